Background: an optimization exercise with open tools, aiming at small area and a short achievable clock period. Do not read the settings as production practice. RTL that was checked went through simulation tests only; none was proved equivalent to the original. Runs are listed by start time; runs that overlapped did not see each other's results, and the first one shown may already differ from the original design. Some runs may be left out. An edit can pass the tests and still lose a function that they never use. Function not checked in run 4: the RTL went through the layout flow alone. Power and IR drop assume default switching activity.

--- design/flow/design.v ---
module generic_dpram(
	rclk, rrst, rce, oe, raddr, dout,
	wclk, wrst, wce, we, waddr, di
);
	parameter aw = 5;   
	parameter dw = 16;  
	input           rclk;   
	input           rrst;   
	input           rce;    
	input           oe;	    
	input  [aw-1:0] raddr;  
	output [dw-1:0] dout;   
	input          wclk;   
	input          wrst;   
	input          wce;    
	input          we;     
	input [aw-1:0] waddr;  
	input [dw-1:0] di;     
	reg	[dw-1:0]	mem [(1<<aw)-1:0];  
	reg	[dw-1:0]	do_reg;             
	assign dout = do_reg;
	always @(posedge rclk)
		if (rce)
			do_reg <= mem[raddr];
	always @(posedge wclk)
		if (wce && we)
			mem[waddr] <= di;
endmodule
module generic_fifo_dc(clk, rst, clr, din, we, dout, re,
			full, empty, full_n, empty_n, level );
parameter dw=8;
parameter aw=8;
parameter n=9;
parameter max_size = 1<<aw;
input			clk, rst, clr;
input	[dw-1:0]	din;
input			we;
output	[dw-1:0]	dout;
input			re;
output			full; 
output			empty;
output			full_n;
output			empty_n;
output	[1:0]		level;
reg	[aw:0]		wp;
wire	[aw:0]		wp_pl1;
reg	[aw:0]		rp;
wire	[aw:0]		rp_pl1;
reg	[aw:0]		wp_s, rp_s;
wire	[aw:0]		diff;
reg	[aw:0]		diff_r1, diff_r2;
reg			re_r, we_r;
reg			full, empty, full_n, empty_n;
reg	[1:0]		level;
generic_dpram  #(aw,dw) u0(
	.rclk(		clk		),
	.rrst(		!rst		),
	.rce(		1'b1		),
	.oe(		1'b1		),
	.raddr(		rp[aw-1:0]	),
	.dout(		dout		),
	.wclk(		clk		),
	.wrst(		!rst		),
	.wce(		1'b1		),
	.we(		we		),
	.waddr(		wp[aw-1:0]	),
	.di(		din		)
	);
always @(posedge clk)
	if(!rst)	wp <= {aw+1{1'b0}};
	else
	if(clr)		wp <= {aw+1{1'b0}};
	else
	if(we)		wp <= wp_pl1;
assign wp_pl1 = wp + { {aw{1'b0}}, 1'b1};
always @(posedge clk)
	if(!rst)	rp <= {aw+1{1'b0}};
	else
	if(clr)		rp <= {aw+1{1'b0}};
	else
	if(re)		rp <= rp_pl1;
assign rp_pl1 = rp + { {aw{1'b0}}, 1'b1};
always @(posedge clk)	wp_s <= wp;
always @(posedge clk)	rp_s <= rp;
always @(posedge clk)
	empty <= (wp_s == rp) | (re & (wp_s == rp_pl1));
always @(posedge clk)
	full <= ((wp[aw-1:0] == rp_s[aw-1:0]) & (wp[aw] != rp_s[aw])) |
	(we & (wp_pl1[aw-1:0] == rp_s[aw-1:0]) & (wp_pl1[aw] != rp_s[aw]));
assign diff = wp-rp;
always @(posedge clk)
	re_r <= re;
always @(posedge clk)
	diff_r1 <= diff;
always @(posedge clk)
	empty_n <= (diff_r1 < n) | ((diff_r1==n) & (re | re_r));
always @(posedge clk)
	we_r <= we;
always @(posedge clk)
	diff_r2 <= diff;
always @(posedge clk)
	full_n <= (diff_r2 > max_size-n) | ((diff_r2==max_size-n) & (we | we_r));
always @(posedge clk)
	level <= {2{diff[aw]}} | diff[aw-1:aw-2];
endmodule
--- design/flow/run.sh ---
#!/bin/bash
# synth_recipe.tcl (not shown) runs the flow's synth.tcl, then flattens the netlist and writes it again
# the make line also repeats each setting of config.mk as NAME=value (left out here)
make -C /OpenROAD-flow-scripts/flow DESIGN_CONFIG=/design/flow/config.mk WORK_HOME=/design/flow/orfs CLKGATE_MAP_FILE= SYNTH_SCRIPT=/design/flow/synth_recipe.tcl finish
--- design/flow/config.mk ---
export PLATFORM = sky130hd
export DESIGN_NAME = generic_fifo_dc
export DESIGN_NICKNAME = generic_fifo_dc
export VERILOG_FILES = /design/flow/design.v
export SDC_FILE = /design/flow/constraint.sdc
export NUM_CORES = 4
export LEC_CHECK = 0
export CAP_MARGIN = 20
export CORE_MARGIN = 2
export CORE_UTILIZATION = 40
export SLEW_MARGIN = 20
--- design/flow/constraint.sdc ---
create_clock -name core_clock -period 5.0 [get_ports {clk}]
set_input_delay 1.0000 -clock core_clock [delete_from_list [all_inputs] [get_ports {clk}]]
set_output_delay 1.0000 -clock core_clock [all_outputs]
set_load 0.01 [all_outputs]
==> notes.md, run 1 <==
- Synth cell types: 74
- Pwr per Cell Area: 385 mW/mm²
- Leak: 0.0280 µW
- Total CTS buffers: 210
- Drt pass-1 iters: 6
- Fin nets: 4186
- Most common cell after layout, fill and taps aside: edfxtp_1
- Post-Route WL: 221000 µm
- Non-Filler Instances: 7023
- Slew Viols, Final: 0
- Crit end category: flip-flop
- DRC errors left: 0
- Hold Violations, Final: 0
- CTS tree: yes
- Reg clk slew, reported paths: 0.07 ns
- Setup ws final: 0.986 ns
- Initial antenna violation count: 11
- Ys Warns: 2
- Root Buffer: clkbuf_16
- Grt total ovfl: 0
- Tmin final: 4.01 ns
- PostCTS Resize Cnt: 0
- Slew HR: 20.0%
- Post-synth EDFFs: 2048
- Worst Max-Slew Pin Slew: 1.19 ns
- Cell count after placement: 6634
- Site Rows: 166
- Synthesized area: 0.0826 mm²
- CORE AREA: 0.205 mm²
- Largest register by flop count: u0.mem
- Register area share after synthesis: 76.0%
- Hpwl dp: 137000 µm
- Drt wl/cell: 31.5 µm
- Post-CTS Setup Bufs: 0
- Startpoint Class: flip-flop
- # Max-Cap Violations: 0
- Gr usage total: 21.0%
- Mapped Avg Cell Area: 20.6 µm²
- Commonest non-fill, non-tap cells in the layout: edfxtp_1, mux4_2, nor2_1
- Pre-CTS setup slack: 0.837 ns
- Port buffer count: 26
- Vias in the first global route: 41177
- Post-synthesis async set-or-reset flop share: 0%
- I/O pin total: 27
- Routability cong.: 0.859
- F_max: 0.249 GHz
- Yosys reg bits: 2109
- Final ANT Viol Nets: 0
- Clock Tree Buf Depth: 3
- RSZ-0062 raised after global routing: no
- VDD IR-drop max: 0.285 mV
- Vias: 41122
- Synth Flop Type: edfxtp_1
- Critical Path RT: 5.73 ns
- Area grow syn2layout: 12.3%
- Fraction of layout cells with a size suffix above 1: 22.9%
- Period utilisation layout: 80.3%
- H-tree depth: 4
- Mapped Cells: 4011
- Skew-Pair Late Insertion Delay: 0.85 ns
- Run status: complete, no violations
- Total Die Area: 0.210 mm²
- CP max FO: 76
- Number of flip-flops under the largest register name: 2048
- 1st-iter DRT viols: 5067
- Die Span Y: 458 µm
- Die width: 458 µm
- First-pass GRT wire length: 315000 µm
- Hold buffers post-CTS: 0
- Clock Skew: 0.0286 ns
- Min-Delay Path Class: reg -> reg
- Syn_nets: 4038
- Arrival time of the worst setup path: 4.74 ns
- Largest net degree at the start of global routing: 133
- Setup tns final: 0 ns
- Setup Viol. Count Final: 0
- Setup Crit Path Kind: reg -> reg
- Clock Sink Count: 2109
- Initial Util: 40.3%
- Via density: 5.86
[per-layer routing]
layer	track usage, %	routed length, µm	up-vias
met5	0	41	-
met4	7.32	7570	6
met3	3.84	18300	351
met2	32.9	105000	1999
met1	29.5	90200	21947
li1	-	-	16819
[cell families after synthesis]
kind of cell	count (synthesis)	synth area share (%)
DFF	2109	76.0
AOI/OAI and AO/OA	266	2.23
xor gates and xnor gates	43	0.456
adders and majority gates	14	0.221
and+or+nand+nor	690	3.55
muxes	641	15.7
buffers and inverters	248	1.91
[final cells by class]
class	instances	area (µm²)
Clock inverter	115	943
Fill cell	16981	112000
Clock buffer	270	5630
Antenna cell	3	7.51
Multi-Input combinational cell	1654	18300
Sequential cell	2109	62700
Inverter	15	62.6
Timing Repair Buffer	169	1640
Tap cell	2688	3360
[cell usage after synthesis (13+ instances only)]
master	n	area, µm²
edfxtp_1	2048	61500
mux4_2	513	11600
nor2_1	330	1240
nand2_1	200	751
mux2i_1	118	1180
clkbuf_1	93	349
dfxtp_1	61	1220
buf_2	53	265
nand3_1	53	265
a21oi_1	52	260
a22oi_1	44	330
buf_6	33	372
o21ai_0	33	165
o22ai_1	29	181
nand4_1	23	144
xor2_1	22	193
xnor2_1	21	184
a31oi_1	17	106
buf_4	17	128
buf_1	16	60.1
nor3_1	16	80.1
and2_1	14	87.6
buf_8	14	210
o221ai_1	14	123
a211oi_1	13	97.6
ha_1	13	163
nor2b_1	13	81.3
[per-stage QoR]
step           cell area (µm²)  total power (µW)  hold WS, ns  util, %
2_1_floorplan            82600             20400        0.326        -
3_3_place_gp             86100             20900        0.435     42.0
3_5_place_dp             86100             20900        0.437     42.0
4_1_cts                  92700             36000        0.457     45.2
5_1_grt                  92700             36700        0.447     45.2
6_report                 92700             35700        0.452     45.2
[worst max-delay path, cell delays in order (launching register included)]
cell	delay, ns
dfxtp_4	1.00
buf_12	0.42
buf_4	0.44
mux4_2	0.38
mux2i_1	0.32
o32ai_1	0.15
a211oi_1	0.74
a22oi_1	0.16
and3_1	0.21
[where the power goes]
part | total, µW | switching, µW | leakage [µW] | internal (µW)
sequential | 19400 | 37.5 | 0.0189 | 19400
combinational | 1090 | 688 | 0.00586 | 399
clock | 15200 | 6650 | 0.00321 | 8550
[path summary, 6_finish.rpt]
kind	from	end	slack [ns]	cells past startpoint
hold / removal	rp[8]	rp_s[8]	0.45	0
setup / recovery	rp[1]	u0.do_reg[6]	0.99	8
setup reg to reg	rp[1]	u0.do_reg[6]	0.99	8
hold reg to reg	rp[8]	rp_s[8]	0.45	0
==> inputs of run 2 (changes only) <==
==> design/flow/design.v (replaced) <==
module generic_dpram(clk, we, waddr, di, rsel_lo, rsel_hi, dout);
	parameter aw = 8;
	parameter dw = 8;
	parameter gb = 2;           
	localparam la = aw/2;
	localparam ha = aw-la;
	localparam ng = 1<<gb;
	localparam gs = (1<<aw)/ng;  
	input                 clk;
	input                 we;
	input  [aw-1:0]       waddr;
	input  [dw-1:0]       di;
	input  [(1<<la)-1:0]  rsel_lo;  
	input  [(1<<ha)-1:0]  rsel_hi;  
	output [dw-1:0]       dout;
	reg	[dw-1:0]	mem [(1<<aw)-1:0];
	reg	[dw-1:0]	part [ng-1:0];
	reg	[dw-1:0]	rd [ng-1:0];
	reg	[dw-1:0]	orp;
	integer g, i;
	always @* begin
		for (g = 0; g < ng; g = g + 1) begin
			rd[g] = {dw{1'b0}};
			for (i = g*gs; i < (g+1)*gs; i = i + 1)
				rd[g] = rd[g] | (mem[i] & {dw{rsel_lo[i % (1<<la)] & rsel_hi[i / (1<<la)]}});
		end
	end
	always @(posedge clk)
		for (g = 0; g < ng; g = g + 1)
			part[g] <= rd[g];
	always @* begin
		orp = {dw{1'b0}};
		for (g = 0; g < ng; g = g + 1)
			orp = orp | part[g];
	end
	assign dout = orp;
	always @(posedge clk)
		if (we)
			mem[waddr] <= di;
endmodule
module generic_fifo_dc(clk, rst, clr, din, we, dout, re,
			full, empty, full_n, empty_n, level );
parameter dw=8;
parameter aw=8;
parameter n=9;
parameter max_size = 1<<aw;
localparam la = aw/2;
localparam ha = aw-la;
input			clk, rst, clr;
input	[dw-1:0]	din;
input			we;
output	[dw-1:0]	dout;
input			re;
output			full;
output			empty;
output			full_n;
output			empty_n;
output	[1:0]		level;
reg	[aw:0]		wp;
wire	[aw:0]		wp_pl1;
reg	[aw:0]		rp;
wire	[aw:0]		rp_pl1;
reg	[aw:0]		wp_s, rp_s;
wire	[aw:0]		diff;
reg	[aw:0]		diff_r1, diff_r2;
reg			re_r, we_r;
reg			full, empty, full_n, empty_n;
reg	[1:0]		level;
reg	[aw:0]		fp;
reg	[(1<<la)-1:0]	fp_lo;		 
reg	[(1<<ha)-1:0]	fp_hi;		 
wire			fetch;
reg			fetch_r;
reg	[1:0]		fidx_r;
wire	[dw-1:0]	rdata;
reg	[dw-1:0]	buf0, buf1, buf2, buf3;
reg	[dw-1:0]	do_reg;
assign dout = do_reg;
generic_dpram  #(aw,dw) u0(
	.clk(		clk		),
	.we(		we		),
	.waddr(		wp[aw-1:0]	),
	.di(		din		),
	.rsel_lo(	fp_lo		),
	.rsel_hi(	fp_hi		),
	.dout(		rdata		)
	);
always @(posedge clk)
	if(!rst)	wp <= {aw+1{1'b0}};
	else
	if(clr)		wp <= {aw+1{1'b0}};
	else
	if(we)		wp <= wp_pl1;
assign wp_pl1 = wp + { {aw{1'b0}}, 1'b1};
always @(posedge clk)
	if(!rst)	rp <= {aw+1{1'b0}};
	else
	if(clr)		rp <= {aw+1{1'b0}};
	else
	if(re)		rp <= rp_pl1;
assign rp_pl1 = rp + { {aw{1'b0}}, 1'b1};
assign fetch = (fp != wp) & ~((fp[1:0] == rp[1:0]) & (fp[2] != rp[2]));
always @(posedge clk)
	if(!rst | clr) begin
		fp    <= {aw+1{1'b0}};
		fp_lo <= {{(1<<la)-1{1'b0}}, 1'b1};
		fp_hi <= {{(1<<ha)-1{1'b0}}, 1'b1};
	end else if(fetch) begin
		fp    <= fp + { {aw{1'b0}}, 1'b1};
		fp_lo <= {fp_lo[(1<<la)-2:0], fp_lo[(1<<la)-1]};
		if(fp_lo[(1<<la)-1])
			fp_hi <= {fp_hi[(1<<ha)-2:0], fp_hi[(1<<ha)-1]};
	end
always @(posedge clk) begin
	fetch_r <= fetch & rst & ~clr;
	fidx_r  <= fp[1:0];
end
always @(posedge clk)
	if(fetch_r)
		case(fidx_r)
		2'd0: buf0 <= rdata;
		2'd1: buf1 <= rdata;
		2'd2: buf2 <= rdata;
		default: buf3 <= rdata;
		endcase
always @(posedge clk)
	case(rp[1:0])
	2'd0: do_reg <= buf0;
	2'd1: do_reg <= buf1;
	2'd2: do_reg <= buf2;
	default: do_reg <= buf3;
	endcase
always @(posedge clk)	wp_s <= wp;
always @(posedge clk)	rp_s <= rp;
always @(posedge clk)
	empty <= (wp_s == rp) | (re & (wp_s == rp_pl1));
always @(posedge clk)
	full <= ((wp[aw-1:0] == rp_s[aw-1:0]) & (wp[aw] != rp_s[aw])) |
	(we & (wp_pl1[aw-1:0] == rp_s[aw-1:0]) & (wp_pl1[aw] != rp_s[aw]));
assign diff = wp-rp;
always @(posedge clk)	re_r <= re;
always @(posedge clk)	diff_r1 <= diff;
always @(posedge clk)
	empty_n <= (diff_r1 < n) | ((diff_r1==n) & (re | re_r));
always @(posedge clk)	we_r <= we;
always @(posedge clk)	diff_r2 <= diff;
always @(posedge clk)
	full_n <= (diff_r2 > max_size-n) | ((diff_r2==max_size-n) & (we | we_r));
always @(posedge clk)
	level <= {2{diff[aw]}} | diff[aw-1:aw-2];
endmodule
--- a/design/flow/config.mk
+++ b/design/flow/config.mk
@@ -8,4 +8,4 @@
 export CAP_MARGIN = 20
 export CORE_MARGIN = 2
-export CORE_UTILIZATION = 40
+export CORE_UTILIZATION = 60
 export SLEW_MARGIN = 20
==> notes.md, run 2 <==
- Slew Viols, Final: 0
- Switching share of power: 20.4%
- Startpoint Class: flip-flop
- Hpwl dp: 155000 µm
- Post-CTS Setup Bufs: 0
- Post-synth top cells: edfxtp_1, a22oi_1, nor2_1
- Ys Warns: 4
- Via density: 7.28
- # Max-Cap Violations: 0
- Drt pass-1 iters: 10
- Routability cong.: 0.917
- Psw: 7480 µW
- Register area share after synthesis: 80.4%
- Largest area contributor in the synthesized netlist: edfxtp_1
- Util after Layout: 67.8%
- Clock Skew: 0.0240 ns
- Largest register by flop count: u0.mem
- Register share of total power: 55.6%
- VDD IR-drop max: 0.371 mV
- F_max: 0.291 GHz
- Root Buffer: clkbuf_16
- Fin nets: 4840
- Int Power: 29100 µW
- Area grow syn2layout: 11.8%
- Drt wl/cell: 38.0 µm
- Setup Viol. Count Final: 0
- Grt total ovfl: 0
- Largest net degree at the start of global routing: 111
- Setup tns final: 0 ns
- Site Rows: 134
- Post-synthesis async set-or-reset flop share: 0%
- Min-Delay Path Class: reg -> reg
- Commonest non-fill, non-tap cells in the layout: edfxtp_1, a22oi_1, nor2_1
- Post-synth EDFFs: 2080
- Crit end category: flip-flop
- Reg clk slew, reported paths: 0.06 ns
- Syn_nets: 4744
- Initial Util: 60.6%
- Die Span Y: 372 µm
- Total Die Area: 0.138 mm²
- Worst Max-Slew Pin Slew: 1.26 ns
- Setup Crit Path Kind: reg -> reg
- Clock Sink Count: 2217
- I/O pin total: 27
- Final ANT Viol Nets: 0
- Mapped Avg Cell Area: 17.2 µm²
- RSZ-0062 raised after global routing: no
- Total CTS buffers: 210
- First-pass GRT wire length: 359000 µm
- Skew-Pair Late Insertion Delay: 0.84 ns
- 1st-iter DRT viols: 9155
- CTS tree: yes
- Top Registers: u0.mem (2048), u0.part (32)
- Fill count: 8900
- Pwr per Cell Area: 403 mW/mm²
- Gr usage total: 37.3%
- Vias in the first global route: 46413
- Port buffer count: 26
- Die width: 372 µm
- CORE AREA: 0.134 mm²
- Clock Tree Buf Depth: 3
- DRC errors left: 0
- Top cells by area, synth: edfxtp_1, a22oi_1, dfxtp_1
- Period utilisation layout: 68.6%
- Tmin final: 3.43 ns
- Run status: complete, no violations
- Synth Flop Type: edfxtp_1
- Mapped Cells: 4713
- Most frequent cell after synthesis: edfxtp_1
- Fraction of layout cells with a size suffix above 1: 10.5%
- Comb power frac: 2.1%
- Share of the synthesized area in the top cell type: 77.0%
- Initial antenna violation count: 11
- Hold Violations, Final: 0
- CP max FO: 16
- Most common cell after layout, fill and taps aside: edfxtp_1
- Yosys reg bits: 2217
- Slew HR: 15.7%
- Critical Path RT: 5.46 ns
- Number of flip-flops under the largest register name: 2048
- Leak: 0.0285 µW
- Post-Route WL: 257000 µm
- PostCTS Resize Cnt: 0
- Hold buffers post-CTS: 0
- Final hold slack: 0.428 ns
- H-tree depth: 4
- Clock network power share: 42.3%
- Vias: 49288
- Synthesized area: 0.0811 mm²
- Arrival time of the worst setup path: 3.89 ns
- Synth cell types: 52
## run 2: cell count changes in the layout (fill, tap and decap cells not counted), moves of 66 or more
cell	delta
mux2i_1	-91
nand3_1	+141
a22o_1	+233
mux4_2	-513
dfxtp_1	+66
a22oi_1	+444
a221oi_1	+187
a222oi_1	+116
nand4_1	+94
## run 2: cell families (layout without fill, tap and decap cells)
family | Yosys count | count (layout) | share of synthesized area (%)
multiplexers | 27 | 27 | 0.333
AND/OR/NAND/NOR | 847 | 847 | 4.82
adder cells (fa/ha/maj) | 18 | 18 | 0.287
buffers and inverters | 374 | 653 | 1.89
other | 0 | 6 | 0
XOR/XNOR | 71 | 71 | 0.767
AO/OA/AOI/OAI | 1159 | 1159 | 11.5
flip-flops | 2217 | 2217 | 80.4
## run 2: critical path: stages (launching register included)
cell and delay, ns:
dfxtp_1 0.88, nor2b_1 0.70, nand3_2 0.34, buf_4 0.30
buf_4 0.25, nor2_1 0.57
## run 2: routing by layer
layer,wire [µm],global-route usage (%),vias to the layer above,part of all wire (%)
met5,69,0,-,0.027
met4,10100,14.0,10,3.9
met3,32000,8.91,523,12
met2,117000,55.4,3887,45
met1,98100,54.2,25278,38
li1,-,-,19590,-
## run 2: path summary, 6_finish.rpt
path              slack (ns)              to  cells after the start  startpoint
setup / recovery        1.57  u0.mem[152][3]                      5       wp[3]
hold / removal          0.43         empty_n                      1  diff_r1[4]
setup reg to reg        1.57  u0.mem[152][3]                      5       wp[3]
hold reg to reg         0.43         empty_n                      1  diff_r1[4]
## run 2: final cells by class
| class | instances | area [µm²] | area share [%] |
|---|---|---|---|
| tap | 1768 | 2210 | 2.44 |
| timing repair buffer | 217 | 2000 | 2.20 |
| clock inverter | 126 | 1020 | 1.12 |
| multi-input combinational | 2122 | 14400 | 15.9 |
| sequential | 2217 | 65300 | 71.9 |
| clock buffer | 269 | 5610 | 6.19 |
| antenna | 6 | 15.0 | 0.0166 |
| inverter | 41 | 154 | 0.170 |
## run 2: power by group through the flow
stage	clock [µW]	combinational [µW]	sequential (µW)
5_1_grt	16200	776	20300
2_1_floorplan	0	200	20700
6_report	15500	750	20300
4_1_cts	15500	739	20300
3_3_place_gp	0	740	20700
3_5_place_dp	0	740	20700
## run 2: through the flow
stage	setup slack (ns)	total power [µW]	instances	area [µm²]
global route	1.54	37400	6760	90700
global placement	1.18	21500	6365	84100
CTS	1.70	36600	6760	90700
finish	1.57	36600	6766	90700
floorplan	2.51	20900	4713	81100
detailed placement	1.14	21500	6365	84100
==> inputs of run 3 (changes only) <==
--- a/design/flow/config.mk
+++ b/design/flow/config.mk
@@ -9,3 +9,4 @@
 export CORE_MARGIN = 2
 export CORE_UTILIZATION = 60
+export SETUP_SLACK_MARGIN = 2.6
 export SLEW_MARGIN = 20
==> notes.md, run 3 <==
- Fin nets: 5106
- Grt total ovfl: 0
- Die width: 372 µm
- Clock Skew: 0.0281 ns
- Syn_nets: 4744
- Top Registers: u0.mem (2048), u0.part (32)
- Hold buffers post-CTS: 0
- 1st-iter DRT viols: 10182
- Post-synth EDFFs: 2080
- Period utilisation layout: 56.6%
- Pwr per Cell Area: 386 mW/mm²
- Hold Violations, Final: 0
- Commonest non-fill, non-tap cells in the layout: edfxtp_1, a22oi_1, buf_4
- Worst Max-Slew Pin Slew: 1.07 ns
- Synthesized area: 0.0811 mm²
- Tot Pwr: 37600 µW
- Root Buffer: clkbuf_16
- Min-Delay Path Class: reg -> reg
- Startpoint Class: flip-flop
- Via density: 7.41
- Slew Viols, Final: 0
- I/O pin total: 27
- Drt pass-1 iters: 9
- Register area share after synthesis: 80.4%
- Critical Path RT: 5.60 ns
- Synth Flop Type: edfxtp_1
- DRC errors left: 0
- Share of the synthesized area in the top cell type: 77.0%
- Site Rows: 134
- Design area: 0.0975 mm²
- Largest area contributor in the synthesized netlist: edfxtp_1
- Gr usage total: 40.7%
- Fraction of layout cells with a size suffix above 1: 23.5%
- Ys Warns: 4
- Post-synthesis async set-or-reset flop share: 0%
- Largest net degree at the start of global routing: 119
- Initial Util: 60.6%
- Final hold slack: 0.419 ns
- Skew-Pair Late Insertion Delay: 0.85 ns
- Setup tns final: 0 ns
- Crit end category: flip-flop
- Reg clk slew, reported paths: 0.06 ns
- Synth cell types: 52
- VDD IR-drop max: 0.388 mV
- Placed inst area: 0.0844 mm²
- Largest register by flop count: u0.mem
- First-pass GRT wire length: 386000 µm
- Post-synth top cells: edfxtp_1, a22oi_1, nor2_1
- RSZ-0062 raised after global routing: yes
- CTS tree: yes
- Run status: complete, no violations
- Most frequent cell after synthesis: edfxtp_1
- H-tree depth: 4
- Leak: 0.0312 µW
- Number of flip-flops under the largest register name: 2048
- Initial antenna violation count: 16
- Most common cell after layout, fill and taps aside: edfxtp_1
- CP max FO: 9
- Total Die Area: 0.138 mm²
- Slew HR: 28.6%
- Vias in the first global route: 48192
- Clock Tree Buf Depth: 3
- Yosys reg bits: 2217
- Post-Route WL: 287000 µm
- Clock Sink Count: 2217
- Arrival time of the worst setup path: 3.43 ns
- Top cells by area, synth: edfxtp_1, a22oi_1, dfxtp_1
- Setup Crit Path Kind: reg -> reg
- Total CTS buffers: 213
- Area grow syn2layout: 20.2%
- Final ANT Viol Nets: 0
- Vias: 52073
- Die Span Y: 372 µm
- Setup Viol. Count Final: 0
- Hpwl dp: 152000 µm
- CORE AREA: 0.134 mm²
- Drt wl/cell: 40.9 µm
- Routability cong.: 0.919
- # Max-Cap Violations: 0
- Mapped Avg Cell Area: 17.2 µm²
- Mapped Cells: 4713
- Port buffer count: 26
- Tmin final: 2.83 ns
- F_max: 0.353 GHz
[run 3: changes by cell type in the layout (fill, tap and decap cells not counted), sizes merged]
cell and delta:
bufbuf +6, clkdlybuf4s15 +1, clkbuf +13, bufinv +10, inv +1, clkinv -15
clkdlybuf4s50 -15, buf +264
[run 3: final timing paths]
path / from / end / slack (ns) / cells past startpoint
worst min-delay path: rp[4] / rp_s[4] / 0.42 / 0
worst max-delay path: fp_lo[14] / u0.part[0][6] / 2.17 / 7
worst min register to register: rp[4] / rp_s[4] / 0.42 / 0
worst max register to register: fp_lo[14] / u0.part[0][6] / 2.17 / 7
[run 3: routing by layer]
metal | routed length [µm] | GRT usage, %
met3 | 41600 | 10.7
met2 | 127000 | 59.2
met4 | 14800 | 17.2
met1 | 104000 | 58.8
met5 | 208 | 0
[run 3: timing repair]
item                                    in CTS  in global routing
gates resized for setup                    544                217
pin swaps                                  112                110
buffers inserted                           150                 66
endpoints found under the setup margin    2102               1247
cloned                                      14                  8
[run 3: cells by family (layout without fill, tap and decap cells)]
kind of cell / Yosys count / count (layout) / share of synthesized area [%]
compound gates: 1159 / 1159 / 11.5
xor+xnor: 71 / 71 / 0.767
fa+ha+maj: 18 / 18 / 0.287
buf+inv: 374 / 918 / 1.89
flops: 2217 / 2217 / 80.4
mux: 27 / 27 / 0.333
other cells: 0 / 6 / 0
simple gates: 847 / 847 / 4.82
[run 3: worst max-delay path, cell delays in order (launching register included)]
cell,delay [ns]
dfxtp_4,0.36
buf_12,0.15
buf_4,0.19
a22o_1,0.24
a221oi_1,0.34
nand3_2,0.20
a222oi_1,0.71
nand3_1,0.38
[run 3: stage by stage]
step,worst slack (ns),cells,util (%)
2_1_floorplan,2.51,4713,-
3_3_place_gp,0.321,6390,63.1
3_5_place_dp,0.678,6390,63.1
4_1_cts,2.41,6951,71.5
5_1_grt,2.31,7025,72.8
6_report,2.17,7031,72.8
[run 3: cell type report]
type	instances	area [µm²]
repair buffers	480	5800
clock inverters	122	1240
fillers	8163	36300
clock buffers	275	5850
diodes	6	15.0
well taps	1768	2210
multi-input cells	2122	16900
flip-flops and latches	2217	65300
inverters	41	154
[run 3: report_power, final]
group	switching, µW	internal, µW	total, µW
Combinational	669	202	871
Sequential	27.5	20300	20300
Clock	6950	9470	16400
==> inputs of run 4 (changes only) <==
--- a/design/flow/design.v
+++ b/design/flow/design.v
@@ -1,6 +1,6 @@
-module generic_dpram(clk, we, waddr, di, rsel_lo, rsel_hi, dout);
+module generic_dpram(clk, we, wsel_lo, wsel_hi, di, rsel_lo, rsel_hi, dout);
 	parameter aw = 8;
 	parameter dw = 8;
-	parameter gb = 2;           
+	parameter gb = 3;           
 	localparam la = aw/2;
 	localparam ha = aw-la;
@@ -9,5 +9,6 @@
 	input                 clk;
 	input                 we;
-	input  [aw-1:0]       waddr;
+	input  [(1<<la)-1:0]  wsel_lo;  
+	input  [(1<<ha)-1:0]  wsel_hi;  
 	input  [dw-1:0]       di;
 	input  [(1<<la)-1:0]  rsel_lo;  
@@ -36,6 +37,7 @@
 	assign dout = orp;
 	always @(posedge clk)
-		if (we)
-			mem[waddr] <= di;
+		for (i = 0; i < (1<<aw); i = i + 1)
+			if (we & wsel_lo[i % (1<<la)] & wsel_hi[i / (1<<la)])
+				mem[i] <= di;
 endmodule
 module generic_fifo_dc(clk, rst, clr, din, we, dout, re,
@@ -62,12 +64,15 @@
 wire	[aw:0]		rp_pl1;
 reg	[aw:0]		wp_s, rp_s;
-wire	[aw:0]		diff;
+reg	[aw:0]		diff;		 
 reg	[aw:0]		diff_r1, diff_r2;
 reg			re_r, we_r;
 reg			full, empty, full_n, empty_n;
 reg	[1:0]		level;
+reg	[(1<<la)-1:0]	wp_lo;		 
+reg	[(1<<ha)-1:0]	wp_hi;		 
 reg	[aw:0]		fp;
 reg	[(1<<la)-1:0]	fp_lo;		 
 reg	[(1<<ha)-1:0]	fp_hi;		 
+reg			fp_av;		 
 wire			fetch;
 reg			fetch_r;
@@ -80,5 +85,6 @@
 	.clk(		clk		),
 	.we(		we		),
-	.waddr(		wp[aw-1:0]	),
+	.wsel_lo(	wp_lo		),
+	.wsel_hi(	wp_hi		),
 	.di(		din		),
 	.rsel_lo(	fp_lo		),
@@ -94,4 +100,13 @@
 assign wp_pl1 = wp + { {aw{1'b0}}, 1'b1};
 always @(posedge clk)
+	if(!rst | clr) begin
+		wp_lo <= {{(1<<la)-1{1'b0}}, 1'b1};
+		wp_hi <= {{(1<<ha)-1{1'b0}}, 1'b1};
+	end else if(we) begin
+		wp_lo <= {wp_lo[(1<<la)-2:0], wp_lo[(1<<la)-1]};
+		if(wp_lo[(1<<la)-1])
+			wp_hi <= {wp_hi[(1<<ha)-2:0], wp_hi[(1<<ha)-1]};
+	end
+always @(posedge clk)
 	if(!rst)	rp <= {aw+1{1'b0}};
 	else
@@ -100,5 +115,15 @@
 	if(re)		rp <= rp_pl1;
 assign rp_pl1 = rp + { {aw{1'b0}}, 1'b1};
-assign fetch = (fp != wp) & ~((fp[1:0] == rp[1:0]) & (fp[2] != rp[2]));
+wire	[aw:0]		diff_pl1 = diff + { {aw{1'b0}}, 1'b1};
+wire	[aw:0]		diff_mi1 = diff - { {aw{1'b0}}, 1'b1};
+always @(posedge clk)
+	if(!rst | clr)		diff <= {aw+1{1'b0}};
+	else
+	case({we, re})
+	2'b10:	diff <= diff_pl1;
+	2'b01:	diff <= diff_mi1;
+	default: ;
+	endcase
+assign fetch = fp_av & ~((fp[1:0] == rp[1:0]) & (fp[2] != rp[2]));
 always @(posedge clk)
 	if(!rst | clr) begin
@@ -112,4 +137,8 @@
 			fp_hi <= {fp_hi[(1<<ha)-2:0], fp_hi[(1<<ha)-1]};
 	end
+always @(posedge clk)
+	if(!rst | clr)	fp_av <= 1'b0;
+	else if(we)	fp_av <= 1'b1;
+	else if(fetch)	fp_av <= (wp != fp + { {aw{1'b0}}, 1'b1});
 always @(posedge clk) begin
 	fetch_r <= fetch & rst & ~clr;
@@ -138,5 +167,4 @@
 	full <= ((wp[aw-1:0] == rp_s[aw-1:0]) & (wp[aw] != rp_s[aw])) |
 	(we & (wp_pl1[aw-1:0] == rp_s[aw-1:0]) & (wp_pl1[aw] != rp_s[aw]));
-assign diff = wp-rp;
 always @(posedge clk)	re_r <= re;
 always @(posedge clk)	diff_r1 <= diff;
--- a/design/flow/config.mk
+++ b/design/flow/config.mk
@@ -8,5 +8,7 @@
 export CAP_MARGIN = 20
 export CORE_MARGIN = 2
-export CORE_UTILIZATION = 60
-export SETUP_SLACK_MARGIN = 2.6
+export CORE_UTILIZATION = 55
+export CTS_CLUSTER_DIAMETER = 100
+export CTS_CLUSTER_SIZE = 30
+export SETUP_SLACK_MARGIN = 2.75
 export SLEW_MARGIN = 20
==> notes.md, run 4 <==
- Hold Violations, Final: 0
- CORE AREA: 0.150 mm²
- CP max FO: 10
- Drt wl/cell: 37.8 µm
- Largest net degree at the start of global routing: 126
- Int Power: 24500 µW
- RR Endpoint: u0.mem[238][5]
- Critical Path RT: 5.40 ns
- Crit end category: flip-flop
- Clock Tree Buf Depth: 3
- Die Span Y: 393 µm
- # Max-Cap Violations: 0
- Arrival time of the worst setup path: 2.70 ns
- Hold path depth: 0
- Min-Delay Path Class: reg -> reg
- Register area share after synthesis: 80.3%
- Clock Skew: 0.0310 ns
- Post-synthesis async set-or-reset flop share: 0%
- Psw: 6260 µW
- Yosys reg bits: 2291
- Total Die Area: 0.154 mm²
- Fin nets: 4736
- Synth Flop Type: edfxtp_1
- Area grow syn2layout: 7.78%
- Period utilisation layout: 46.2%
- Port buffer count: 26
- Ys Warns: 5
- CTS tree: yes
- First-pass GRT wire length: 354000 µm
- VDD IR-drop max: 0.328 mV
- Fraction of layout cells with a size suffix above 1: 12.0%
- Area share of fa/ha/maj cells after synthesis: 0.235%
- Root Buffer: clkbuf_16
- Reg clk slew, reported paths: 0.11 ns
- Worst R2R Path Depth: 2
- Slew Viols, Final: 0
- Tot Pwr: 30800 µW
- Top Registers: u0.mem (2048), u0.part (64)
- Comb power frac: 2.3%
- Final ANT Viol Nets: 0
- Leak: 0.0283 µW
- Mapped Avg Cell Area: 17.3 µm²
- Most common cell after layout, fill and taps aside: edfxtp_1
- Switching share of power: 20.3%
- Via density: 7.09
- Slew HR: 22.8%
- Initial antenna violation count: 20
- Top cells by area, synth: edfxtp_1, dfxtp_1, a22oi_1
- Mux cell area share after synthesis: 0.365%
- Gr usage total: 32.8%
- Most frequent cell after synthesis: edfxtp_1
- I/O pin total: 27
- Site Rows: 142
- Clock network power share: 29.9%
- Syn_nets: 4825
- 1st-iter DRT viols: 8192
- Mapped Cells: 4797
- R2R Setup Slk: 2.69 ns
- Number of flip-flops under the largest register name: 2048
- Worst reg2reg startpoint: wp_lo[14]
- Setup Crit Path Kind: reg -> reg
- Pwr per Cell Area: 344 mW/mm²
- Die width: 393 µm
- Worst Hold Launch: diff[7]
- RSZ-0062 raised after global routing: yes
- Compound-Gate Fraction of Synth Area: 11.6%
- Largest register by flop count: u0.mem
- Non-Filler Instances: 6826
- Vias: 48414
- Post-synth EDFFs: 2080
- Startpoint Class: flip-flop
- Post-synth top cells: edfxtp_1, a22oi_1, a22o_1
- Drt pass-1 iters: 9
- Cell count after placement: 6596
- Setup Viol. Count Final: 0
- DRC errors left: 0
- Synth Area in XOR/XNOR: 0.706%
- Worst Max-Slew Pin Slew: 1.16 ns
- Commonest non-fill, non-tap cells in the layout: edfxtp_1, a22oi_1, a22o_1
- Grt total ovfl: 0
- Tmin final: 2.31 ns
- Register share of total power: 67.8%
- Synthesized area: 0.0831 mm²
- Setup tns final: 0 ns
- Simple logic cell fraction of the synthesized area: 5.03%
- Hpwl dp: 143000 µm
- Worst Hold End: diff_r1[7]
- F_max: 0.433 GHz
- Share of the synthesized area in the top cell type: 75.2%
- Hold buffers post-CTS: 0
- Routability cong.: 0.875
- Clock Sink Count: 2291
- Initial Util: 55.4%
- Run status: complete, no violations
- Largest area contributor in the synthesized netlist: edfxtp_1
- Skew-Pair Late Insertion Delay: 0.75 ns
- Vias in the first global route: 44983
- Synth cell types: 56
- Total CTS buffers: 86
- Post-Route WL: 258000 µm
- Main combinational cell family by area after synthesis: compound AO/OA/AOI/OAI gates
- H-tree depth: 3
## run 4: cell types whose count changed in the layout (fill, tap and decap cells not counted), sizes merged, moves of 74 or more
cell,delta
a222oi,-97
and3,+230
buf,-297
clkbuf,-130
clkinv,-83
dfxtp,+74
nand3,-90
nor2,-258
## run 4: kinds of logic (layout without fill, tap and decap cells)
kind of cell / after synthesis / count (layout)
DFF: 2291 / 2291
AOI/OAI and AO/OA: 1239 / 1239
muxes: 30 / 30
xor gates and xnor gates: 67 / 67
adders and majority gates: 15 / 15
other: 0 / 28
and+or+nand+nor: 783 / 783
buffers and inverters: 372 / 357
## run 4: area by class of cell
cell class | instances | area [µm²]
Clock buffer | 156 | 2500
Tap cell | 2016 | 2520
Fill cell | 11123 | 60400
Clock inverter | 6 | 85.1
Multi-Input combinational cell | 2134 | 15400
Inverter | 30 | 123
Timing Repair Buffer | 165 | 2040
Antenna cell | 28 | 70.1
Sequential cell | 2291 | 66800
## run 4: what timing repair did
item / in CTS / in global routing
endpoints found under the hold margin: 0 / 0
setup buffers: 19 / 18
gates resized for setup: 108 / 36
pin swaps: 4 / 5
setup endpoints to repair: 85 / 63
gates cloned: 1 / 2
## run 4: worst max-delay path by stage
stage / endpoint / startpoint
after floorplan: diff[8] / we
after global placement: diff[8] / re
after detailed placement: diff[8] / re
after CTS: u0.part[2][4] / fp_lo[8]
after global routing: diff[8] / re
final: u0.mem[238][5] / wp_lo[14]
## run 4: per-layer routing
layer / vias up / GRT usage, % / share of wire, %
met1: 25239 / 48.4 / 40
met4: 4 / 8.71 / 3.0
met2: 3304 / 50.8 / 47
met3: 387 / 5.82 / 11
met5: - / 0 / 0.010
li1: 19480 / - / -
## run 4: worst max-delay path: stages (launching register included)
cell and delay (ns):
dfxtp_2 0.93, buf_4 0.44, and3_1 0.57
## run 4: through the flow
stage,hold WS (ns),area (µm²),setup WS (ns),util (%)
2_1_floorplan,0.326,83400,2.25,-
3_3_place_gp,0.379,86000,1.32,57.4
3_5_place_dp,0.382,86000,1.36,57.4
4_1_cts,0.401,89000,2.62,59.4
5_1_grt,0.413,89500,2.63,59.7
6_report,0.397,89500,2.69,59.7
## run 4: power by group through the flow
stage | registers [µW] | clock network, µW | logic [µW]
floorplan | 21300 | 0 | 174
global placement | 21300 | 0 | 673
detailed placement | 21300 | 0 | 679
CTS | 20900 | 9230 | 676
global route | 20900 | 9810 | 724
finish | 20900 | 9210 | 694
==> inputs of run 5 (changes only) <==
--- a/design/flow/design.v
+++ b/design/flow/design.v
@@ -36,7 +36,9 @@
 	end
 	assign dout = orp;
+	wire	[(1<<la)-1:0]	wl_n = ~({(1<<la){we}} & wsel_lo);
+	wire	[(1<<ha)-1:0]	wh_n = ~wsel_hi;
 	always @(posedge clk)
 		for (i = 0; i < (1<<aw); i = i + 1)
-			if (we & wsel_lo[i % (1<<la)] & wsel_hi[i / (1<<la)])
+			if (~(wl_n[i % (1<<la)] | wh_n[i / (1<<la)]))
 				mem[i] <= di;
 endmodule
@@ -64,5 +66,5 @@
 wire	[aw:0]		rp_pl1;
 reg	[aw:0]		wp_s, rp_s;
-reg	[aw:0]		diff;		 
+wire	[aw:0]		diff;
 reg	[aw:0]		diff_r1, diff_r2;
 reg			re_r, we_r;
@@ -70,5 +72,5 @@
 reg	[1:0]		level;
 reg	[(1<<la)-1:0]	wp_lo;		 
-reg	[(1<<ha)-1:0]	wp_hi;		 
+reg	[(1<<ha)-1:0]	wp_hi_n;	 
 reg	[aw:0]		fp;
 reg	[(1<<la)-1:0]	fp_lo;		 
@@ -86,5 +88,5 @@
 	.we(		we		),
 	.wsel_lo(	wp_lo		),
-	.wsel_hi(	wp_hi		),
+	.wsel_hi(	~wp_hi_n	),
 	.di(		din		),
 	.rsel_lo(	fp_lo		),
@@ -102,9 +104,9 @@
 	if(!rst | clr) begin
 		wp_lo <= {{(1<<la)-1{1'b0}}, 1'b1};
-		wp_hi <= {{(1<<ha)-1{1'b0}}, 1'b1};
+		wp_hi_n <= {{(1<<ha)-1{1'b1}}, 1'b0};
 	end else if(we) begin
 		wp_lo <= {wp_lo[(1<<la)-2:0], wp_lo[(1<<la)-1]};
 		if(wp_lo[(1<<la)-1])
-			wp_hi <= {wp_hi[(1<<ha)-2:0], wp_hi[(1<<ha)-1]};
+			wp_hi_n <= {wp_hi_n[(1<<ha)-2:0], wp_hi_n[(1<<ha)-1]};
 	end
 always @(posedge clk)
@@ -115,14 +117,5 @@
 	if(re)		rp <= rp_pl1;
 assign rp_pl1 = rp + { {aw{1'b0}}, 1'b1};
-wire	[aw:0]		diff_pl1 = diff + { {aw{1'b0}}, 1'b1};
-wire	[aw:0]		diff_mi1 = diff - { {aw{1'b0}}, 1'b1};
-always @(posedge clk)
-	if(!rst | clr)		diff <= {aw+1{1'b0}};
-	else
-	case({we, re})
-	2'b10:	diff <= diff_pl1;
-	2'b01:	diff <= diff_mi1;
-	default: ;
-	endcase
+assign diff = wp-rp;
 assign fetch = fp_av & ~((fp[1:0] == rp[1:0]) & (fp[2] != rp[2]));
 always @(posedge clk)
==> notes.md, run 5 <==
- Run status: complete, no violations
- Fraction of layout cells with a size suffix above 1: 11.9%
- Root Buffer: clkbuf_16
- Worst Hold Launch: rp[6]
- # Max-Cap Violations: 0
- Drt wl/cell: 38.7 µm
- H-tree depth: 3
- Synthesized area: 0.0823 mm²
- Area grow syn2layout: 9.34%
- Mapped Avg Cell Area: 17.1 µm²
- Routability cong.: 0.908
- RR Endpoint: u0.part[2][5]
- Vias: 48522
- I/O pin total: 27
- Syn_nets: 4847
- Hold path depth: 0
- Synth cell types: 50
- Hold Violations, Final: 0
- Die Span Y: 391 µm
- Critical Path RT: 5.57 ns
- Mapped Cells: 4819
- Largest area contributor in the synthesized netlist: edfxtp_1
- Worst Max-Slew Pin Slew: 1.14 ns
- Pwr per Cell Area: 339 mW/mm²
- Post-synth top cells: edfxtp_1, a22oi_1, nor2_1
- Period utilisation layout: 46.7%
- Total Die Area: 0.153 mm²
- Commonest non-fill, non-tap cells in the layout: edfxtp_1, a22oi_1, a22o_1
- Leak: 0.0273 µW
- Synth Flop Type: edfxtp_1
- Most frequent cell after synthesis: edfxtp_1
- Port buffer count: 26
- Slew Viols, Final: 0
- Worst Hold End: rp_s[6]
- Site Rows: 141
- Most common cell after layout, fill and taps aside: edfxtp_1
- Arrival time of the worst setup path: 2.90 ns
- CTS tree: yes
- Skew-Pair Late Insertion Delay: 0.75 ns
- Register area share after synthesis: 80.8%
- Setup Viol. Count Final: 0
- CP max FO: 7
- Worst reg2reg startpoint: fp_lo[7]
- Top Registers: u0.mem (2048), u0.part (64)
- Via density: 7.11
- Gr usage total: 34.1%
- Clock Tree Buf Depth: 3
- Post-synth EDFFs: 2080
- Clock Sink Count: 2282
- Drt pass-1 iters: 6
- Die width: 391 µm
- Tmin final: 2.34 ns
- Final ANT Viol Nets: 0
- Crit end category: flip-flop
- Hpwl dp: 149000 µm
- 1st-iter DRT viols: 8551
- Largest register by flop count: u0.mem
- First-pass GRT wire length: 362000 µm
- Slew HR: 23.8%
- Post-synthesis async set-or-reset flop share: 0%
- Grt total ovfl: 0
- Vias in the first global route: 45366
- Share of the synthesized area in the top cell type: 75.9%
- Clock Skew: 0.0366 ns
- Reg clk slew, reported paths: 0.12 ns
- CP startpoint: fp_lo[7]
- Number of flip-flops under the largest register name: 2048
- RSZ-0062 raised after global routing: yes
- Hold buffers post-CTS: 0
- Util after Layout: 60.7%
- Initial Util: 55.5%
- Final hold slack: 0.424 ns
- Top cells by area, synth: edfxtp_1, a22oi_1, dfxtp_1
- Min-Delay Path Class: reg -> reg
- DRC errors left: 0
- VDD IR-drop max: 0.322 mV
- Setup Crit Path Kind: reg -> reg
- Post-Route WL: 264000 µm
- Yosys reg bits: 2282
- Largest net degree at the start of global routing: 95
- R2R Setup Slk: 2.66 ns
- Setup tns final: 0 ns
- Initial antenna violation count: 6
- F_max: 0.428 GHz
- CORE AREA: 0.148 mm²
- Fin nets: 4851
- Ys Warns: 5
- Startpoint Class: flip-flop
- Worst R2R Path Depth: 5
- Total CTS buffers: 86
-- run 5: logic make-up after synthesis --
logic type / share of synthesized area [%]
fa+ha+maj: 0.237
xor+xnor: 0.798
buf+inv: 1.77
compound gates: 11.6
mux: 0.122
simple gates: 4.69
flops: 80.8
-- run 5: power breakdown --
part / switching (µW) / internal (µW)
Sequential: 19.7 / 20800
Combinational: 555 / 135
Clock: 5620 / 3440
-- run 5: timing repair --
item	in CTS	in global routing
resized for setup	128	43
hold endpoints to repair	0	0
pin swaps	13	17
buffers inserted	59	21
endpoints found under the setup margin	1167	324
gates cloned	3	2
-- run 5: cell type report --
cell class,count,area (µm²)
Clock buffer,156,2480
Fill cell,10801,58200
Inverter,21,78.8
Timing Repair Buffer,258,2950
Clock inverter,2,37.5
Antenna cell,2,5.00
Tap cell,1930,2410
Sequential cell,2282,66600
Multi-Input combinational cell,2174,15400
-- run 5: worst max-delay path by stage --
stage	endpoint	slack, ns	depth (start not counted)
final	u0.part[2][5]	2.66	5
after CTS	u0.part[2][5]	2.73	5
after global routing	level[1]	2.68	8
after global placement	u0.mem[6][7]	1.26	5
after floorplan	u0.mem[113][0]	2.49	5
after detailed placement	u0.mem[6][3]	1.21	5
-- run 5: critical path, stage by stage, from the launching register on --
cell and delay [ns]:
dfxtp_4 0.43, a222oi_1 0.65, and3_1 0.32, nand4_1 0.14, a222oi_1 0.34, nand2_1 0.27
-- run 5: metal layers --
metal  up-vias  track usage [%]  wire, µm
li1      19515                -         -
met1     25036             49.5    102000
met2      3468             51.8    121000
met3       497             6.09     28800
met4         6             13.0     11900
met5         -                0        35
-- run 5: through the flow --
step | instance area (µm²) | total power (µW) | instances | setup slack [ns]
CTS | 89500 | 30600 | 6800 | 2.73
floorplan | 83200 | 21400 | 4819 | 2.49
global placement | 86000 | 21900 | 6580 | 1.26
detailed placement | 86000 | 21900 | 6580 | 1.21
finish | 90000 | 30600 | 6825 | 2.66
global route | 90000 | 31200 | 6823 | 2.68
==> inputs of run 6 (changes only) <==
--- a/design/flow/design.v
+++ b/design/flow/design.v
@@ -2,9 +2,6 @@
 	parameter aw = 8;
 	parameter dw = 8;
-	parameter gb = 3;           
 	localparam la = aw/2;
 	localparam ha = aw-la;
-	localparam ng = 1<<gb;
-	localparam gs = (1<<aw)/ng;  
 	input                 clk;
 	input                 we;
@@ -16,22 +13,25 @@
 	output [dw-1:0]       dout;
 	reg	[dw-1:0]	mem [(1<<aw)-1:0];
-	reg	[dw-1:0]	part [ng-1:0];
-	reg	[dw-1:0]	rd [ng-1:0];
+	reg	[dw-1:0]	part [(1<<ha)-1:0];
+	reg	[dw-1:0]	rd [(1<<ha)-1:0];
+	reg	[(1<<ha)-1:0]	rsel_hi_r;
 	reg	[dw-1:0]	orp;
-	integer g, i;
+	integer r, i;
 	always @* begin
-		for (g = 0; g < ng; g = g + 1) begin
-			rd[g] = {dw{1'b0}};
-			for (i = g*gs; i < (g+1)*gs; i = i + 1)
-				rd[g] = rd[g] | (mem[i] & {dw{rsel_lo[i % (1<<la)] & rsel_hi[i / (1<<la)]}});
+		for (r = 0; r < (1<<ha); r = r + 1) begin
+			rd[r] = {dw{1'b0}};
+			for (i = 0; i < (1<<la); i = i + 1)
+				rd[r] = rd[r] | (mem[r*(1<<la)+i] & {dw{rsel_lo[i]}});
 		end
 	end
-	always @(posedge clk)
-		for (g = 0; g < ng; g = g + 1)
-			part[g] <= rd[g];
+	always @(posedge clk) begin
+		for (r = 0; r < (1<<ha); r = r + 1)
+			part[r] <= rd[r];
+		rsel_hi_r <= rsel_hi;
+	end
 	always @* begin
 		orp = {dw{1'b0}};
-		for (g = 0; g < ng; g = g + 1)
-			orp = orp | part[g];
+		for (r = 0; r < (1<<ha); r = r + 1)
+			orp = orp | (part[r] & {dw{rsel_hi_r[r]}});
 	end
 	assign dout = orp;
@@ -66,5 +66,5 @@
 wire	[aw:0]		rp_pl1;
 reg	[aw:0]		wp_s, rp_s;
-wire	[aw:0]		diff;
+reg	[aw:0]		diff;		 
 reg	[aw:0]		diff_r1, diff_r2;
 reg			re_r, we_r;
@@ -117,5 +117,10 @@
 	if(re)		rp <= rp_pl1;
 assign rp_pl1 = rp + { {aw{1'b0}}, 1'b1};
-assign diff = wp-rp;
+wire	[aw:0]		diff_pl1 = diff + { {aw{1'b0}}, 1'b1};
+wire	[aw:0]		diff_mi1 = ~(~diff + { {aw{1'b0}}, 1'b1});
+always @(posedge clk)
+	if(!rst | clr)		diff <= {aw+1{1'b0}};
+	else if(we & !re)	diff <= diff_pl1;
+	else if(re & !we)	diff <= diff_mi1;
 assign fetch = fp_av & ~((fp[1:0] == rp[1:0]) & (fp[2] != rp[2]));
 always @(posedge clk)
--- a/design/flow/config.mk
+++ b/design/flow/config.mk
@@ -10,5 +10,5 @@
 export CORE_UTILIZATION = 55
 export CTS_CLUSTER_DIAMETER = 100
-export CTS_CLUSTER_SIZE = 30
-export SETUP_SLACK_MARGIN = 2.75
+export CTS_CLUSTER_SIZE = 26
+export SETUP_SLACK_MARGIN = 2.8
 export SLEW_MARGIN = 20
==> notes.md, run 6 <==
- CP max FO: 76
- Drt wl/cell: 37.3 µm
- Routability cong.: 0.894
- Arrival time of the worst setup path: 2.82 ns
- # Max-Cap Violations: 0
- Gr usage total: 31.7%
- Yosys reg bits: 2371
- Area grow syn2layout: 8.39%
- Setup Viol. Count Final: 0
- Min-Delay Path Class: reg -> reg
- F_max: 0.447 GHz
- Final ANT Viol Nets: 0
- Share of the synthesized area in the top cell type: 74.5%
- Critical path's slowest cell: dfxtp_4
- DRC errors left: 0
- Commonest non-fill, non-tap cells in the layout: edfxtp_1, a22o_1, a221oi_1
- Tot Pwr: 32200 µW
- Total CTS buffers: 101
- First-pass GRT wire length: 349000 µm
- Syn_nets: 4706
- Tmin final: 2.24 ns
- Clock Tree Buf Depth: 3
- Period utilisation layout: 44.7%
- Slew HR: 26.6%
- Vias: 47131
- Via density: 7.00
- Top cells by area, synth: edfxtp_1, dfxtp_1, a221oi_1
- CP Depth: 4
- Switching share of power: 20.3%
- Initial Util: 55.3%
- Register area share after synthesis: 81.4%
- Reg clk slew, reported paths: 0.11 ns
- Fill count: 11094
- Total Die Area: 0.156 mm²
- RSZ-0062 raised after global routing: yes
- Cell count after placement: 6521
- Drt pass-1 iters: 8
- Top Registers: u0.mem (2048), u0.part (128)
- Ys Warns: 5
- Synth Flop Type: edfxtp_1
- Most common cell after layout, fill and taps aside: edfxtp_1
- Worst Max-Slew Pin Slew: 1.10 ns
- Port buffer count: 26
- Buf+Inv Stages, Crit Path: 1
- Crit-path cells: buf_12, a22o_1, a221oi_1, nand4_1
- Run status: complete, no violations
- Vias in the first global route: 44284
- Hold Violations, Final: 0
- Grt total ovfl: 0
- Psw: 6550 µW
- Post-synth top cells: edfxtp_1, a221oi_1, a22o_1
- Startpoint Class: flip-flop
- Initial antenna violation count: 10
- Die Span Y: 394 µm
- Fin nets: 4631
- Fraction of layout cells with a size suffix above 1: 10.6%
- Setup tns final: 0 ns
- Clock Skew: 0.0273 ns
- CTS tree: yes
- Worst R2R Path Depth: 4
- VDD IR-drop max: 0.344 mV
- Clock network power share: 30.8%
- Setup Crit Path Kind: reg -> reg
- Post-synthesis async set-or-reset flop share: 0%
- Largest area contributor in the synthesized netlist: edfxtp_1
- Non-Filler Instances: 6730
- Mapped Avg Cell Area: 17.9 µm²
- Hold buffers post-CTS: 0
- Number of flip-flops under the largest register name: 2048
- Mapped Cells: 4684
- Clock Sink Count: 2371
- Critical Path RT: 5.59 ns
- Hpwl dp: 147000 µm
- I/O pin total: 27
- CORE AREA: 0.152 mm²
- Largest net degree at the start of global routing: 108
- Synthesized area: 0.0839 mm²
- Hold path depth: 0
- Pwr per Cell Area: 355 mW/mm²
- H-tree depth: 3
- Post-Route WL: 251000 µm
- Die width: 394 µm
- Crit end category: flip-flop
- Int Power: 25700 µW
- Leak: 0.0273 µW
- Final hold slack: 0.364 ns
- Most frequent cell after synthesis: edfxtp_1
- Site Rows: 143
- Largest register by flop count: u0.mem
- Root Buffer: clkbuf_16
- Comb power frac: 2.3%
- Slew Viols, Final: 0
- Skew-Pair Late Insertion Delay: 0.77 ns
- Post-synth EDFFs: 2080
- CP peak stage delay: 0.51 ns
- Critical path's top delay family: compound AO/OA/AOI/OAI gates
- 1st-iter DRT viols: 7269
- Register share of total power: 67.0%
- Synth cell types: 64
==> run 6: what timing repair did <==
action                                  4_1_cts  5_1_grt
hold endpoints to repair                      0        0
buffers inserted                              9        6
gates resized for setup                      92       43
endpoints found under the setup margin      873      103
pin swaps                                     6        6
==> run 6: worst paths after layout <==
kind                 start              end  slack [ns]
hold reg to reg   fp_hi[4]  u0.rsel_hi_r[4]        0.36
setup / recovery  fp_lo[3]    u0.part[0][6]        2.76
setup reg to reg  fp_lo[3]    u0.part[0][6]        2.76
hold / removal    fp_hi[4]  u0.rsel_hi_r[4]        0.36
==> run 6: layer usage <==
layer / GRT usage (%) / part of all wire (%) / wire [µm] / up-vias
met1: 46.9 / 40 / 99700 / 24493
met2: 48.3 / 46 / 115000 / 3081
li1: - / - / - / 19145
met5: 0 / 0.018 / 45 / -
met3: 6.13 / 11 / 26900 / 406
met4: 9.58 / 3.7 / 9290 / 6
==> run 6: logic make-up (layout without fill, tap and decap cells) <==
| kind of cell | after synthesis | after routing | share of synthesized area [%] |
|---|---|---|---|
| AO/OA/AOI/OAI | 1206 | 1206 | 12.2 |
| buffers and inverters | 353 | 367 | 1.66 |
| XOR/XNOR | 66 | 66 | 0.689 |
| AND/OR/NAND/NOR | 665 | 665 | 3.69 |
| adder cells (fa/ha/maj) | 9 | 9 | 0.134 |
| flip-flops | 2371 | 2371 | 81.4 |
| multiplexers | 14 | 14 | 0.170 |
| other | 0 | 2 | 0 |
==> run 6: layout make-up <==
cell class	count	area, µm²	share of cell area [%]
sequential	2371	68400	75.2
antenna	2	5.00	0.00551
timing repair buffer	157	1770	1.95
inverter	18	70.1	0.0771
multi-input combinational	1960	15200	16.7
clock inverter	6	67.6	0.0743
clock buffer	186	2910	3.20
tap	2030	2540	2.79
==> run 6: power groups by stage <==
stage / Clock, µW / Combinational [µW] / Sequential, µW
after global placement: 0 / 718 / 22000
after CTS: 10000 / 722 / 21600
after floorplan: 0 / 184 / 22000
after detailed placement: 0 / 718 / 22000
final: 9920 / 727 / 21600
after global routing: 10700 / 762 / 21600
==> run 6: per-stage QoR <==
step | setup WS, ns | util, % | cell area, µm²
2_1_floorplan | 2.55 | - | 84800
3_3_place_gp | 1.57 | 57.6 | 87500
3_5_place_dp | 1.57 | 57.6 | 87500
4_1_cts | 2.62 | 59.8 | 90700
5_1_grt | 2.74 | 59.9 | 90900
6_report | 2.76 | 59.9 | 90900
==> inputs of run 7 (changes only) <==
--- a/design/flow/design.v
+++ b/design/flow/design.v
@@ -1,3 +1,3 @@
-module generic_dpram(clk, we, wsel_lo, wsel_hi, di, rsel_lo, rsel_hi, dout);
+module generic_dpram(clk, wsel_lo, wsel_hi, di, rsel_lo, rsel_hi, dout);
 	parameter aw = 8;
 	parameter dw = 8;
@@ -5,5 +5,4 @@
 	localparam ha = aw-la;
 	input                 clk;
-	input                 we;
 	input  [(1<<la)-1:0]  wsel_lo;  
 	input  [(1<<ha)-1:0]  wsel_hi;  
@@ -36,5 +35,5 @@
 	end
 	assign dout = orp;
-	wire	[(1<<la)-1:0]	wl_n = ~({(1<<la){we}} & wsel_lo);
+	wire	[(1<<la)-1:0]	wl_n = ~wsel_lo;
 	wire	[(1<<ha)-1:0]	wh_n = ~wsel_hi;
 	always @(posedge clk)
@@ -51,4 +50,20 @@
 localparam la = aw/2;
 localparam ha = aw-la;
+function [aw:0] inc;
+	input [aw:0] a;
+	integer k;
+	begin
+		for (k = 0; k <= aw; k = k + 1)
+			inc[k] = a[k] ^ ((a & ((1 << k) - 1)) == ((1 << k) - 1));
+	end
+endfunction
+function [aw:0] dec;
+	input [aw:0] a;
+	integer k;
+	begin
+		for (k = 0; k <= aw; k = k + 1)
+			dec[k] = a[k] ^ ((a & ((1 << k) - 1)) == 0);
+	end
+endfunction
 input			clk, rst, clr;
 input	[dw-1:0]	din;
@@ -66,10 +81,9 @@
 wire	[aw:0]		rp_pl1;
 reg	[aw:0]		wp_s, rp_s;
-reg	[aw:0]		diff;		 
 reg	[aw:0]		diff_r1, diff_r2;
 reg			re_r, we_r;
 reg			full, empty, full_n, empty_n;
 reg	[1:0]		level;
-reg	[(1<<la)-1:0]	wp_lo;		 
+reg	[(1<<la)-1:0]	wp_lo_n;	 
 reg	[(1<<ha)-1:0]	wp_hi_n;	 
 reg	[aw:0]		fp;
@@ -86,6 +100,5 @@
 generic_dpram  #(aw,dw) u0(
 	.clk(		clk		),
-	.we(		we		),
-	.wsel_lo(	wp_lo		),
+	.wsel_lo(	~wp_lo_n	),
 	.wsel_hi(	~wp_hi_n	),
 	.di(		din		),
@@ -100,12 +113,12 @@
 	else
 	if(we)		wp <= wp_pl1;
-assign wp_pl1 = wp + { {aw{1'b0}}, 1'b1};
+assign wp_pl1 = inc(wp);
 always @(posedge clk)
 	if(!rst | clr) begin
-		wp_lo <= {{(1<<la)-1{1'b0}}, 1'b1};
+		wp_lo_n <= {{(1<<la)-1{1'b1}}, 1'b0};
 		wp_hi_n <= {{(1<<ha)-1{1'b1}}, 1'b0};
 	end else if(we) begin
-		wp_lo <= {wp_lo[(1<<la)-2:0], wp_lo[(1<<la)-1]};
-		if(wp_lo[(1<<la)-1])
+		wp_lo_n <= {wp_lo_n[(1<<la)-2:0], wp_lo_n[(1<<la)-1]};
+		if(!wp_lo_n[(1<<la)-1])
 			wp_hi_n <= {wp_hi_n[(1<<ha)-2:0], wp_hi_n[(1<<ha)-1]};
 	end
@@ -116,11 +129,12 @@
 	else
 	if(re)		rp <= rp_pl1;
-assign rp_pl1 = rp + { {aw{1'b0}}, 1'b1};
-wire	[aw:0]		diff_pl1 = diff + { {aw{1'b0}}, 1'b1};
-wire	[aw:0]		diff_mi1 = ~(~diff + { {aw{1'b0}}, 1'b1});
+assign rp_pl1 = inc(rp);
+reg			zero_r;
+wire	[aw:0]		diff_nxt;
 always @(posedge clk)
-	if(!rst | clr)		diff <= {aw+1{1'b0}};
-	else if(we & !re)	diff <= diff_pl1;
-	else if(re & !we)	diff <= diff_mi1;
+	zero_r <= !rst | clr;
+assign diff_nxt = zero_r ? {aw+1{1'b0}} :
+		  (we_r & !re_r) ? inc(diff_r1) :
+		  (re_r & !we_r) ? dec(diff_r1) : diff_r1;
 assign fetch = fp_av & ~((fp[1:0] == rp[1:0]) & (fp[2] != rp[2]));
 always @(posedge clk)
@@ -130,5 +144,5 @@
 		fp_hi <= {{(1<<ha)-1{1'b0}}, 1'b1};
 	end else if(fetch) begin
-		fp    <= fp + { {aw{1'b0}}, 1'b1};
+		fp    <= inc(fp);
 		fp_lo <= {fp_lo[(1<<la)-2:0], fp_lo[(1<<la)-1]};
 		if(fp_lo[(1<<la)-1])
@@ -138,5 +152,5 @@
 	if(!rst | clr)	fp_av <= 1'b0;
 	else if(we)	fp_av <= 1'b1;
-	else if(fetch)	fp_av <= (wp != fp + { {aw{1'b0}}, 1'b1});
+	else if(fetch)	fp_av <= (wp != inc(fp));
 always @(posedge clk) begin
 	fetch_r <= fetch & rst & ~clr;
@@ -166,12 +180,12 @@
 	(we & (wp_pl1[aw-1:0] == rp_s[aw-1:0]) & (wp_pl1[aw] != rp_s[aw]));
 always @(posedge clk)	re_r <= re;
-always @(posedge clk)	diff_r1 <= diff;
+always @(posedge clk)	diff_r1 <= diff_nxt;
 always @(posedge clk)
 	empty_n <= (diff_r1 < n) | ((diff_r1==n) & (re | re_r));
 always @(posedge clk)	we_r <= we;
-always @(posedge clk)	diff_r2 <= diff;
+always @(posedge clk)	diff_r2 <= diff_nxt;
 always @(posedge clk)
 	full_n <= (diff_r2 > max_size-n) | ((diff_r2==max_size-n) & (we | we_r));
 always @(posedge clk)
-	level <= {2{diff[aw]}} | diff[aw-1:aw-2];
+	level <= {2{diff_nxt[aw]}} | diff_nxt[aw-1:aw-2];
 endmodule
--- a/design/flow/config.mk
+++ b/design/flow/config.mk
@@ -8,5 +8,5 @@
 export CAP_MARGIN = 20
 export CORE_MARGIN = 2
-export CORE_UTILIZATION = 55
+export CORE_UTILIZATION = 60
 export CTS_CLUSTER_DIAMETER = 100
 export CTS_CLUSTER_SIZE = 26
==> notes.md, run 7 <==
- Root Buffer: clkbuf_16
- Fraction of layout cells with a size suffix above 1: 6.24%
- VDD IR-drop max: 0.286 mV
- CTS tree: yes
- Gr usage total: 34.3%
- Synth cell types: 46
- FF/Latch Area: 0.0682 mm²
- Drt wl/cell: 38.0 µm
- Final hold slack: 0.379 ns
- First-pass GRT wire length: 339000 µm
- Area grow syn2layout: 6.75%
- Hpwl dp: 131000 µm
- Final ANT Viol Nets: 0
- Arrival time of the worst setup path: 2.74 ns
- Share of the synthesized area in the top cell type: 74.7%
- Setup Crit Path Kind: reg -> reg
- Reg clk slew, reported paths: 0.10 ns
- Most frequent cell after synthesis: edfxtp_1
- Tmin final: 2.30 ns
- Worst Max-Slew Pin Slew: 1.27 ns
- Grt total ovfl: 0
- Total CTS buffers: 100
- Vias in the first global route: 43156
- Vias: 46238
- Slew HR: 15.4%
- Register area share after synthesis: 81.5%
- Hold Violations, Final: 0
- Ys Warns: 5
- Highest routed layer: met5
- Critical Path RT: 5.45 ns
- Top cells by area, synth: edfxtp_1, dfxtp_1, a221oi_1
- Yosys reg bits: 2363
- Clock Tree Buf Depth: 3
- Port buffer count: 26
- CP peak stage delay: 0.51 ns
- RSZ-0062 raised after global routing: yes
- Commonest non-fill, non-tap cells in the layout: edfxtp_1, a22o_1, a221oi_1
- Min-Delay Path Class: reg -> reg
- Critical path's slowest cell: dfxtp_4
- Post-synthesis async set-or-reset flop share: 0%
- Synth Flop Type: edfxtp_1
- Multi-input gate area: 0.0142 mm²
- Die width: 377 µm
- # Max-Cap Violations: 0
- Routed wl met2: 113000 µm
- Pwr per Cell Area: 358 mW/mm²
- CP startpoint: fp_lo[5]
- CP max FO: 56
- I/O pin total: 27
- F_max: 0.435 GHz
- Routability cong.: 0.852
- Worst reg2reg startpoint: fp_lo[5]
- Mapped Avg Cell Area: 18.0 µm²
- CORE AREA: 0.138 mm²
- Total Die Area: 0.142 mm²
- WL met3: 24800 µm
- 1st-iter DRT viols: 7073
- Initial Util: 60.7%
- Mapped Cells: 4652
- Leak: 0.0274 µW
- Clock Skew: 0.0427 ns
- Top Registers: u0.mem (2048), u0.part (128)
- Pre-CTS setup slack: 1.91 ns
- Via density: 7.19
- Site Rows: 136
- Largest area contributor in the synthesized netlist: edfxtp_1
- Initial antenna violation count: 6
- Skew-Pair Late Insertion Delay: 0.77 ns
- Fin nets: 4578
- Setup ws final: 2.70 ns
- Largest register by flop count: u0.mem
- Post-synth top cells: edfxtp_1, a221oi_1, a22o_1
- M1 wire length: 97300 µm
- Most common cell after layout, fill and taps aside: edfxtp_1
- Clock Sink Count: 2363
- Hold buffers post-CTS: 0
- Period utilisation layout: 45.9%
- Startpoint Class: flip-flop
- Setup Viol. Count Final: 0
- Setup tns final: 0 ns
- Synthesized area: 0.0836 mm²
- Largest net degree at the start of global routing: 166
- Crit end category: flip-flop
- Die Span Y: 377 µm
- DRC errors left: 0
- Crit-path cells: buf_12, a22o_1, a221oi_2, nand4_1
- Syn_nets: 4686
- Run status: complete, no violations
- Drt pass-1 iters: 5
- Worst Hold Launch: fp_hi[9]
- H-tree depth: 3
- Number of flip-flops under the largest register name: 2048
- Post-synth EDFFs: 2080
- Slew Viols, Final: 0
- Post-Route WL: 244000 µm
- Fill count: 9576
[run 7: cell count changes after synthesis, moves of 6 or more]
cell	change
nor2_1	-25
nand2_1	+20
mux2i_1	+18
buf_1	+17
o21ai_0	-17
a21oi_1	-16
nand3_1	+16
ha_1	+12
nand2b_1	-12
buf_2	-10
dfxtp_1	-8
or3_1	-6
[run 7: cell families after synthesis]
kind of cell	after synthesis	synth area share [%]
adder cells (fa/ha/maj)	22	0.326
buffers and inverters	364	1.67
flip-flops	2363	81.5
AO/OA/AOI/OAI	1167	12.0
AND/OR/NAND/NOR	639	3.47
XOR/XNOR	67	0.702
multiplexers	30	0.359
[run 7: final cells by class]
| class | instances | area share, % |
|---|---|---|
| clock buffers | 187 | 3.28 |
| repair buffers | 131 | 1.77 |
| flip-flops and latches | 2363 | 76.4 |
| multi-input cells | 1925 | 15.9 |
| clock inverters | 3 | 0.0505 |
| well taps | 1794 | 2.51 |
| inverters | 23 | 0.0995 |
| diodes | 2 | 0.00561 |
[run 7: what timing repair did]
| item | CTS | global route |
|---|---|---|
| buffers inserted | 25 | 1 |
| gates resized for setup | 72 | 7 |
| cloned | 4 | 0 |
| setup endpoints to repair | 134 | 38 |
| pin swaps | 2 | 1 |
[run 7: path summary, 6_finish.rpt]
kind                      to  slack, ns  cells past startpoint
max            u0.part[1][5]       2.70                      4
min          u0.rsel_hi_r[9]       0.38                      0
max reg2reg    u0.part[1][5]       2.70                      4
min reg2reg  u0.rsel_hi_r[9]       0.38                      0
[run 7: stage by stage]
stage | utilization (%) | area, µm² | power, µW | cells
floorplan | - | 83600 | 22100 | 4652
global placement | 62.2 | 85700 | 22500 | 6203
detailed placement | 62.2 | 85700 | 22500 | 6205
CTS | 64.7 | 89200 | 32000 | 6424
global route | 64.8 | 89300 | 32700 | 6426
finish | 64.8 | 89300 | 32000 | 6428
[run 7: layer usage]
layer	track usage, %	vias up
met5	0	-
met2	53.0	2663
met1	50.4	24263
li1	-	18928
met4	10.7	4
met3	5.85	380
[run 7: worst max-delay path, delay by kind of cell, from the launching register on]
kind,cells,cell delay (ns)
compound gates,2,0.59
simple gates,1,0.49
buf+inv,1,0.29
flops,1,0.51
[run 7: report_power, final]
part	switching [µW]	total, µW	internal, µW
clock	5860	9860	4000
sequential	73.8	21500	21500
combinational	450	580	130
==> inputs of run 8 (changes only) <==
--- a/design/flow/design.v
+++ b/design/flow/design.v
@@ -1,29 +1,31 @@
-module generic_dpram(clk, wsel_lo, wsel_hi, di, rsel_lo, rsel_hi, dout);
+module generic_dpram(clk, wsel_lo_n, wsel_hi_n, di, rsel_lo, rsel_hi, dout);
 	parameter aw = 8;
 	parameter dw = 8;
-	localparam la = aw/2;
-	localparam ha = aw-la;
+	parameter wl = 4;
+	parameter rl = 5;
+	localparam wh = aw-wl;
+	localparam rh = aw-rl;
 	input                 clk;
-	input  [(1<<la)-1:0]  wsel_lo;  
-	input  [(1<<ha)-1:0]  wsel_hi;  
+	input  [(1<<wl)-1:0]  wsel_lo_n;  
+	input  [(1<<wh)-1:0]  wsel_hi_n;  
 	input  [dw-1:0]       di;
-	input  [(1<<la)-1:0]  rsel_lo;  
-	input  [(1<<ha)-1:0]  rsel_hi;  
+	input  [(1<<rl)-1:0]  rsel_lo;    
+	input  [(1<<rh)-1:0]  rsel_hi;    
 	output [dw-1:0]       dout;
 	reg	[dw-1:0]	mem [(1<<aw)-1:0];
-	reg	[dw-1:0]	part [(1<<ha)-1:0];
-	reg	[dw-1:0]	rd [(1<<ha)-1:0];
-	reg	[(1<<ha)-1:0]	rsel_hi_r;
+	reg	[dw-1:0]	part [(1<<rh)-1:0];
+	reg	[dw-1:0]	rd [(1<<rh)-1:0];
+	reg	[(1<<rh)-1:0]	rsel_hi_r;
 	reg	[dw-1:0]	orp;
 	integer r, i;
 	always @* begin
-		for (r = 0; r < (1<<ha); r = r + 1) begin
+		for (r = 0; r < (1<<rh); r = r + 1) begin
 			rd[r] = {dw{1'b0}};
-			for (i = 0; i < (1<<la); i = i + 1)
-				rd[r] = rd[r] | (mem[r*(1<<la)+i] & {dw{rsel_lo[i]}});
+			for (i = 0; i < (1<<rl); i = i + 1)
+				rd[r] = rd[r] | (mem[r*(1<<rl)+i] & {dw{rsel_lo[i]}});
 		end
 	end
 	always @(posedge clk) begin
-		for (r = 0; r < (1<<ha); r = r + 1)
+		for (r = 0; r < (1<<rh); r = r + 1)
 			part[r] <= rd[r];
 		rsel_hi_r <= rsel_hi;
@@ -31,13 +33,11 @@
 	always @* begin
 		orp = {dw{1'b0}};
-		for (r = 0; r < (1<<ha); r = r + 1)
+		for (r = 0; r < (1<<rh); r = r + 1)
 			orp = orp | (part[r] & {dw{rsel_hi_r[r]}});
 	end
 	assign dout = orp;
-	wire	[(1<<la)-1:0]	wl_n = ~wsel_lo;
-	wire	[(1<<ha)-1:0]	wh_n = ~wsel_hi;
 	always @(posedge clk)
 		for (i = 0; i < (1<<aw); i = i + 1)
-			if (~(wl_n[i % (1<<la)] | wh_n[i / (1<<la)]))
+			if (~(wsel_lo_n[i % (1<<wl)] | wsel_hi_n[i / (1<<wl)]))
 				mem[i] <= di;
 endmodule
@@ -48,6 +48,8 @@
 parameter n=9;
 parameter max_size = 1<<aw;
-localparam la = aw/2;
+localparam la = aw/2;		 
 localparam ha = aw-la;
+localparam rl = aw-3;		 
+localparam rh = aw-rl;
 function [aw:0] inc;
 	input [aw:0] a;
@@ -88,6 +90,6 @@
 reg	[(1<<ha)-1:0]	wp_hi_n;	 
 reg	[aw:0]		fp;
-reg	[(1<<la)-1:0]	fp_lo;		 
-reg	[(1<<ha)-1:0]	fp_hi;		 
+reg	[(1<<rl)-1:0]	fp_lo;		 
+reg	[(1<<rh)-1:0]	fp_hi;		 
 reg			fp_av;		 
 wire			fetch;
@@ -98,8 +100,8 @@
 reg	[dw-1:0]	do_reg;
 assign dout = do_reg;
-generic_dpram  #(aw,dw) u0(
+generic_dpram  #(aw,dw,la,rl) u0(
 	.clk(		clk		),
-	.wsel_lo(	~wp_lo_n	),
-	.wsel_hi(	~wp_hi_n	),
+	.wsel_lo_n(	wp_lo_n		),
+	.wsel_hi_n(	wp_hi_n		),
 	.di(		din		),
 	.rsel_lo(	fp_lo		),
@@ -141,11 +143,11 @@
 	if(!rst | clr) begin
 		fp    <= {aw+1{1'b0}};
-		fp_lo <= {{(1<<la)-1{1'b0}}, 1'b1};
-		fp_hi <= {{(1<<ha)-1{1'b0}}, 1'b1};
+		fp_lo <= {{(1<<rl)-1{1'b0}}, 1'b1};
+		fp_hi <= {{(1<<rh)-1{1'b0}}, 1'b1};
 	end else if(fetch) begin
 		fp    <= inc(fp);
-		fp_lo <= {fp_lo[(1<<la)-2:0], fp_lo[(1<<la)-1]};
-		if(fp_lo[(1<<la)-1])
-			fp_hi <= {fp_hi[(1<<ha)-2:0], fp_hi[(1<<ha)-1]};
+		fp_lo <= {fp_lo[(1<<rl)-2:0], fp_lo[(1<<rl)-1]};
+		if(fp_lo[(1<<rl)-1])
+			fp_hi <= {fp_hi[(1<<rh)-2:0], fp_hi[(1<<rh)-1]};
 	end
 always @(posedge clk)
==> notes.md, run 8 <==
- Post-synthesis async set-or-reset flop share: 0%
- Largest net degree at the start of global routing: 146
- Pwr per Cell Area: 352 mW/mm²
- Synth Flop Type: edfxtp_1
- Site Rows: 135
- Die Span Y: 374 µm
- Critical path's slowest cell: or4_4
- Vias in the first global route: 44326
- Share of the synthesized area in the top cell type: 76.0%
- 1st-iter DRT viols: 8864
- # Max-Cap Violations: 0
- Cell count after placement: 6375
- Yosys reg bits: 2299
- Clock Skew: 0.0356 ns
- Ys Warns: 5
- F_max: 0.441 GHz
- Worst Hold Launch: fp_hi[1]
- Post-Route WL: 269000 µm
- Mapped Avg Cell Area: 17.2 µm²
- Tot Pwr: 31100 µW
- Setup Viol. Count Final: 0
- R2R Setup Slk: 2.73 ns
- Worst Max-Slew Pin Slew: 1.24 ns
- Arrival time of the worst setup path: 2.88 ns
- RSZ-0062 raised after global routing: yes
- Reg clk slew, reported paths: 0.10 ns
- First-pass GRT wire length: 362000 µm
- Final ANT Viol Nets: 0
- VDD IR-drop max: 0.382 mV
- Post-synth top cells: edfxtp_1, a22oi_1, nor2_1
- Syn_nets: 4808
- Setup Crit Path Kind: reg -> reg
- Crit end category: flip-flop
- Register area share after synthesis: 81.3%
- Hold Violations, Final: 0
- Skew-Pair Late Insertion Delay: 0.77 ns
- Top cells by area, synth: edfxtp_1, a22oi_1, dfxtp_1
- CORE AREA: 0.136 mm²
- Crit-path cells: buf_4, a22oi_1, nand4_1, or4_4
- Total Die Area: 0.140 mm²
- Post-synth EDFFs: 2080
- Mapped Cells: 4774
- Most frequent cell after synthesis: edfxtp_1
- Clock Tree Buf Depth: 3
- Non-Filler Instances: 6594
- Clock Sink Count: 2299
- CP startpoint: fp_lo[10]
- Largest register by flop count: u0.mem
- Total CTS buffers: 98
- Slew HR: 16.7%
- Run status: complete, no violations
- Min-Delay Path Class: reg -> reg
- Via density: 7.39
- Largest area contributor in the synthesized netlist: edfxtp_1
- Top Registers: u0.mem (2048), u0.part (64), fp_lo (32)
- Routability cong.: 0.874
- Synth cell types: 52
- Fraction of layout cells with a size suffix above 1: 8.36%
- Synthesized area: 0.0822 mm²
- Critical Path RT: 5.61 ns
- Drt wl/cell: 40.7 µm
- RR Endpoint: u0.part[0][1]
- I/O pin total: 27
- Gr usage total: 37.5%
- Hpwl dp: 146000 µm
- Initial Util: 60.5%
- Period utilisation layout: 45.4%
- Tmin final: 2.27 ns
- Drt pass-1 iters: 6
- Final hold slack: 0.384 ns
- Startpoint Class: flip-flop
- Worst reg2reg startpoint: fp_lo[10]
- Port buffer count: 26
- Number of flip-flops under the largest register name: 2048
- Grt total ovfl: 0
- H-tree depth: 3
- Worst R2R Path Depth: 4
- Initial antenna violation count: 16
- CTS tree: yes
- CP max FO: 20
- Commonest non-fill, non-tap cells in the layout: edfxtp_1, a22oi_1, nand4_1
- Area grow syn2layout: 7.49%
- Slew Viols, Final: 0
- CP peak stage delay: 0.67 ns
- Leak: 0.0267 µW
- Die width: 374 µm
- Vias: 48711
- CP endpoint: u0.part[0][1]
- Fin nets: 4764
- Setup tns final: 0 ns
- Most common cell after layout, fill and taps aside: edfxtp_1
- Root Buffer: clkbuf_16
- DRC errors left: 0
## run 8: layout make-up
cell class | count | area (µm²)
diodes | 5 | 12.5
fillers | 9533 | 47400
clock buffers | 175 | 2780
repair buffers | 195 | 2140
inverters | 21 | 81.3
multi-input cells | 2115 | 14100
clock inverters | 3 | 41.3
flip-flops and latches | 2299 | 67000
well taps | 1781 | 2230
## run 8: per-stage QoR
| step | utilization (%) | area, µm² | setup WS (ns) |
|---|---|---|---|
| 3_5_place_dp | 62.4 | 84700 | 1.83 |
| 3_3_place_gp | 62.3 | 84600 | 1.85 |
| 4_1_cts | 64.8 | 88000 | 2.58 |
| 2_1_floorplan | - | 82200 | 3.00 |
| 5_1_grt | 65.1 | 88400 | 2.70 |
| 6_report | 65.1 | 88400 | 2.73 |
## run 8: layer usage
metal | global-route usage [%] | vias to the layer above | part of all wire [%]
met5 | 0 | - | 0.020
met4 | 12.2 | 10 | 4.0
met3 | 9.00 | 523 | 14
met2 | 56.6 | 3751 | 45
met1 | 54.6 | 25190 | 37
li1 | - | 19237 | -
## run 8: cell families (layout without fill, tap and decap cells)
logic type / count (synthesis) / in the layout / share of synthesized area (%)
other cells: 0 / 5 / 0
simple gates: 849 / 849 / 5.19
xor+xnor: 62 / 62 / 0.661
mux: 31 / 31 / 0.379
fa+ha+maj: 21 / 21 / 0.320
flops: 2299 / 2299 / 81.3
compound gates: 1152 / 1152 / 10.4
buf+inv: 360 / 394 / 1.74
## run 8: how the worst min path moves through the flow
stage,end,cells after the start,slack [ns]
global placement,u0.rsel_hi_r[0],0,0.36
finish,u0.rsel_hi_r[1],0,0.38
global route,u0.rsel_hi_r[2],0,0.39
CTS,u0.rsel_hi_r[0],0,0.38
detailed placement,u0.rsel_hi_r[0],0,0.36
floorplan,rp_s[6],0,0.33
## run 8: timing repair
action,4_1_cts,5_1_grt
pin swaps,1,4
resized for setup,100,26
buffers inserted,17,14
hold endpoints to repair,0,0
endpoints found under the setup margin,116,39
hold buffers,0,0
## run 8: power by group
group          leakage (µW)  switching (µW)  internal, µW  total [µW]
registers            0.0205            55.6         20900       21000
clock network       0.00134            5750          3830        9580
logic               0.00487             429           107         536
## run 8: critical path: cells and delay by family, from the launching register on
family | cells | cell delay [ns]
AOI/OAI and AO/OA | 1 | 0.27
DFF | 1 | 0.55
buffers and inverters | 1 | 0.34
and+or+nand+nor | 2 | 0.97
==> inputs of run 9 (changes only) <==
--- a/design/flow/design.v
+++ b/design/flow/design.v
@@ -94,6 +94,7 @@
 reg			fp_av;		 
 wire			fetch;
-reg			fetch_r;
-reg	[1:0]		fidx_r;
+reg			fetch_r, fetch_rr;
+reg	[1:0]		fidx_r, fidx_rr;
+reg	[dw-1:0]	rdata_r;
 wire	[dw-1:0]	rdata;
 reg	[dw-1:0]	buf0, buf1, buf2, buf3;
@@ -156,16 +157,22 @@
 	else if(fetch)	fp_av <= (wp != inc(fp));
 always @(posedge clk) begin
-	fetch_r <= fetch & rst & ~clr;
-	fidx_r  <= fp[1:0];
+	fetch_r  <= fetch & rst & ~clr;
+	fidx_r   <= fp[1:0];
+	fetch_rr <= fetch_r & rst & ~clr;
+	fidx_rr  <= fidx_r;
+	rdata_r  <= rdata;
 end
 always @(posedge clk)
-	if(fetch_r)
-		case(fidx_r)
-		2'd0: buf0 <= rdata;
-		2'd1: buf1 <= rdata;
-		2'd2: buf2 <= rdata;
-		default: buf3 <= rdata;
+	if(fetch_rr)
+		case(fidx_rr)
+		2'd0: buf0 <= rdata_r;
+		2'd1: buf1 <= rdata_r;
+		2'd2: buf2 <= rdata_r;
+		default: buf3 <= rdata_r;
 		endcase
 always @(posedge clk)
+	if(fetch_rr & (fidx_rr == rp[1:0]))
+		do_reg <= rdata_r;
+	else
 	case(rp[1:0])
 	2'd0: do_reg <= buf0;
==> notes.md, run 9 <==
- Synth cell types: 53
- Largest register by flop count: u0.mem
- Drt wl/cell: 41.9 µm
- First-pass GRT wire length: 370000 µm
- Die width: 375 µm
- Initial Util: 60.3%
- R2R Setup Slk: 2.77 ns
- Buf+Inv Stages, Crit Path: 0
- Routability cong.: 0.871
- Mapped Avg Cell Area: 17.2 µm²
- H-tree depth: 3
- RSZ-0062 raised after global routing: yes
- Post-synth top cells: edfxtp_1, a22oi_1, nor2_1
- Total Die Area: 0.141 mm²
- Worst reg2reg startpoint: wp_lo_n[3]
- Clock Tree Buf Depth: 3
- Grt total ovfl: 0
- Placed inst area: 0.0851 mm²
- Die Span Y: 375 µm
- Mapped Cells: 4804
- Register area share after synthesis: 81.2%
- I/O pin total: 27
- Critical path's top delay family: simple AND/OR/NAND/NOR gates
- Initial antenna violation count: 11
- CP Depth: 1
- # Max-Cap Violations: 0
- Most frequent cell after synthesis: edfxtp_1
- Final hold slack: 0.341 ns
- Critical path's slowest cell: nor2_1
- CTS tree: yes
- Port buffer count: 26
- Most common cell after layout, fill and taps aside: edfxtp_1
- Tmin final: 2.23 ns
- Top cells by area, synth: edfxtp_1, a22oi_1, dfxtp_1
- Util after Layout: 64.8%
- Multi-input gate area: 0.0142 mm²
- Worst R2R Path Depth: 1
- Slew HR: 17.7%
- Run status: complete, no violations
- Ys Warns: 5
- Syn_nets: 4838
- FF/Latch Area: 0.0672 mm²
- 1st-iter DRT viols: 9428
- Vias: 49556
- F_max: 0.448 GHz
- CP max FO: 18
- Largest net degree at the start of global routing: 146
- Total CTS buffers: 98
- Setup Crit Path Kind: reg -> reg
- Fraction of layout cells with a size suffix above 1: 8.90%
- Hold buffers post-CTS: 0
- Clock Sink Count: 2310
- Synth Flop Type: edfxtp_1
- Setup Viol. Count Final: 0
- Crit end category: flip-flop
- Gr usage total: 38.3%
- Vias in the first global route: 45250
- Drt pass-1 iters: 8
- Commonest non-fill, non-tap cells in the layout: edfxtp_1, a22oi_1, nand4_1
- Skew-Pair Late Insertion Delay: 0.78 ns
- Largest area contributor in the synthesized netlist: edfxtp_1
- Min-Delay Path Class: reg -> reg
- Post-Route WL: 279000 µm
- Startpoint Class: flip-flop
- RR Endpoint: u0.mem[35][6]
- Fill count: 9583
- Crit-path cells: nor2_1
- Site Rows: 136
- DRC errors left: 0
- Critical Path RT: 5.36 ns
- Yosys reg bits: 2310
- VDD IR-drop max: 0.366 mV
- Period utilisation layout: 44.7%
- Arrival time of the worst setup path: 2.60 ns
- Cell count after placement: 6431
- Top Registers: u0.mem (2048), u0.part (64), fp_lo (32)
- Worst Hold End: fidx_rr[1]
- Hold path depth: 0
- Post-synthesis async set-or-reset flop share: 0%
- Hold Violations, Final: 0
- Share of the synthesized area in the top cell type: 75.6%
- Setup tns final: 0 ns
- Pwr per Cell Area: 352 mW/mm²
- Leak: 0.0269 µW
- Worst Hold Launch: fidx_r[1]
- Via density: 7.45
- Clock Skew: 0.0479 ns
- Reg clk slew, reported paths: 0.11 ns
- Synthesized area: 0.0826 mm²
- CORE AREA: 0.137 mm²
- Non-Filler Instances: 6656
- Post-synth EDFFs: 2080
- Worst Max-Slew Pin Slew: 1.23 ns
- Final ANT Viol Nets: 0
- Root Buffer: clkbuf_16
- Number of flip-flops under the largest register name: 2048
- Hpwl dp: 147000 µm
- Design area: 0.0889 mm²
- CP peak stage delay: 1.09 ns
- Area grow syn2layout: 7.63%
- Slew Viols, Final: 0
- Fin nets: 4809
[run 9: cell count changes in the layout (fill, tap and decap cells not counted), sizes merged, moves of 7 or more]
| cell | before | now |
|---|---|---|
| buf | 184 | 201 |
| dfxtp | 219 | 230 |
| inv | 23 | 14 |
| nand2 | 143 | 150 |
| nor2 | 293 | 302 |
| xnor2 | 27 | 35 |
[run 9: power breakdown]
group	internal [µW]	switching [µW]	total, µW
logic	100	406	506
clock network	3880	5780	9660
registers	21000	78.2	21100
[run 9: how the worst max path moves through the flow]
stage | startpoint | end | slack, ns
2_1_floorplan | we | wp_lo_n[10] | 3.06
3_3_place_gp | clr | fp_lo[21] | 1.80
3_5_place_dp | clr | fp_lo[11] | 1.79
4_1_cts | full | full | 2.60
5_1_grt | full | full | 2.74
6_report | wp_lo_n[3] | u0.mem[35][6] | 2.77
[run 9: area by class of cell]
type,count,area share [%]
diodes,8,0.0225
clock buffers,177,3.19
clock inverters,2,0.0239
inverters,14,0.0619
multi-input cells,2141,16.0
flip-flops and latches,2310,75.6
well taps,1794,2.52
repair buffers,210,2.60
[run 9: cell families after synthesis]
| logic type | Yosys count | share of synthesized area [%] |
|---|---|---|
| buffers and inverters | 353 | 1.83 |
| multiplexers | 26 | 0.318 |
| XOR/XNOR | 64 | 0.697 |
| AO/OA/AOI/OAI | 1164 | 10.4 |
| adder cells (fa/ha/maj) | 21 | 0.318 |
| AND/OR/NAND/NOR | 866 | 5.25 |
| flip-flops | 2310 | 81.2 |
[run 9: timing repair]
action / 4_1_cts / 5_1_grt
pin swaps: 0 / 5
gates resized for setup: 100 / 38
buffers inserted: 14 / 17
gates cloned: 0 / 0
setup endpoints to repair: 105 / 64
[run 9: metal layers]
layer,wire length [µm],GRT usage (%),vias up
li1,-,-,19377
met1,103000,55.7,25415
met2,125000,57.5,4122
met3,37700,8.65,638
met4,13800,14.5,4
met5,25,0,-
[run 9: stage by stage]
stage | total power, µW | setup slack [ns]
final | 31300 | 2.77
after floorplan | 21600 | 3.06
after global routing | 31900 | 2.74
after CTS | 31200 | 2.60
after detailed placement | 22000 | 1.79
after global placement | 22000 | 1.80
==> inputs of run 10 (changes only) <==
--- a/design/flow/config.mk
+++ b/design/flow/config.mk
@@ -11,4 +11,4 @@
 export CTS_CLUSTER_DIAMETER = 100
 export CTS_CLUSTER_SIZE = 26
-export SETUP_SLACK_MARGIN = 2.8
+export SETUP_SLACK_MARGIN = 2.95
 export SLEW_MARGIN = 20
==> notes.md, run 10 <==
- # Max-Cap Violations: 0
- Syn_nets: 4838
- R2R Setup Slk: 2.80 ns
- Tmin final: 2.21 ns
- Worst R2R Path Depth: 2
- Drt pass-1 iters: 6
- Drt wl/cell: 42.9 µm
- Fraction of layout cells with a size suffix above 1: 11.5%
- Ys Warns: 5
- Critical path's slowest cell: dfxtp_2
- Startpoint Class: flip-flop
- Total CTS buffers: 98
- Commonest non-fill, non-tap cells in the layout: edfxtp_1, a22oi_1, nand4_1
- Top Registers: u0.mem (2048), u0.part (64), fp_lo (32)
- Slew Viols, Final: 0
- Hold Violations, Final: 0
- Setup Crit Path Kind: reg -> out
- Total Die Area: 0.141 mm²
- 1st-iter DRT viols: 9652
- Post-synth EDFFs: 2080
- Critical Path RT: 4.00 ns
- Arrival time of the worst setup path: 1.21 ns
- Most frequent cell after synthesis: edfxtp_1
- Clock network power share: 31.0%
- Mapped Cells: 4804
- Worst reg2reg startpoint: wp_lo_n[0]
- H-tree depth: 3
- Crit-path cells: buf_6
- Area grow syn2layout: 9.02%
- Synthesized area: 0.0826 mm²
- Root Buffer: clkbuf_16
- Largest net degree at the start of global routing: 146
- Most common cell after layout, fill and taps aside: edfxtp_1
- DRC errors left: 0
- Comb power frac: 1.7%
- Grt total ovfl: 0
- Die width: 375 µm
- Slew HR: 18.9%
- Clock Tree Buf Depth: 3
- Leak: 0.0274 µW
- Crit end category: primary output
- Period utilisation layout: 44.2%
- Gr usage total: 40.4%
- Yosys reg bits: 2310
- Largest register by flop count: u0.mem
- Min-Delay Path Class: reg -> reg
- Hpwl dp: 147000 µm
- CORE AREA: 0.137 mm²
- I/O pin total: 27
- Share of the synthesized area in the top cell type: 75.6%
- Fin nets: 4884
- Setup Viol. Count Final: 0
- Pwr per Cell Area: 347 mW/mm²
- Clock Sink Count: 2310
- Final hold slack: 0.339 ns
- Vias: 50298
- Util after Layout: 65.7%
- Clock Skew: 0.0461 ns
- CP peak stage delay: 0.37 ns
- Synth Flop Type: edfxtp_1
- Initial antenna violation count: 18
- Post-Route WL: 289000 µm
- Final ANT Viol Nets: 0
- Hold path depth: 0
- Skew-Pair Late Insertion Delay: 0.78 ns
- Routability cong.: 0.871
- RR Endpoint: u0.mem[176][6]
- VDD IR-drop max: 0.368 mV
- Post-synthesis async set-or-reset flop share: 0%
- Die Span Y: 375 µm
- Via density: 7.47
- CTS tree: yes
- Number of flip-flops under the largest register name: 2048
- Psw: 6300 µW
- Switching share of power: 20.1%
- Reg clk slew, reported paths: 0.10 ns
- Tot Pwr: 31300 µW
- Setup tns final: 0 ns
- Top cells by area, synth: edfxtp_1, a22oi_1, dfxtp_1
- CP max FO: 1
- Buf+Inv Stages, Crit Path: 1
- Mapped Avg Cell Area: 17.2 µm²
- Run status: complete, no violations
- F_max: 0.453 GHz
- Post-synth top cells: edfxtp_1, a22oi_1, nor2_1
- Critical path's top delay family: flip-flops
- Worst Max-Slew Pin Slew: 1.22 ns
- Vias in the first global route: 45795
- Worst Hold End: fidx_rr[1]
- Port buffer count: 26
- First-pass GRT wire length: 386000 µm
- Synth cell types: 53
- Largest area contributor in the synthesized netlist: edfxtp_1
- Worst Hold Launch: fidx_r[1]
- Int Power: 25000 µW
- Hold buffers post-CTS: 0
- Site Rows: 136
- Initial Util: 60.3%
- Register share of total power: 67.4%
- Register area share after synthesis: 81.2%
- RSZ-0062 raised after global routing: yes
## run 10: cell counts after synthesis
Identical to the previous run, type by type.
## run 10: power groups by stage
stage | logic [µW] | registers (µW) | clock network (µW)
2_1_floorplan | 142 | 21500 | 0
3_3_place_gp | 480 | 21500 | 0
3_5_place_dp | 491 | 21500 | 0
4_1_cts | 499 | 21100 | 9650
5_1_grt | 551 | 21100 | 10200
6_report | 525 | 21100 | 9690
## run 10: repair_timing
item                                    4_1_cts  5_1_grt
buffers inserted                             73       36
endpoints found under the setup margin      396      313
gates cloned                                  0        1
pin swaps                                     7       10
gates resized for setup                     175       54
## run 10: stage by stage
stage / instances / area [µm²] / setup slack (ns)
2_1_floorplan: 4804 / 82600 / 3.06
3_3_place_gp: 6430 / 85000 / 1.80
3_5_place_dp: 6431 / 85100 / 1.79
4_1_cts: 6683 / 89500 / 2.65
5_1_grt: 6723 / 90100 / 2.75
6_report: 6733 / 90100 / 2.79
## run 10: per-layer routing
metal	track usage [%]	routed length, µm
met5	0	130
met4	18.5	15500
met3	11.2	42800
met2	58.8	127000
met1	57.6	104000
## run 10: cells by family after synthesis
family                   synth area share [%]
XOR/XNOR                                0.697
AO/OA/AOI/OAI                            10.4
buffers and inverters                    1.83
adder cells (fa/ha/maj)                 0.318
AND/OR/NAND/NOR                          5.25
multiplexers                            0.318
flip-flops                               81.2
## run 10: worst max path at each step
| stage | startpoint | end | cells past startpoint | slack [ns] |
|---|---|---|---|---|
| floorplan | we | wp_lo_n[10] | 4 | 3.06 |
| global placement | clr | fp_lo[21] | 6 | 1.80 |
| detailed placement | clr | fp_lo[11] | 6 | 1.79 |
| CTS | full | full | 1 | 2.65 |
| global route | full | full | 1 | 2.75 |
| finish | full | full | 1 | 2.79 |
## run 10: cell type report
| type | count | area (µm²) |
|---|---|---|
| Timing Repair Buffer | 284 | 3270 |
| Tap cell | 1794 | 2240 |
| Clock buffer | 177 | 2830 |
| Fill cell | 9438 | 47100 |
| Clock inverter | 2 | 21.3 |
| Sequential cell | 2310 | 67200 |
| Antenna cell | 10 | 25.0 |
| Inverter | 14 | 57.6 |
| Multi-Input combinational cell | 2142 | 14400 |
==> inputs of run 11 (changes only) <==
--- a/design/flow/config.mk
+++ b/design/flow/config.mk
@@ -6,5 +6,5 @@
 export NUM_CORES = 4
 export LEC_CHECK = 0
-export CAP_MARGIN = 20
+export CAP_MARGIN = 10
 export CORE_MARGIN = 2
 export CORE_UTILIZATION = 60
@@ -12,3 +12,3 @@
 export CTS_CLUSTER_SIZE = 26
 export SETUP_SLACK_MARGIN = 2.95
-export SLEW_MARGIN = 20
+export SLEW_MARGIN = 10
==> notes.md, run 11 <==
- RSZ-0062 raised after global routing: yes
- Setup tns final: 0 ns
- Via density: 7.51
- Crit end category: primary output
- Critical Path RT: 4.00 ns
- Most common cell after layout, fill and taps aside: edfxtp_1
- VDD IR-drop max: 0.344 mV
- Initial antenna violation count: 18
- Hold Violations, Final: 0
- Vias: 50405
- Min-Delay Path Class: reg -> reg
- Initial Util: 60.3%
- Post-synth top cells: edfxtp_1, a22oi_1, nor2_1
- Top cells by area, synth: edfxtp_1, a22oi_1, dfxtp_1
- Commonest non-fill, non-tap cells in the layout: edfxtp_1, a22oi_1, nand4_1
- Largest area contributor in the synthesized netlist: edfxtp_1
- # Max-Cap Violations: 0
- Share of the synthesized area in the top cell type: 75.6%
- Synth Flop Type: edfxtp_1
- Setup Viol. Count Final: 0
- Crit-path cells: buf_6
- Mapped Avg Cell Area: 17.2 µm²
- Yosys reg bits: 2310
- Gr usage total: 40.5%
- Tot Pwr: 31300 µW
- Synthesized area: 0.0826 mm²
- Hpwl dp: 146000 µm
- CTS tree: yes
- F_max: 0.458 GHz
- Clock Tree Buf Depth: 3
- Clock Sink Count: 2310
- Skew-Pair Late Insertion Delay: 0.77 ns
- Fin nets: 4868
- Syn_nets: 4838
- Placed inst area: 0.0850 mm²
- Top Registers: u0.mem (2048), u0.part (64), fp_lo (32)
- Drt pass-1 iters: 6
- Period utilisation layout: 43.7%
- Post-Route WL: 288000 µm
- Final ANT Viol Nets: 0
- Design area: 0.0900 mm²
- Setup Crit Path Kind: reg -> out
- Worst Max-Slew Pin Slew: 1.26 ns
- Total CTS buffers: 98
- CORE AREA: 0.137 mm²
- Slew HR: 16.0%
- Clock Skew: 0.0539 ns
- Fraction of layout cells with a size suffix above 1: 11.1%
- Vias in the first global route: 46012
- R2R Setup Slk: 2.83 ns
- Reg clk slew, reported paths: 0.10 ns
- Routability cong.: 0.871
- DRC errors left: 0
- 1st-iter DRT viols: 9940
- Buf+Inv Stages, Crit Path: 1
- Run status: complete, no violations
- Area grow syn2layout: 8.88%
- Slew Viols, Final: 0
- I/O pin total: 27
- Tmin final: 2.18 ns
- Register area share after synthesis: 81.2%
- Total Die Area: 0.141 mm²
- First-pass GRT wire length: 386000 µm
- Synth cell types: 53
- Die Span Y: 375 µm
- CP max FO: 1
- Root Buffer: clkbuf_16
- Post-synth EDFFs: 2080
- Ys Warns: 5
- Port buffer count: 26
- Site Rows: 136
- CP peak stage delay: 0.36 ns
- Number of flip-flops under the largest register name: 2048
- Largest net degree at the start of global routing: 146
- Setup ws final: 2.82 ns
- Hold buffers post-CTS: 0
- Pre-CTS setup slack: 1.81 ns
- Critical path's top delay family: flip-flops
- Post-synthesis async set-or-reset flop share: 0%
- Largest register by flop count: u0.mem
- Arrival time of the worst setup path: 1.18 ns
- Critical path's slowest cell: dfxtp_2
- H-tree depth: 3
- Drt wl/cell: 42.8 µm
- Grt total ovfl: 0
- Pwr per Cell Area: 348 mW/mm²
- Final hold slack: 0.336 ns
- Die width: 375 µm
- Mapped Cells: 4804
- Leak: 0.0273 µW
- Most frequent cell after synthesis: edfxtp_1
- Startpoint Class: flip-flop
[run 11: cell counts after synthesis]
Identical to the previous run, type by type.
[run 11: final cells by class]
class	instances	area, µm²
Antenna cell	10	25.0
Clock buffer	176	2830
Fill cell	9443	47200
Tap cell	1794	2240
Inverter	14	57.6
Clock inverter	2	21.3
Sequential cell	2310	67200
Multi-Input combinational cell	2142	14400
Timing Repair Buffer	268	3180
[run 11: metrics by stage]
step           utilization [%]  instances
4_1_cts                   65.2       6672
5_1_grt                   65.6       6706
6_report                  65.6       6716
3_3_place_gp              62.0       6430
3_5_place_dp              62.0       6430
2_1_floorplan                -       4804
[run 11: what timing repair did]
item	CTS	global route
pin swaps	6	9
gates cloned	0	1
resized for setup	198	63
endpoints found under the setup margin	579	397
buffers inserted	64	33
[run 11: kinds of logic after synthesis]
group	Yosys count	share of synthesized area (%)
flops	2310	81.2
compound gates	1164	10.4
mux	26	0.318
xor+xnor	64	0.697
simple gates	866	5.25
buf+inv	353	1.83
fa+ha+maj	21	0.318
[run 11: power breakdown]
part | leakage [µW] | switching, µW | internal, µW
registers | 0.0206 | 72.9 | 21000
logic | 0.00534 | 423 | 107
clock network | 0.00136 | 5800 | 3880
[run 11: routing by layer]
layer	GRT usage [%]	vias to the layer above	part of all wire [%]
met5	0	-	0.049
met4	17.5	12	5.0
met3	11.5	702	14
met2	59.2	4233	44
met1	57.4	25961	36
li1	-	19497	-
[run 11: path summary, 6_finish.rpt]
| kind | startpoint | end | cells past startpoint |
|---|---|---|---|
| hold / removal | fidx_r[0] | fidx_rr[0] | 0 |
| setup reg to reg | wp_lo_n[15] | u0.mem[143][3] | 1 |
| setup / recovery | full | full | 1 |
| hold reg to reg | fidx_r[0] | fidx_rr[0] | 0 |
==> inputs of run 12 (changes only) <==
--- a/design/flow/config.mk
+++ b/design/flow/config.mk
@@ -6,9 +6,9 @@
 export NUM_CORES = 4
 export LEC_CHECK = 0
-export CAP_MARGIN = 10
+export CAP_MARGIN = 20
 export CORE_MARGIN = 2
-export CORE_UTILIZATION = 60
+export CORE_UTILIZATION = 70
 export CTS_CLUSTER_DIAMETER = 100
 export CTS_CLUSTER_SIZE = 26
 export SETUP_SLACK_MARGIN = 2.95
-export SLEW_MARGIN = 10
+export SLEW_MARGIN = 20
==> notes.md, run 12 <==
- Run status: complete, no violations
- Post-Route WL: 276000 µm
- Multi-input gate area: 0.0143 mm²
- Comb power frac: 1.8%
- Int Power: 24900 µW
- Fin nets: 4840
- Total CTS buffers: 98
- Number of flip-flops under the largest register name: 2048
- Die width: 348 µm
- Largest net degree at the start of global routing: 162
- Post-synth top cells: edfxtp_1, a22oi_1, nor2_1
- Setup Viol. Count Final: 0
- # Max-Cap Violations: 0
- First-pass GRT wire length: 370000 µm
- Psw: 6250 µW
- Buf+Inv Stages, Crit Path: 1
- Leak: 0.0272 µW
- Synth Flop Type: edfxtp_1
- FF/Latch Area: 0.0672 mm²
- Setup Crit Path Kind: reg -> out
- Clock Skew: 0.0316 ns
- Share of the synthesized area in the top cell type: 75.6%
- Die Span Y: 348 µm
- Skew-Pair Late Insertion Delay: 0.77 ns
- Startpoint Class: flip-flop
- Clock network power share: 30.7%
- Critical path's top delay family: flip-flops
- Critical Path RT: 4.00 ns
- DRC errors left: 0
- Synthesized area: 0.0826 mm²
- Post-synth EDFFs: 2080
- Min-Delay Path Class: reg -> reg
- Ys Warns: 5
- Final ANT Viol Nets: 0
- Cell count after placement: 6131
- Hold buffers post-CTS: 0
- Arrival time of the worst setup path: 1.19 ns
- H-tree depth: 3
- Switching share of power: 20.0%
- Total Die Area: 0.121 mm²
- Largest register by flop count: u0.mem
- Port buffer count: 26
- CORE AREA: 0.118 mm²
- 1st-iter DRT viols: 11018
- VDD IR-drop max: 0.449 mV
- Crit end category: primary output
- Site Rows: 126
- Clock Tree Buf Depth: 3
- Clock Sink Count: 2310
- Drt wl/cell: 42.9 µm
- Slew Viols, Final: 0
- Crit-path cells: buf_6
- Setup tns final: 0 ns
- Tmin final: 2.19 ns
- Register area share after synthesis: 81.2%
- Period utilisation layout: 43.9%
- Register share of total power: 67.5%
- Initial Util: 70.3%
- Pwr per Cell Area: 349 mW/mm²
- Yosys reg bits: 2310
- RSZ-0062 raised after global routing: yes
- Grt total ovfl: 0
- CTS tree: yes
- Area grow syn2layout: 8.16%
- Routability cong.: 0.917
- Largest area contributor in the synthesized netlist: edfxtp_1
- Non-Filler Instances: 6430
- Most frequent cell after synthesis: edfxtp_1
- Gr usage total: 45.1%
- CP max FO: 1
- I/O pin total: 27
- Root Buffer: clkbuf_16
- Top cells by area, synth: edfxtp_1, a22oi_1, dfxtp_1
- Via density: 7.89
- Critical path's slowest cell: dfxtp_2
- Mapped Avg Cell Area: 17.2 µm²
- CP peak stage delay: 0.34 ns
- Most common cell after layout, fill and taps aside: edfxtp_1
- Top Registers: u0.mem (2048), u0.part (64), fp_lo (32)
- Vias: 50728
- Hpwl dp: 139000 µm
- Initial antenna violation count: 14
- Commonest non-fill, non-tap cells in the layout: edfxtp_1, a22oi_1, nand4_1
- Reg clk slew, reported paths: 0.10 ns
- Fill count: 6686
- Post-synthesis async set-or-reset flop share: 0%
- Synth cell types: 53
- Fraction of layout cells with a size suffix above 1: 10.1%
- Slew HR: 15.0%
- Mapped Cells: 4804
- F_max: 0.456 GHz
- Syn_nets: 4838
- Worst Max-Slew Pin Slew: 1.27 ns
- Drt pass-1 iters: 8
- Vias in the first global route: 46527
- Hold Violations, Final: 0
-- run 12: cell counts after synthesis --
Identical to the previous run, type by type.
-- run 12: final timing paths --
check        slack (ns)  depth (start not counted)              to         from
max reg2reg        2.83                          1  u0.mem[109][6]  wp_lo_n[13]
min                0.34                          0      fidx_rr[1]    fidx_r[1]
max                2.81                          1           empty        empty
min reg2reg        0.34                          0      fidx_rr[1]    fidx_r[1]
-- run 12: logic make-up after synthesis --
| logic type | count (synthesis) | synth area share [%] |
|---|---|---|
| AOI/OAI and AO/OA | 1164 | 10.4 |
| buffers and inverters | 353 | 1.83 |
| and+or+nand+nor | 866 | 5.25 |
| muxes | 26 | 0.318 |
| adders and majority gates | 21 | 0.318 |
| DFF | 2310 | 81.2 |
| xor gates and xnor gates | 64 | 0.697 |
-- run 12: cell type report --
type / instances / share of cell area [%]
Timing Repair Buffer: 241 / 3.33
Clock buffer: 170 / 3.09
Antenna cell: 12 / 0.0336
Multi-Input combinational cell: 2141 / 16.0
Clock inverter: 6 / 0.0798
Tap cell: 1536 / 2.15
Inverter: 14 / 0.0644
Sequential cell: 2310 / 75.2
-- run 12: routing by layer --
metal | up-vias | GRT usage (%) | part of all wire (%)
met5 | - | 1.24 | 0.025
met4 | 10 | 25.1 | 7.1
met3 | 1007 | 15.2 | 18
met2 | 5166 | 64.3 | 43
met1 | 25113 | 62.1 | 33
li1 | 19432 | - | -
-- run 12: power groups by stage --
stage,Clock (µW),Combinational [µW],Sequential [µW]
2_1_floorplan,0,142,21500
3_3_place_gp,0,481,21500
3_5_place_dp,0,498,21500
4_1_cts,9440,508,21100
5_1_grt,10000,570,21100
6_report,9580,549,21100
-- run 12: timing repair --
action | 4_1_cts | 5_1_grt
buffers inserted | 71 | 34
pin swaps | 1 | 7
gates resized for setup | 165 | 38
endpoints found under the setup margin | 352 | 182
-- run 12: through the flow --
stage	worst slack (ns)	hold WS, ns	utilization (%)	total power, µW	cell area [µm²]
floorplan	3.06	0.310	-	21600	82600
global placement	1.85	0.314	71.7	22000	84300
detailed placement	1.83	0.315	71.8	22000	84500
CTS	2.76	0.340	75.5	31000	88700
global route	2.76	0.344	76.0	31700	89300
finish	2.81	0.338	76.0	31200	89400
==> inputs of run 13 (changes only) <==
--- a/design/flow/design.v
+++ b/design/flow/design.v
@@ -94,7 +94,6 @@
 reg			fp_av;		 
 wire			fetch;
-reg			fetch_r, fetch_rr;
-reg	[1:0]		fidx_r, fidx_rr;
-reg	[dw-1:0]	rdata_r;
+reg			fetch_r;
+reg	[1:0]		fidx_r;
 wire	[dw-1:0]	rdata;
 reg	[dw-1:0]	buf0, buf1, buf2, buf3;
@@ -157,22 +156,16 @@
 	else if(fetch)	fp_av <= (wp != inc(fp));
 always @(posedge clk) begin
-	fetch_r  <= fetch & rst & ~clr;
-	fidx_r   <= fp[1:0];
-	fetch_rr <= fetch_r & rst & ~clr;
-	fidx_rr  <= fidx_r;
-	rdata_r  <= rdata;
+	fetch_r <= fetch & rst & ~clr;
+	fidx_r  <= fp[1:0];
 end
 always @(posedge clk)
-	if(fetch_rr)
-		case(fidx_rr)
-		2'd0: buf0 <= rdata_r;
-		2'd1: buf1 <= rdata_r;
-		2'd2: buf2 <= rdata_r;
-		default: buf3 <= rdata_r;
+	if(fetch_r)
+		case(fidx_r)
+		2'd0: buf0 <= rdata;
+		2'd1: buf1 <= rdata;
+		2'd2: buf2 <= rdata;
+		default: buf3 <= rdata;
 		endcase
 always @(posedge clk)
-	if(fetch_rr & (fidx_rr == rp[1:0]))
-		do_reg <= rdata_r;
-	else
 	case(rp[1:0])
 	2'd0: do_reg <= buf0;
==> notes.md, run 13 <==
- Share of the synthesized area in the top cell type: 76.0%
- Number of flip-flops under the largest register name: 2048
- Grt total ovfl: 0
- Critical path's slowest cell: dfxtp_1
- Period utilisation layout: 43.7%
- Startpoint Class: flip-flop
- Most common cell after layout, fill and taps aside: edfxtp_1
- Synth Area in XOR/XNOR: 0.661%
- Mapped Cells: 4774
- Synth Flop Type: edfxtp_1
- Post-synthesis async set-or-reset flop share: 0%
- Area share of fa/ha/maj cells after synthesis: 0.320%
- Worst Max-Slew Pin Slew: 1.26 ns
- Via density: 7.88
- Total Die Area: 0.120 mm²
- Initial Util: 70.7%
- Largest register by flop count: u0.mem
- CP startpoint: do_reg[0]
- Clock Sink Count: 2299
- Min-Delay Path Class: reg -> reg
- Run status: complete, no violations
- Setup Viol. Count Final: 0
- Tmin final: 2.18 ns
- RR Endpoint: u0.mem[48][7]
- Register area share after synthesis: 81.3%
- Vias: 50423
- Drt wl/cell: 42.4 µm
- Most frequent cell after synthesis: edfxtp_1
- Skew-Pair Late Insertion Delay: 0.76 ns
- Yosys reg bits: 2299
- Die width: 347 µm
- Routability cong.: 0.896
- Synthesized area: 0.0822 mm²
- Site Rows: 125
- F_max: 0.458 GHz
- Critical path's top delay family: flip-flops
- DRC errors left: 0
- Gr busiest metal: met2
- Worst reg2reg startpoint: wp_lo_n[0]
- Clock Tree Buf Depth: 3
- Critical Path RT: 4.00 ns
- Commonest non-fill, non-tap cells in the layout: edfxtp_1, a22oi_1, nand4_1
- Largest area contributor in the synthesized netlist: edfxtp_1
- RSZ-0062 raised after global routing: yes
- Syn_nets: 4808
- Largest net degree at the start of global routing: 154
- Final hold slack: 0.371 ns
- Vias in the first global route: 46438
- CTS tree: yes
- Setup tns final: 0 ns
- Gr usage total: 44.8%
- Worst R2R Path Depth: 1
- CP peak stage delay: 0.32 ns
- Fin nets: 4820
- Post-synth top cells: edfxtp_1, a22oi_1, nor2_1
- Post-Route WL: 271000 µm
- Slew HR: 15.7%
- CP Depth: 1
- Die Span Y: 347 µm
- Top Registers: u0.mem (2048), u0.part (64), fp_lo (32)
- CP max FO: 1
- 1st-iter DRT viols: 11013
- # Max-Cap Violations: 0
- Fraction of layout cells with a size suffix above 1: 10.3%
- Mux cell area share after synthesis: 0.379%
- Util after Layout: 76.6%
- Area grow syn2layout: 8.46%
- VDD IR-drop max: 0.375 mV
- CORE AREA: 0.116 mm²
- Compound-Gate Fraction of Synth Area: 10.4%
- Main combinational cell family by area after synthesis: compound AO/OA/AOI/OAI gates
- Initial antenna violation count: 20
- I/O pin total: 27
- Pwr per Cell Area: 348 mW/mm²
- M1 GR Usage: 61.0%
- Mapped Avg Cell Area: 17.2 µm²
- Total CTS buffers: 98
- CP endpoint: dout[0]
- Ys Warns: 5
- Top cells by area, synth: edfxtp_1, a22oi_1, dfxtp_1
- Clock Skew: 0.0350 ns
- Fill count: 6533
- Setup Crit Path Kind: reg -> out
- Reg clk slew, reported paths: 0.10 ns
- Simple logic cell fraction of the synthesized area: 5.19%
- Port buffer count: 26
- Synth cell types: 52
- Crit-path cells: buf_2
- First-pass GRT wire length: 367000 µm
- Root Buffer: clkbuf_16
- Crit end category: primary output
- Grt met3 use: 15.5%
- Slew Viols, Final: 0
- Hpwl dp: 136000 µm
- Hold Violations, Final: 0
- Arrival time of the worst setup path: 1.18 ns
- Drt pass-1 iters: 9
- R2R Setup Slk: 2.86 ns
- H-tree depth: 3
- Met2 usage: 64.0%
- Final ANT Viol Nets: 0
- Post-synth EDFFs: 2080
- Leak: 0.0271 µW
- Buf+Inv Stages, Crit Path: 1
[run 13: changes by cell type after synthesis, sizes merged, moves of 7 or more]
cell    previous run  this run
xnor2             35        27
inv               14        21
clkbuf           136       182
nand2            150       143
nor2             302       293
dfxtp            230       219
buf              203       157
[run 13: stage by stage]
step,total power (µW),std cells,cell area (µm²),setup slack [ns]
final,31000,6401,89200,2.82
after global routing,31500,6390,89100,2.80
after CTS,30900,6349,88600,2.80
after detailed placement,21900,6081,84000,1.54
after global placement,21900,6078,84000,1.53
after floorplan,21500,4774,82200,3.00
[run 13: worst min path at each step]
stage / from / end / slack, ns / depth (start not counted)
finish: fp_hi[5] / u0.rsel_hi_r[5] / 0.37 / 0
detailed placement: fp_hi[0] / u0.rsel_hi_r[0] / 0.36 / 0
floorplan: rp[6] / rp_s[6] / 0.33 / 0
global route: fp_hi[2] / u0.rsel_hi_r[2] / 0.39 / 0
CTS: fp_hi[5] / u0.rsel_hi_r[5] / 0.37 / 0
global placement: fp_hi[7] / u0.rsel_hi_r[7] / 0.36 / 0
[run 13: layer usage]
layer / vias up / part of all wire (%) / wire (µm)
met1: 24870 / 32 / 87500
met4: 17 / 7.3 / 19700
met2: 5097 / 43 / 116000
li1: 19357 / - / -
met5: - / 0.14 / 379
met3: 1082 / 18 / 47800
[run 13: report_power, final]
| part | switching (µW) | total (µW) | internal [µW] |
|---|---|---|---|
| clock | 5670 | 9500 | 3830 |
| combinational | 435 | 541 | 106 |
| sequential | 50.7 | 21000 | 20900 |
[run 13: final cells by class]
class	count	area (µm²)	share of cell area (%)
multi-input combinational	2117	14300	16.0
sequential	2299	67000	75.1
tap	1524	1910	2.14
clock buffer	177	2790	3.13
antenna	11	27.5	0.0309
inverter	21	81.3	0.0912
timing repair buffer	249	3050	3.42
clock inverter	3	41.3	0.0463
[run 13: timing repair]
action / 4_1_cts / 5_1_grt
hold buffers: 0 / 0
resized for setup: 161 / 41
pin swaps: 8 / 13
setup endpoints to repair: 301 / 197
setup buffers: 87 / 37
gates cloned: 1 / 1
[run 13: kinds of logic after synthesis]
family,Yosys count
xor gates and xnor gates,62
adders and majority gates,21
muxes,31
buffers and inverters,360
and+or+nand+nor,849
DFF,2299
AOI/OAI and AO/OA,1152
==> inputs of run 14 (changes only) <==
--- a/design/flow/design.v
+++ b/design/flow/design.v
@@ -94,6 +94,7 @@
 reg			fp_av;		 
 wire			fetch;
-reg			fetch_r;
-reg	[1:0]		fidx_r;
+reg			fetch_r, fetch_rr;
+reg	[1:0]		fidx_r, fidx_rr;
+reg	[dw-1:0]	rdata_r;
 wire	[dw-1:0]	rdata;
 reg	[dw-1:0]	buf0, buf1, buf2, buf3;
@@ -156,16 +157,22 @@
 	else if(fetch)	fp_av <= (wp != inc(fp));
 always @(posedge clk) begin
-	fetch_r <= fetch & rst & ~clr;
-	fidx_r  <= fp[1:0];
+	fetch_r  <= fetch & rst & ~clr;
+	fidx_r   <= fp[1:0];
+	fetch_rr <= fetch_r & rst & ~clr;
+	fidx_rr  <= fidx_r;
+	rdata_r  <= rdata;
 end
 always @(posedge clk)
-	if(fetch_r)
-		case(fidx_r)
-		2'd0: buf0 <= rdata;
-		2'd1: buf1 <= rdata;
-		2'd2: buf2 <= rdata;
-		default: buf3 <= rdata;
+	if(fetch_rr)
+		case(fidx_rr)
+		2'd0: buf0 <= rdata_r;
+		2'd1: buf1 <= rdata_r;
+		2'd2: buf2 <= rdata_r;
+		default: buf3 <= rdata_r;
 		endcase
 always @(posedge clk)
+	if(fetch_rr & (fidx_rr == rp[1:0]))
+		do_reg <= rdata_r;
+	else
 	case(rp[1:0])
 	2'd0: do_reg <= buf0;
--- a/design/flow/config.mk
+++ b/design/flow/config.mk
@@ -8,7 +8,7 @@
 export CAP_MARGIN = 20
 export CORE_MARGIN = 2
-export CORE_UTILIZATION = 70
+export CORE_UTILIZATION = 65
 export CTS_CLUSTER_DIAMETER = 100
 export CTS_CLUSTER_SIZE = 26
-export SETUP_SLACK_MARGIN = 2.95
+export SETUP_SLACK_MARGIN = 3.05
 export SLEW_MARGIN = 20
==> notes.md, run 14 <==
- Run status: complete, no violations
- Via density: 7.65
- Largest net degree at the start of global routing: 181
- Setup Viol. Count Final: 0
- Fin nets: 4881
- Total CTS buffers: 98
- Clock Tree Buf Depth: 3
- CP max FO: 1
- Reg clk slew, reported paths: 0.11 ns
- Total Die Area: 0.130 mm²
- Register area share after synthesis: 81.2%
- Leak: 0.0274 µW
- Clock Skew: 0.0247 ns
- Int Power: 25100 µW
- H-tree depth: 3
- Non-Filler Instances: 6587
- Slew Viols, Final: 0
- Yosys reg bits: 2310
- Gr usage total: 42.1%
- Slew HR: 19.6%
- Arrival time of the worst setup path: 1.20 ns
- Post-synth EDFFs: 2080
- Critical path's top delay family: flip-flops
- Tmin final: 2.20 ns
- VDD IR-drop max: 0.334 mV
- Synthesized area: 0.0826 mm²
- Synth Flop Type: edfxtp_1
- Synth cell types: 53
- Area grow syn2layout: 9.39%
- Drt wl/cell: 42.1 µm
- # Max-Cap Violations: 0
- Hold path depth: 0
- Final ANT Viol Nets: 0
- Routability cong.: 0.872
- Comb power frac: 1.8%
- Grt total ovfl: 0
- Setup Crit Path Kind: reg -> out
- Skew-Pair Late Insertion Delay: 0.77 ns
- Period utilisation layout: 43.9%
- F_max: 0.455 GHz
- Site Rows: 130
- Clock network power share: 30.9%
- Cell count after placement: 6277
- Vias: 50385
- Most common cell after layout, fill and taps aside: edfxtp_1
- Die width: 361 µm
- CTS tree: yes
- Switching share of power: 19.9%
- Root Buffer: clkbuf_16
- Crit-path cells: buf_6
- I/O pin total: 27
- 1st-iter DRT viols: 10242
- DRC errors left: 0
- First-pass GRT wire length: 373000 µm
- Fraction of layout cells with a size suffix above 1: 12.8%
- Setup ws final: 2.80 ns
- Crit end category: primary output
- Setup tns final: 0 ns
- Largest register by flop count: u0.mem
- Commonest non-fill, non-tap cells in the layout: edfxtp_1, a22oi_1, nand4_1
- Die Span Y: 361 µm
- CP Depth: 1
- Worst R2R Path Depth: 2
- Register share of total power: 67.4%
- Hpwl dp: 142000 µm
- Pwr per Cell Area: 346 mW/mm²
- Pre-CTS setup slack: 1.86 ns
- Hold Violations, Final: 0
- Ys Warns: 5
- Startpoint Class: flip-flop
- Vias in the first global route: 45885
- Clock Sink Count: 2310
- CP peak stage delay: 0.34 ns
- Post-Route WL: 277000 µm
- Largest area contributor in the synthesized netlist: edfxtp_1
- Most frequent cell after synthesis: edfxtp_1
- Port buffer count: 26
- CORE AREA: 0.126 mm²
- Number of flip-flops under the largest register name: 2048
- Fill count: 7797
- Mapped Avg Cell Area: 17.2 µm²
- Buf+Inv Stages, Crit Path: 1
- Hold buffers post-CTS: 0
- Mapped Cells: 4804
- Critical path's slowest cell: dfxtp_2
- Min-Delay Path Class: reg -> reg
- Share of the synthesized area in the top cell type: 75.6%
- Initial Util: 65.6%
- Post-synth top cells: edfxtp_1, a22oi_1, nor2_1
- Post-synthesis async set-or-reset flop share: 0%
- Psw: 6220 µW
- Util after Layout: 71.8%
- Syn_nets: 4838
- Top Registers: u0.mem (2048), u0.part (64), fp_lo (32)
- RSZ-0062 raised after global routing: yes
- Top cells by area, synth: edfxtp_1, a22oi_1, dfxtp_1
- Worst Max-Slew Pin Slew: 1.21 ns
- Initial antenna violation count: 18
- Critical Path RT: 4.00 ns
- Drt pass-1 iters: 7
==> run 14: cell count changes in the layout (fill, tap and decap cells not counted), sizes merged, moves of 7 or more <==
cell / change
buf: +30
dfxtp: +11
inv: -9
nand2: +7
nor2: +9
xnor2: +8
==> run 14: kinds of logic after synthesis <==
group	synth area share (%)
mux	0.318
buf+inv	1.83
compound gates	10.4
xor+xnor	0.697
simple gates	5.25
fa+ha+maj	0.318
flops	81.2
==> run 14: layer usage <==
metal  vias up  routed length, µm  share of wire, %  track usage [%]
met5         -                241             0.087            0.407
met4        24              17500               6.3             21.1
met3       829              44600                16             13.5
met2      4610             121000                44             61.4
met1     25397              93700                34             57.8
li1      19525                  -                 -                -
==> run 14: repair_timing <==
item | in CTS | in global routing
resized for setup | 232 | 98
buffers inserted | 103 | 14
gates cloned | 0 | 2
setup endpoints to repair | 594 | 500
pin swaps | 15 | 21
==> run 14: per-stage QoR <==
stage	hold WS, ns	area (µm²)	total power [µW]
after CTS	0.346	89800	31200
after detailed placement	0.322	84800	22000
after global placement	0.317	84800	22000
final	0.343	90400	31300
after global routing	0.352	90400	31900
after floorplan	0.310	82600	21600
==> run 14: cell type report <==
class	instances	area, µm²	area share (%)
well taps	1650	2060	2.28
flip-flops and latches	2310	67200	74.4
diodes	8	20.0	0.0221
multi-input cells	2143	14700	16.3
clock inverters	2	46.3	0.0512
inverters	14	57.6	0.0637
clock buffers	180	2850	3.15
repair buffers	280	3410	3.77
==> run 14: worst paths after layout <==
path	from	end	slack [ns]
setup reg to reg	wp_lo_n[4]	u0.mem[116][5]	2.94
hold / removal	fidx_r[0]	fidx_rr[0]	0.34
hold reg to reg	fidx_r[0]	fidx_rr[0]	0.34
setup / recovery	full	full	2.80
==> run 14: power groups by stage <==
| stage | combinational (µW) | clock, µW | sequential (µW) |
|---|---|---|---|
| 6_report | 553 | 9660 | 21100 |
| 5_1_grt | 580 | 10200 | 21100 |
| 4_1_cts | 522 | 9610 | 21100 |
| 3_5_place_dp | 497 | 0 | 21500 |
| 3_3_place_gp | 482 | 0 | 21500 |
| 2_1_floorplan | 142 | 0 | 21500 |

## port drivers added, routing unchanged
Ports are ideal in the flow. The routed layouts listed here were re-timed in OpenROAD.
Step 1 (the two cells are an assumption about what drives the block):
set clk [get_ports {clk}]
set_driving_cell -lib_cell sky130_fd_sc_hd__clkbuf_16 $clk
set_driving_cell -lib_cell sky130_fd_sc_hd__buf_2 [delete_from_list [all_inputs] $clk]
Step 2 times the ports against the registers' clock, not the clock port: input delays grow and output delays shrink by t, the midpoint of the rising clock arrivals with the driver on.
Slacks: no drivers / after step 1 / after step 2; pairs: no drivers / after step 1.
run	shift t [ns]	slack for setup (ns)	pins driven straight from the clock port
run 1	0.918	0.986 / 0.986 / 0.769	1
run 2	0.903	1.568 / 1.568 / 0.961	1
run 3	0.912	2.170 / 2.170 / 1.700	1
run 4	0.826	2.692 / 2.686 / 1.861	1
run 5	0.824	2.664 / 2.664 / 2.045	1
run 6	0.836	2.763 / 2.713 / 2.000	1
run 7	0.829	2.703 / 2.703 / 2.247	1
run 8	0.837	2.731 / 2.670 / 2.098	1
run 9	0.839	2.766 / 2.700 / 2.084	1
run 10	0.846	2.791 / 2.705 / 2.291	1
run 11	0.833	2.817 / 2.729 / 2.253	1
run 12	0.829	2.807 / 2.734 / 2.194	1
run 13	0.819	2.816 / 2.736 / 2.199	1
run 14	0.831	2.804 / 2.725 / 2.285	1
After both steps setup and hold are still met in every run listed. The setup slack of run 4, which loses most, moves by -0.006 ns with the drivers and by -0.831 ns with both steps.
